Background: an optimization exercise with open tools, aiming at small area, a short achievable clock period and few clock cycles. Do not read the settings as production practice.
In this exercise RTL edits were held to simulation tests only and were not proved equivalent to the original.
Order is by start time. A run may have started before the one above it ended, and the first run may already hold edits.
Some runs may be left out. An edit can pass the tests and still lose a function that they never use.
Power and IR drop assume default switching activity.

==> flow/design.v <==
module veryl_Alu (
    input  logic [8-1:0]  i_command,
    input  logic [32-1:0] i_a      ,
    input  logic [32-1:0] i_b      ,
    output logic [1-1:0]  o_zero   ,
    output logic [32-1:0] o_out
);
    logic signed [32-1:0] i_a_signed; always_comb i_a_signed = i_a;
    logic signed [32-1:0] i_b_signed; always_comb i_b_signed = i_b;
    logic signed [32-1:0] o_sra_out ; always_comb o_sra_out  = i_a_signed >>> i_b_signed[4:0];
    always_comb o_zero = (o_out == 32'b0);
    always_comb o_out = (((i_command) == (8'h1)) ? (
        i_a + i_b
    ) : ((i_command) == (8'h2)) ? (
        i_a - i_b
    ) : ((i_command) == (8'h3)) ? (
        i_a & i_b
    ) : ((i_command) == (8'h4)) ? (
        i_a | i_b
    ) : ((i_command) == (8'h5)) ? (
        i_a ^ i_b
    ) : ((i_command) == (8'h6)) ? (
        i_a >> i_b[4:0]
    ) : ((i_command) == (8'h7)) ? (
        o_sra_out
    ) : ((i_command) == (8'h8)) ? (
        i_a << i_b[4:0]
    ) : (
        32'b0
    ));
endmodule
module veryl_Core (
    input logic i_clk,
    input logic i_rst,
    output logic [32-1:0] o_imem_addr ,
    input  logic [48-1:0] i_imem_rdata,
    output logic [1-1:0]  o_imem_we   ,
    output logic [32-1:0] o_imem_waddr,
    output logic [8-1:0]  o_imem_wdata,
    output logic [32-1:0] o_dmem_addr ,
    output logic [1-1:0]  o_dmem_re   ,
    output logic [4-1:0]  o_dmem_wmask,
    output logic [32-1:0] o_dmem_wdata,
    input  logic [32-1:0] i_dmem_rdata,
    output logic [32-1:0] o_io_addr  ,
    output logic [1-1:0]  o_io_rd    ,
    input  logic [1-1:0]  i_io_rvalid,
    input  logic [32-1:0] i_io_rdata ,
    output logic [1-1:0]  o_io_wr    ,
    output logic [32-1:0] o_io_wdata ,
    input  logic [1-1:0]  i_io_wready
);
    localparam logic [32-1:0] IROM_BASE = 32'h8000_0004;
    logic [32-1:0] i_dev_id;
    logic [1-1:0]  if_io_bus_din_valid ;
    logic [1-1:0]  if_io_bus_din_ready ;
    logic [32-1:0] if_io_bus_din_bits  ;
    logic [1-1:0]  if_io_bus_dout_valid;
    logic [1-1:0]  if_io_bus_dout_ready;
    logic [32-1:0] if_io_bus_dout_bits ;
    typedef struct packed {
        logic [5-1:0]  opcode    ;
        logic [3-1:0]  opcode_sub;
        logic [5-1:0]  rd        ;
        logic [5-1:0]  rs1       ;
        logic [5-1:0]  rs1_i     ;
        logic [5-1:0]  rs1_s     ;
        logic [5-1:0]  rs2       ;
        logic [5-1:0]  rs2_s     ;
        logic [32-1:0] imm       ;
        logic [25-1:0] imm_b     ;
        logic [32-1:0] imm_b_sext;
    } Instructure;
    Instructure w_instr;
    logic [8-1:0]  w_command;
    logic [32-1:0] w_a      ;
    logic [32-1:0] w_b      ;
    logic [1-1:0]  w_zero   ;
    logic [32-1:0] w_out    ;
    logic [32-1:0] m_regfile [0:32-1];
    logic [32-1:0] w_pc_next    ;
    logic [32-1:0] w_pc_fetching;
    logic [32-1:0] r_pc_fetched ;
    logic [48-1:0] w_instr_raw  ;
    logic [1-1:0]  w_is_dmem  ;
    logic [1-1:0]  w_is_imem  ;
    logic [4-1:0]  w_wen      ;
    logic [1-1:0]  w_ren      ;
    logic [32-1:0] w_dmem_read;
    always_comb begin
        o_imem_addr  = w_pc_fetching;
        w_instr_raw  = i_imem_rdata;
        o_imem_we    = (|w_wen) & w_is_imem;
        o_imem_waddr = w_out;
        o_imem_wdata = m_regfile[w_instr.rs2_s][7:0];
        o_dmem_addr  = w_out;
        o_dmem_re    = w_ren;
        o_dmem_wmask = w_wen & {4{w_is_dmem}};
        o_dmem_wdata = m_regfile[w_instr.rs2_s];
        w_dmem_read  = i_dmem_rdata;
        o_io_addr            = i_dev_id;
        o_io_rd              = if_io_bus_din_ready;
        if_io_bus_din_valid  = i_io_rvalid;
        if_io_bus_din_bits   = i_io_rdata;
        o_io_wr              = if_io_bus_dout_valid;
        o_io_wdata           = if_io_bus_dout_bits;
        if_io_bus_dout_ready = i_io_wready;
    end
    logic [1-1:0] r_load_ready  ;
    logic [1-1:0] w_branch_taken;
    always_comb begin
        w_pc_next = ((({w_instr.opcode_sub, w_instr.opcode}) == (BEQ)) ? (
            ((w_branch_taken) ? ( r_pc_fetched + w_instr.imm_b_sext ) : ( r_pc_fetched + 32'h6 ))
        ) : (({w_instr.opcode_sub, w_instr.opcode}) == (BNE)) ? (
            ((w_branch_taken) ? ( r_pc_fetched + w_instr.imm_b_sext ) : ( r_pc_fetched + 32'h6 ))
        ) : (({w_instr.opcode_sub, w_instr.opcode}) == (BLT)) ? (
            ((w_branch_taken) ? ( r_pc_fetched + w_instr.imm_b_sext ) : ( r_pc_fetched + 32'h6 ))
        ) : (({w_instr.opcode_sub, w_instr.opcode}) == (BLE)) ? (
            ((w_branch_taken) ? ( r_pc_fetched + w_instr.imm_b_sext ) : ( r_pc_fetched + 32'h6 ))
        ) : (({w_instr.opcode_sub, w_instr.opcode}) == (JAL)) ? (
            w_out
        ) : (({w_instr.opcode_sub, w_instr.opcode}) == (LW)) ? (
            ((!r_load_ready) ? ( r_pc_fetched ) : ( r_pc_fetched + 32'h6 ))
        ) : (({w_instr.opcode_sub, w_instr.opcode}) == (LH)) ? (
            ((!r_load_ready) ? ( r_pc_fetched ) : ( r_pc_fetched + 32'h6 ))
        ) : (({w_instr.opcode_sub, w_instr.opcode}) == (LB)) ? (
            ((!r_load_ready) ? ( r_pc_fetched ) : ( r_pc_fetched + 32'h6 ))
        ) : (({w_instr.opcode_sub, w_instr.opcode}) == (LHU)) ? (
            ((!r_load_ready) ? ( r_pc_fetched ) : ( r_pc_fetched + 32'h6 ))
        ) : (({w_instr.opcode_sub, w_instr.opcode}) == (LBU)) ? (
            ((!r_load_ready) ? ( r_pc_fetched ) : ( r_pc_fetched + 32'h6 ))
        ) : (({w_instr.opcode_sub, w_instr.opcode}) == (IN)) ? (
            ((!if_io_bus_din_valid) ? ( r_pc_fetched ) : ( r_pc_fetched + 32'h6 ))
        ) : (({w_instr.opcode_sub, w_instr.opcode}) == (OUT)) ? (
            ((!if_io_bus_dout_ready) ? ( r_pc_fetched ) : ( r_pc_fetched + 32'h6 ))
        ) : (
            r_pc_fetched + 32'h6
        ));
    end
    always_comb w_pc_fetching = (i_rst) ? ( IROM_BASE ) : ( w_pc_next );
    always_ff @ (posedge i_clk) begin
        if (i_rst) begin
            r_pc_fetched <= IROM_BASE;
        end else begin
            r_pc_fetched <= w_pc_fetching;
        end
    end
    always_comb w_instr.opcode     = w_instr_raw[4:0];
    always_comb w_instr.opcode_sub = w_instr_raw[7:5];
    always_comb w_instr.rd         = w_instr_raw[12:8];
    always_comb w_instr.rs1        = w_instr_raw[17:13];
    always_comb w_instr.rs1_i      = {2'b0, w_instr_raw[15:13]};
    always_comb w_instr.rs1_s      = {2'b0, w_instr_raw[15:13]};
    always_comb w_instr.rs2        = w_instr_raw[22:18];
    always_comb w_instr.rs2_s      = w_instr_raw[12:8];
    always_comb w_instr.imm        = w_instr_raw[47:16];
    always_comb w_instr.imm_b      = w_instr_raw[47:23];
    always_comb w_instr.imm_b_sext = {{7{w_instr_raw[47]}}, w_instr_raw[47:23]};
    localparam logic [8-1:0] NOP  = (8'h0 << 5) | 8'h0;
    localparam logic [8-1:0] ADD  = (8'h1 << 5) | 8'h1;
    localparam logic [8-1:0] SUB  = (8'h2 << 5) | 8'h1;
    localparam logic [8-1:0] ADDI = (8'h1 << 5) | 8'h2;
    localparam logic [8-1:0] SUBI = (8'h2 << 5) | 8'h2;
    localparam logic [8-1:0] BEQ  = (8'h0 << 5) | 8'h3;
    localparam logic [8-1:0] BNE  = (8'h1 << 5) | 8'h3;
    localparam logic [8-1:0] BLT  = (8'h2 << 5) | 8'h3;
    localparam logic [8-1:0] BLE  = (8'h3 << 5) | 8'h3;
    localparam logic [8-1:0] JAL  = (8'h4 << 5) | 8'h3;
    localparam logic [8-1:0] LW   = (8'h0 << 5) | 8'h4;
    localparam logic [8-1:0] LH   = (8'h1 << 5) | 8'h4;
    localparam logic [8-1:0] LB   = (8'h2 << 5) | 8'h4;
    localparam logic [8-1:0] LHU  = (8'h3 << 5) | 8'h4;
    localparam logic [8-1:0] LBU  = (8'h4 << 5) | 8'h4;
    localparam logic [8-1:0] SW   = (8'h0 << 5) | 8'h5;
    localparam logic [8-1:0] SH   = (8'h1 << 5) | 8'h5;
    localparam logic [8-1:0] SB   = (8'h2 << 5) | 8'h5;
    localparam logic [8-1:0] ISB  = (8'h3 << 5) | 8'h5;
    localparam logic [8-1:0] IN   = (8'h0 << 5) | 8'h6;
    localparam logic [8-1:0] OUT  = (8'h1 << 5) | 8'h6;
    localparam logic [8-1:0] AND  = (8'h0 << 5) | 8'h7;
    localparam logic [8-1:0] OR   = (8'h1 << 5) | 8'h7;
    localparam logic [8-1:0] XOR  = (8'h2 << 5) | 8'h7;
    localparam logic [8-1:0] SRL  = (8'h3 << 5) | 8'h7;
    localparam logic [8-1:0] SRA  = (8'h4 << 5) | 8'h7;
    localparam logic [8-1:0] SLL  = (8'h5 << 5) | 8'h7;
    localparam logic [8-1:0] ANDI = (8'h0 << 5) | 8'h8;
    localparam logic [8-1:0] ORI  = (8'h1 << 5) | 8'h8;
    localparam logic [8-1:0] XORI = (8'h2 << 5) | 8'h8;
    localparam logic [8-1:0] SRLI = (8'h3 << 5) | 8'h8;
    localparam logic [8-1:0] SRAI = (8'h4 << 5) | 8'h8;
    localparam logic [8-1:0] SLLI = (8'h5 << 5) | 8'h8;
    typedef enum logic [3-1:0] {
        InstKind_R = 3'h0,
        InstKind_I = 3'h1,
        InstKind_B = 3'h2,
        InstKind_S = 3'h3,
        InstKind_Nop = 3'h7
    } InstKind;
    InstKind inst_kind; always_comb inst_kind = (((w_instr.opcode) == (1)) ? (
        InstKind_R
    ) : ((w_instr.opcode) == (2)) ? (
        InstKind_I
    ) : ((w_instr.opcode) == (3)) ? (
        (((w_instr.opcode_sub) == (0)) ? (
            InstKind_B
        ) : ((w_instr.opcode_sub) == (1)) ? (
            InstKind_B
        ) : ((w_instr.opcode_sub) == (2)) ? (
            InstKind_B
        ) : ((w_instr.opcode_sub) == (3)) ? (
            InstKind_B
        ) : ((w_instr.opcode_sub) == (4)) ? (
            InstKind_I
        )  
         : (            InstKind_Nop
        ))
    ) : ((w_instr.opcode) == (4)) ? (
        InstKind_I
    ) : ((w_instr.opcode) == (5)) ? (
        InstKind_S
    ) : ((w_instr.opcode) == (6)) ? (
        (((w_instr.opcode_sub) == (0)) ? (
            InstKind_I
        ) : ((w_instr.opcode_sub) == (1)) ? (
            InstKind_S
        )  
         : (            InstKind_Nop
        ))
    ) : ((w_instr.opcode) == (7)) ? (
        InstKind_R
    ) : ((w_instr.opcode) == (8)) ? (
        InstKind_I
    ) : (
        InstKind_Nop
    ));
    always_comb w_is_dmem = ((({w_instr.opcode_sub, w_instr.opcode}) == (LW)) ? (
        1'b1
    ) : (({w_instr.opcode_sub, w_instr.opcode}) == (LH)) ? (
        1'b1
    ) : (({w_instr.opcode_sub, w_instr.opcode}) == (LB)) ? (
        1'b1
    ) : (({w_instr.opcode_sub, w_instr.opcode}) == (LHU)) ? (
        1'b1
    ) : (({w_instr.opcode_sub, w_instr.opcode}) == (LBU)) ? (
        1'b1
    ) : (({w_instr.opcode_sub, w_instr.opcode}) == (SW)) ? (
        1'b1
    ) : (({w_instr.opcode_sub, w_instr.opcode}) == (SH)) ? (
        1'b1
    ) : (({w_instr.opcode_sub, w_instr.opcode}) == (SB)) ? (
        1'b1
    ) : (
        1'b0
    ));
    always_comb w_is_imem = ((({w_instr.opcode_sub, w_instr.opcode}) == (ISB)) ? (
        1'b1
    ) : (
        1'b0
    ));
    always_comb w_command = ((({w_instr.opcode_sub, w_instr.opcode}) == (ADD)) ? (
        8'h1
    ) : (({w_instr.opcode_sub, w_instr.opcode}) == (SUB)) ? (
        8'h2
    ) : (({w_instr.opcode_sub, w_instr.opcode}) == (ADDI)) ? (
        8'h1
    ) : (({w_instr.opcode_sub, w_instr.opcode}) == (SUBI)) ? (
        8'h2
    ) : (({w_instr.opcode_sub, w_instr.opcode}) == (BEQ)) ? (
        8'h2
    ) : (({w_instr.opcode_sub, w_instr.opcode}) == (BNE)) ? (
        8'h2
    ) : (({w_instr.opcode_sub, w_instr.opcode}) == (BLT)) ? (
        8'h2
    ) : (({w_instr.opcode_sub, w_instr.opcode}) == (BLE)) ? (
        8'h2
    ) : (({w_instr.opcode_sub, w_instr.opcode}) == (JAL)) ? (
        8'h1
    ) : (({w_instr.opcode_sub, w_instr.opcode}) == (LW)) ? (
        8'h1
    ) : (({w_instr.opcode_sub, w_instr.opcode}) == (LH)) ? (
        8'h1
    ) : (({w_instr.opcode_sub, w_instr.opcode}) == (LB)) ? (
        8'h1
    ) : (({w_instr.opcode_sub, w_instr.opcode}) == (LHU)) ? (
        8'h1
    ) : (({w_instr.opcode_sub, w_instr.opcode}) == (LBU)) ? (
        8'h1
    ) : (({w_instr.opcode_sub, w_instr.opcode}) == (SW)) ? (
        8'h1
    ) : (({w_instr.opcode_sub, w_instr.opcode}) == (SH)) ? (
        8'h1
    ) : (({w_instr.opcode_sub, w_instr.opcode}) == (SB)) ? (
        8'h1
    ) : (({w_instr.opcode_sub, w_instr.opcode}) == (ISB)) ? (
        8'h1
    ) : (({w_instr.opcode_sub, w_instr.opcode}) == (IN)) ? (
        8'h1
    ) : (({w_instr.opcode_sub, w_instr.opcode}) == (OUT)) ? (
        8'h1
    ) : (({w_instr.opcode_sub, w_instr.opcode}) == (AND)) ? (
        8'h3
    ) : (({w_instr.opcode_sub, w_instr.opcode}) == (OR)) ? (
        8'h4
    ) : (({w_instr.opcode_sub, w_instr.opcode}) == (XOR)) ? (
        8'h5
    ) : (({w_instr.opcode_sub, w_instr.opcode}) == (SRL)) ? (
        8'h6
    ) : (({w_instr.opcode_sub, w_instr.opcode}) == (SRA)) ? (
        8'h7
    ) : (({w_instr.opcode_sub, w_instr.opcode}) == (SLL)) ? (
        8'h8
    ) : (({w_instr.opcode_sub, w_instr.opcode}) == (ANDI)) ? (
        8'h3
    ) : (({w_instr.opcode_sub, w_instr.opcode}) == (ORI)) ? (
        8'h4
    ) : (({w_instr.opcode_sub, w_instr.opcode}) == (XORI)) ? (
        8'h5
    ) : (({w_instr.opcode_sub, w_instr.opcode}) == (SRLI)) ? (
        8'h6
    ) : (({w_instr.opcode_sub, w_instr.opcode}) == (SRAI)) ? (
        8'h7
    ) : (({w_instr.opcode_sub, w_instr.opcode}) == (SLLI)) ? (
        8'h8
    ) : (
        8'h0
    ));
    always_comb w_a = (((inst_kind) == (InstKind_R)) ? (
        m_regfile[w_instr.rs1]
    ) : ((inst_kind) == (InstKind_I)) ? (
        m_regfile[w_instr.rs1_i]
    ) : ((inst_kind) == (InstKind_B)) ? (
        m_regfile[w_instr.rs1]
    ) : ((inst_kind) == (InstKind_S)) ? (
        m_regfile[w_instr.rs1_s]
    ) : (
        0
    ));
    always_comb w_b = (((inst_kind) == (InstKind_R)) ? (
        m_regfile[w_instr.rs2]
    ) : ((inst_kind) == (InstKind_I)) ? (
        w_instr.imm
    ) : ((inst_kind) == (InstKind_B)) ? (
        m_regfile[w_instr.rs2]
    ) : ((inst_kind) == (InstKind_S)) ? (
        w_instr.imm
    ) : (
        0
    ));
    veryl_Alu alu (
        .i_command (w_command),
        .i_a       (w_a      ),
        .i_b       (w_b      ),
        .o_zero    (w_zero   ),
        .o_out     (w_out    )
    );
    always_comb begin
        case (1'b1)
            ({w_instr.opcode_sub, w_instr.opcode}) == (SW                                                  ): w_wen = 4'b1111;
            ({w_instr.opcode_sub, w_instr.opcode}) == (SH                                                  ): w_wen = 4'b0011;
            ({w_instr.opcode_sub, w_instr.opcode}) == (SB), ({w_instr.opcode_sub, w_instr.opcode}) == (ISB): w_wen = 4'b0001;
            default                                                                                          : w_wen = 4'b0000;
        endcase
        case (1'b1)
            ({w_instr.opcode_sub, w_instr.opcode}) == (LW), ({w_instr.opcode_sub, w_instr.opcode}) == (LH), ({w_instr.opcode_sub, w_instr.opcode}) == (LB), ({w_instr.opcode_sub, w_instr.opcode}) == (LHU), ({w_instr.opcode_sub, w_instr.opcode}) == (LBU): w_ren = 1'b1;
            default                                                                                                                                                                                                                                              : w_ren = 1'b0;
        endcase
    end
    always_ff @ (posedge i_clk) begin
        if (i_rst) begin
            r_load_ready <= 0;
        end else begin
            case (1'b1)
                ({w_instr.opcode_sub, w_instr.opcode}) == (LW), ({w_instr.opcode_sub, w_instr.opcode}) == (LH), ({w_instr.opcode_sub, w_instr.opcode}) == (LB), ({w_instr.opcode_sub, w_instr.opcode}) == (LHU), ({w_instr.opcode_sub, w_instr.opcode}) == (LBU): begin
                    if (!r_load_ready) begin
                        r_load_ready <= 1;
                    end else begin
                        r_load_ready <= 0;
                    end
                end
                default: r_load_ready <= 0;
            endcase
        end
    end
    always_comb begin
        i_dev_id = w_out;
        if_io_bus_din_ready = {w_instr.opcode_sub, w_instr.opcode} == IN;
        if_io_bus_dout_valid = {w_instr.opcode_sub, w_instr.opcode} == OUT;
        if_io_bus_dout_bits  = m_regfile[w_instr.rs2_s];
    end
    always_comb begin
        w_branch_taken = ((({w_instr.opcode_sub, w_instr.opcode}) == (BEQ)) ? (
            w_zero
        ) : (({w_instr.opcode_sub, w_instr.opcode}) == (BNE)) ? (
            !w_zero
        ) : (({w_instr.opcode_sub, w_instr.opcode}) == (BLT)) ? (
            w_out[31]
        ) : (({w_instr.opcode_sub, w_instr.opcode}) == (BLE)) ? (
            w_out[31] || w_zero
        ) : (({w_instr.opcode_sub, w_instr.opcode}) == (JAL)) ? (
            1'h1
        ) : (
            1'h0
        ));
    end
    always_ff @ (posedge i_clk) begin
        if (i_rst) begin
            for (int unsigned i = 0; i < 32; i++) begin
                m_regfile[i] <= 32'h0;
            end
        end else if (w_instr.rd != 0) begin
            m_regfile[w_instr.rd] <= ((({w_instr.opcode_sub, w_instr.opcode}) == (BEQ)) ? (
                r_pc_fetched + 32'h6
            ) : (({w_instr.opcode_sub, w_instr.opcode}) == (BNE)) ? (
                r_pc_fetched + 32'h6
            ) : (({w_instr.opcode_sub, w_instr.opcode}) == (BLT)) ? (
                r_pc_fetched + 32'h6
            ) : (({w_instr.opcode_sub, w_instr.opcode}) == (BLE)) ? (
                r_pc_fetched + 32'h6
            ) : (({w_instr.opcode_sub, w_instr.opcode}) == (JAL)) ? (
                r_pc_fetched + 32'h6
            ) : (({w_instr.opcode_sub, w_instr.opcode}) == (LW)) ? (
                w_dmem_read
            ) : (({w_instr.opcode_sub, w_instr.opcode}) == (LH)) ? (
                {{16{w_dmem_read[15]}}, w_dmem_read[0+:16]}
            ) : (({w_instr.opcode_sub, w_instr.opcode}) == (LHU)) ? (
                {16'b0, w_dmem_read[0+:16]}
            ) : (({w_instr.opcode_sub, w_instr.opcode}) == (LB)) ? (
                {{24{w_dmem_read[7]}}, w_dmem_read[0+:8]}
            ) : (({w_instr.opcode_sub, w_instr.opcode}) == (LBU)) ? (
                {24'b0, w_dmem_read[0+:8]}
            ) : (({w_instr.opcode_sub, w_instr.opcode}) == (SW)) ? (
                m_regfile[w_instr.rd]
            ) : (({w_instr.opcode_sub, w_instr.opcode}) == (SH)) ? (
                m_regfile[w_instr.rd]
            ) : (({w_instr.opcode_sub, w_instr.opcode}) == (SB)) ? (
                m_regfile[w_instr.rd]
            ) : (({w_instr.opcode_sub, w_instr.opcode}) == (ISB)) ? (
                m_regfile[w_instr.rd]
            ) : (({w_instr.opcode_sub, w_instr.opcode}) == (IN)) ? (
                ((if_io_bus_din_valid) ? ( if_io_bus_din_bits ) : ( m_regfile[w_instr.rd] ))
            ) : (({w_instr.opcode_sub, w_instr.opcode}) == (OUT)) ? (
                m_regfile[w_instr.rd]
            ) : (
                w_out
            ));
        end
    end
endmodule
==> flow/run.sh <==
#!/bin/bash
# synth_recipe.tcl (not shown) runs the flow's synth.tcl, then flattens the netlist and writes it again
# the make line also repeats each setting of config.mk as NAME=value (left out here)
make -C /OpenROAD-flow-scripts/flow DESIGN_CONFIG=/design/flow/config.mk WORK_HOME=/design/flow/orfs CLKGATE_MAP_FILE= SYNTH_SCRIPT=/design/flow/synth_recipe.tcl finish
==> flow/config.mk <==
export PLATFORM = sky130hd
export DESIGN_NAME = veryl_Core
export DESIGN_NICKNAME = veryl_Core
export VERILOG_FILES = /design/flow/design.v
export SDC_FILE = /design/flow/constraint.sdc
export NUM_CORES = 4
export LEC_CHECK = 0
export CAP_MARGIN = 20
export CORE_MARGIN = 2
export CORE_UTILIZATION = 40
export PLACE_DENSITY = 0.6
export SETUP_SLACK_MARGIN = 0.2
export SLEW_MARGIN = 20
==> flow/constraint.sdc <==
create_clock -name core_clock -period 14.0 [get_ports {i_clk}]
set_input_delay 2.8000 -clock core_clock [delete_from_list [all_inputs] [get_ports {i_clk}]]
set_output_delay 2.8000 -clock core_clock [all_outputs]
set_load 0.01 [all_outputs]
==> results of run 1 <==
-- cells in the mapped netlist (13+ instances only) --
master    instances
a211o_1          45
a211oi_1         81
a21o_1           20
a21oi_1         215
a221o_1          20
a221oi_1         37
a22oi_1         102
a31oi_1          81
and3_1           57
buf_1            85
buf_2            45
buf_4           119
buf_6            20
clkbuf_1        480
dfxtp_1          33
edfxtp_1       1024
ha_1            128
inv_1           119
mux2_2           28
mux2i_1         226
mux4_2          854
nand2_1         241
nand2b_1         58
nand3_1          45
nand4_1          16
nor2_1         1223
nor3_1           81
nor4_1           39
o211ai_1         32
o21ai_0         161
o21bai_1         27
o221ai_1         44
o22ai_1         213
o31ai_1          13
or3_1            23
xnor2_1          40
xor2_1           44
-- layout make-up --
class | instances | area [µm²]
inverters | 128 | 480.5
fillers | 16890 | 101700
clock buffers | 148 | 3023
diodes | 12 | 30.03
clock inverters | 68 | 575.6
well taps | 2511 | 3142
flip-flops and latches | 1057 | 31410
repair buffers | 830 | 7649
multi-input cells | 4495 | 42000
-- state kept, by name (all words and copies together) (netlist names) --
signal and cells:
m_regfile 1024, r_pc_fetched 32, r_load_ready 1
-- timing repair --
action / in CTS / in global routing
setup buffers: 4 / 5
gates resized for setup: 10 / 49
cloned: 2 / 2
setup endpoints to repair: 32 / 32
pin swaps: 1 / 1
-- per-stage QoR --
stage	utilization	power, µW	hold slack [ns]	TNS (ns)	setup slack (ns)
after floorplan	-	4998	0.3973	0	0.6848
after global placement	0.4428	6000	0.4089	-7.087	-0.3552
after detailed placement	0.4432	6015	0.4164	-3.976	-0.2405
after CTS	0.4629	8977	0.4270	0	0.2786
after global routing	0.4647	9248	0.4552	0	0.1918
final	0.4648	9082	0.4313	0	0.4202
-- cell families after synthesis --
logic type,Yosys count,share of synthesized area
and+or+nand+nor,1880,0.1056
AOI/OAI and AO/OA,1250,0.1122
muxes,1118,0.2877
DFF,1057,0.4110
buffers and inverters,879,0.05215
adders and majority gates,131,0.02174
xor gates and xnor gates,84,0.009627
other,1,0.00004907
-- metal layers --
metal | global-route usage | share of wire
met5 | 0 | 0.00033
met4 | 0.3252 | 0.10
met3 | 0.1296 | 0.14
met2 | 0.5853 | 0.44
met1 | 0.4404 | 0.32
-- report_power, final --
group          internal, µW  leakage, µW  switching (µW)
Clock                  1610      0.00174            1400
Sequential             3590       0.0109            88.6
Combinational           908       0.0184            1480
-- final timing paths --
| check | end | slack, ns |
|---|---|---|
| hold reg to reg | r_load_ready | 0.43 |
| setup reg to reg | m_regfile[28][30] | 6.33 |
| setup / recovery | o_imem_addr[26] | 0.42 |
| hold / removal | r_load_ready | 0.43 |
==> results by group, run 1 <==
Yosys
  – Post-synth EDFFs: 1024
  – Register area share after synthesis: 0.4110
  – Syn Inst Count: 6400
  – Synth Register Bits: 1057
  – Synth warn: 2
  – Async SR Flop Fraction: 0
  – Top cells by area, synth: edfxtp_1 40%, mux4_2 25%, nor2_1 6.0%, mux2i_1 3.0%, clkbuf_1 2.4%
  – Cell area after synthesis: 76420 µm²
  – Yosys top cell area share: 0.4024
  – Syn Area/Cell: 11.94 µm²
  – Primary FF master, synth: edfxtp_1
  – Cell taking the most area after synthesis: edfxtp_1
  – Synth cell types: 100

GRT
  – Initial antenna violation count: 21
  – First-pass GRT wire length: 518.6 mm
  – Total GRT Usage: 0.3858
  – Vias in the first global route: 64.05k
  – Total gr overflow: 0
  – Largest net degree at the start of global routing: 134

Worst setup path
  – CP Data Arrival Time: 10.78 ns
  – Critical Path RT: 11.20 ns
  – Crit path kind: in2out
  – CP max FO: 16
  – Critical path startpoint: i_imem_rdata[13]
  – Critical path buffers and inverters: 7
  – Delay-heaviest family, CP: simple AND/OR/NAND/NOR gates
  – Crit-path max cell delay: 0.63 ns
  – FF-to-FF path depth: 26
  – Setup crit end kind: primary output
  – Startpoint Class: input pin
  – Reg2reg start: m_regfile[29][0]
  – CP max-delay cell: mux4_2
  – Critical path depth: 29

Die
  – Die height: 441.1 µm
  – I/O pins: 324
  – Core area: 190000 µm²
  – Die width: 441.1 µm
  – Row cnt: 160
  – Die area: 194600 µm²
  – Initial core utilization: 0.4023

STA
  – Worst-margin pin slew: 1.284 ns
  – Max-slew violations: 0
  – Final-report hold violation count: 0
  – Final Cycle Share: 0.9700
  – Unrepaired setup endpoints after global routing: false
  – Period minus WS final: 13.58 ns
  – Worst Skew: 0.08960 ns
  – FMAX: 0.07364 GHz
  – Count of final setup violators: 0
  – Rel. slew slack: 0.1368

Clock network
  – Worst skew pair latency: 0.81 ns
  – Longest Clk Path Bufs: 3
  – Cts bufs inserted: 116
  – Root buffer cell: clkbuf_16
  – Clk sinks: 1057
  – Clock Pin Slew Worst Setup and Hold Paths: 0.07 ns
  – CTS tree: built
  – H-tree depth: 3
  – Hold_buf cts: 0

Detailed routing
  – DRC violation total after the first TritonRoute iteration: 10.18k
  – DR WL/cell: 41.43 µm
  – Post-DR vias/cell: 7.133
  – DRC errors left: 0
  – DR pass1 iterations: 8
  – Post-Route WL: 383.2 mm
  – Vias: 65.97k
  – Post-DRT Antenna Nets: 0

Min path
  – Hold Path Stages: 1
  – Beginning of the worst hold path: r_load_ready
  – Hold Path Class: reg2reg

Status
  – Outcome: no timing/DRC/antenna violations

Final layout
  – Final std cells w/o fill: 9249
  – Post-layout nets: 6875
  – Share of layout cells above drive strength 1: 0.2694
  – Leading cell type in the layout, fill and taps excluded: nor2_1
  – Commonest cells after routing, fill and taps aside: 1215 x nor2_1, 1024 x edfxtp_1, 854 x mux4_2
  – Final instance area: 88310 µm²
  – Synth-to-layout area growth: 15.56%

Place
  – Input/output buffers: 323
  – Detailed-placement wirelength estimate: 257.7 mm
  – DP Area: 84190 µm²
  – Placed cells: 9007
  – Routability cong.: 1.062

Power
  – Leakage power figure: 0.03104 µW
  – PD cells: 102.8 nW/µm²
  – Max IR drop VDD: 0.1245 mV

Flow run
  – Maximum capacitance violations: 0
Testbench counts, summed over its fixed seeds: cycles 108,608.
==> run 2: changes to the inputs <==
==> flow/design.v (replaced) <==
module veryl_Add32 (
    input  logic [32-1:0] i_a  ,
    input  logic [32-1:0] i_b  ,
    input  logic [1-1:0]  i_cin,
    output logic [32-1:0] o_sum
);
    logic [32-1:0] g ;
    logic [32-1:0] p ;
    logic [32-1:0] gg;
    logic [32-1:0] pp;
    always_comb begin
        g  = i_a & i_b;
        p  = i_a ^ i_b;
        gg = g;
        pp = p;
        gg[0] = g[0] | (p[0] & i_cin);
        for (int l = 0; l < 5; l++) begin
            for (int i = 0; i < 32; i++) begin
                if (((i >> l) & 1) == 1) begin
                    gg[i] = gg[i] | (pp[i] & gg[((i >> l) << l) - 1]);
                    pp[i] = pp[i] & pp[((i >> l) << l) - 1];
                end
            end
        end
        o_sum = p ^ {gg[30:0], i_cin};
    end
endmodule
module veryl_Alu (
    input  logic [32-1:0] i_a      ,
    input  logic [32-1:0] i_b      ,  
    input  logic [5-1:0]  i_shamt  ,  
    input  logic [1-1:0]  i_sub    ,
    input  logic [1-1:0]  i_sel_sum,
    input  logic [1-1:0]  i_sel_and,
    input  logic [1-1:0]  i_sel_or ,
    input  logic [1-1:0]  i_sel_xor,
    input  logic [1-1:0]  i_sel_sh ,
    input  logic [1-1:0]  i_sh_left,
    input  logic [1-1:0]  i_sh_arith,
    output logic [32-1:0] o_sum    ,
    output logic [32-1:0] o_out
);
    veryl_Add32 adder (
        .i_a  (i_a                 ),
        .i_b  (i_b                 ),
        .i_cin(i_sub               ),
        .o_sum(o_sum               )
    );
    logic [32-1:0] sh_in ;
    logic [32-1:0] sh_res;
    logic [32-1:0] sh_out;
    always_comb begin
        for (int i = 0; i < 32; i++) sh_in[i] = (i_sh_left) ? ( i_a[31 - i] ) : ( i_a[i] );
    end
    logic signed [33-1:0] sh_src;
    logic signed [33-1:0] sh_ext;
    always_comb sh_src = {i_sh_arith & i_a[31], sh_in};
    always_comb sh_ext = sh_src >>> i_shamt;
    always_comb sh_res = sh_ext[31:0];
    always_comb begin
        for (int i = 0; i < 32; i++) sh_out[i] = (i_sh_left) ? ( sh_res[31 - i] ) : ( sh_res[i] );
    end
    always_comb o_out = ({32{i_sel_sum}} & o_sum)
                      | ({32{i_sel_and}} & (i_a & i_b))
                      | ({32{i_sel_or}}  & (i_a | i_b))
                      | ({32{i_sel_xor}} & (i_a ^ i_b))
                      | ({32{i_sel_sh}}  & sh_out);
endmodule
module veryl_Core (
    input logic i_clk,
    input logic i_rst,
    output logic [32-1:0] o_imem_addr ,
    input  logic [48-1:0] i_imem_rdata,
    output logic [1-1:0]  o_imem_we   ,
    output logic [32-1:0] o_imem_waddr,
    output logic [8-1:0]  o_imem_wdata,
    output logic [32-1:0] o_dmem_addr ,
    output logic [1-1:0]  o_dmem_re   ,
    output logic [4-1:0]  o_dmem_wmask,
    output logic [32-1:0] o_dmem_wdata,
    input  logic [32-1:0] i_dmem_rdata,
    output logic [32-1:0] o_io_addr  ,
    output logic [1-1:0]  o_io_rd    ,
    input  logic [1-1:0]  i_io_rvalid,
    input  logic [32-1:0] i_io_rdata ,
    output logic [1-1:0]  o_io_wr    ,
    output logic [32-1:0] o_io_wdata ,
    input  logic [1-1:0]  i_io_wready
);
    localparam logic [32-1:0] IROM_BASE = 32'h8000_0004;
    logic [32-1:0] m_regfile [1:32-1];
    logic [32-1:0] r_pc_f;    
    logic [32-1:0] r_pc_d;    
    logic [1-1:0]  r_v_d ;    
    logic [1-1:0]  r_v_e      ;
    logic [1-1:0]  r_we_e     ;
    logic [5-1:0]  r_rd_e     ;
    logic [32-1:0] r_a_e      ;
    logic [32-1:0] r_addr_e   ;  
    logic [32-1:0] r_b_e      ;  
    logic [5-1:0]  r_shamt_e  ;  
    logic [32-1:0] r_s_e      ;  
    logic [32-1:0] r_tgt_e    ;  
    logic [1-1:0]  r_sub_e    ;
    logic [1-1:0]  r_sel_sum_e;
    logic [1-1:0]  r_sel_and_e;
    logic [1-1:0]  r_sel_or_e ;
    logic [1-1:0]  r_sel_xor_e;
    logic [1-1:0]  r_sel_sh_e ;
    logic [1-1:0]  r_sh_l_e   ;
    logic [1-1:0]  r_sh_a_e   ;
    logic [1-1:0]  r_link_e   ;
    logic [1-1:0]  r_ld_e     ;
    logic [3-1:0]  r_ldk_e    ;
    logic [4-1:0]  r_mask_e   ;
    logic [1-1:0]  r_isb_e    ;
    logic [1-1:0]  r_in_e     ;
    logic [1-1:0]  r_out_e    ;
    logic [1-1:0]  r_jal_e    ;  
    logic [1-1:0]  r_pred_e   ;  
    logic [1-1:0]  r_br_e     ;
    logic [2-1:0]  r_brk_e    ;
    logic [1-1:0]  r_we_w ;
    logic [5-1:0]  r_rd_w ;
    logic [32-1:0] r_res_w;
    logic [1-1:0]  r_ld_w ;
    logic [3-1:0]  r_ldk_w;
    logic [32-1:0] w_ld_val;
    logic [32-1:0] w_val_w ;
    always_comb begin
        case (r_ldk_w)
            3'd1   : w_ld_val = {{16{i_dmem_rdata[15]}}, i_dmem_rdata[15:0]};
            3'd2   : w_ld_val = {{24{i_dmem_rdata[7]}}, i_dmem_rdata[7:0]};
            3'd3   : w_ld_val = {16'b0, i_dmem_rdata[15:0]};
            3'd4   : w_ld_val = {24'b0, i_dmem_rdata[7:0]};
            default: w_ld_val = i_dmem_rdata;
        endcase
        w_val_w = (r_ld_w) ? ( w_ld_val ) : ( r_res_w );
    end
    logic [32-1:0] w_wdata;
    always_comb w_wdata = (i_rst) ? ( 32'h0 ) : ( w_val_w );
    always_ff @ (posedge i_clk) begin
        for (int i = 1; i < 32; i++) begin
            if (i_rst || (r_we_w && r_rd_w == 5'(i))) begin
                m_regfile[i] <= w_wdata;
            end
        end
    end
    logic [32-1:0] w_sum  ;
    logic [32-1:0] w_alu  ;
    logic [32-1:0] w_res_e;
    veryl_Alu alu (
        .i_a       (r_a_e      ),
        .i_b       (r_b_e      ),
        .i_shamt   (r_shamt_e  ),
        .i_sub     (r_sub_e    ),
        .i_sel_sum (r_sel_sum_e),
        .i_sel_and (r_sel_and_e),
        .i_sel_or  (r_sel_or_e ),
        .i_sel_xor (r_sel_xor_e),
        .i_sel_sh  (r_sel_sh_e ),
        .i_sh_left (r_sh_l_e   ),
        .i_sh_arith(r_sh_a_e   ),
        .o_sum     (w_sum      ),
        .o_out     (w_alu      )
    );
    always_comb w_res_e = (r_link_e) ? ( r_s_e ) : (r_in_e) ? ( i_io_rdata ) : ( w_alu );
    logic [1-1:0] w_eq   ;
    logic [1-1:0] w_taken;
    always_comb begin
        w_eq = &(r_a_e ^ r_b_e);
        case (r_brk_e)
            2'd0   : w_taken = w_eq;
            2'd1   : w_taken = !w_eq;
            2'd2   : w_taken = w_sum[31];
            default: w_taken = w_sum[31] | w_eq;
        endcase
    end
    logic [1-1:0]  w_stall_e ;
    logic [1-1:0]  w_redirect;
    logic [32-1:0] w_tgt     ;
    always_comb begin
        w_stall_e  = r_v_e & ((r_in_e & !i_io_rvalid) | (r_out_e & !i_io_wready));   
        w_redirect = r_v_e & (r_jal_e | (r_br_e & (w_taken != r_pred_e)) | w_stall_e);
        w_tgt      = (r_jal_e) ? ( r_addr_e ) : ( r_tgt_e );
    end
    always_comb begin
        o_dmem_addr  = r_addr_e;
        o_dmem_re    = r_v_e & r_ld_e;
        o_dmem_wmask = r_mask_e & {4{r_v_e}};
        o_dmem_wdata = r_s_e;
        o_imem_we    = r_v_e & r_isb_e;
        o_imem_waddr = r_addr_e;
        o_imem_wdata = r_s_e[7:0];
        o_io_addr    = r_addr_e;
        o_io_rd      = r_v_e & r_in_e;
        o_io_wr      = r_v_e & r_out_e;
        o_io_wdata   = r_s_e;
    end
    logic [32-1:0] w_fetch_next;
    logic [48-1:0] w_ir;
    always_comb w_ir = i_imem_rdata;
    logic [5-1:0]  d_op ;
    logic [3-1:0]  d_sub;
    logic [8-1:0]  d_key;
    logic [5-1:0]  d_rd ;
    logic [32-1:0] d_imm;
    logic [32-1:0] d_off;
    always_comb begin
        d_op  = w_ir[4:0];
        d_sub = w_ir[7:5];
        d_key = {d_sub, d_op};
        d_rd  = w_ir[12:8];
        d_imm = w_ir[47:16];
        d_off = {{7{w_ir[47]}}, w_ir[47:23]};
    end
    localparam logic [8-1:0] ADD  = (8'h1 << 5) | 8'h1;
    localparam logic [8-1:0] SUB  = (8'h2 << 5) | 8'h1;
    localparam logic [8-1:0] ADDI = (8'h1 << 5) | 8'h2;
    localparam logic [8-1:0] SUBI = (8'h2 << 5) | 8'h2;
    localparam logic [8-1:0] BEQ  = (8'h0 << 5) | 8'h3;
    localparam logic [8-1:0] BNE  = (8'h1 << 5) | 8'h3;
    localparam logic [8-1:0] BLT  = (8'h2 << 5) | 8'h3;
    localparam logic [8-1:0] BLE  = (8'h3 << 5) | 8'h3;
    localparam logic [8-1:0] JAL  = (8'h4 << 5) | 8'h3;
    localparam logic [8-1:0] LW   = (8'h0 << 5) | 8'h4;
    localparam logic [8-1:0] LH   = (8'h1 << 5) | 8'h4;
    localparam logic [8-1:0] LB   = (8'h2 << 5) | 8'h4;
    localparam logic [8-1:0] LHU  = (8'h3 << 5) | 8'h4;
    localparam logic [8-1:0] LBU  = (8'h4 << 5) | 8'h4;
    localparam logic [8-1:0] SW   = (8'h0 << 5) | 8'h5;
    localparam logic [8-1:0] SH   = (8'h1 << 5) | 8'h5;
    localparam logic [8-1:0] SB   = (8'h2 << 5) | 8'h5;
    localparam logic [8-1:0] ISB  = (8'h3 << 5) | 8'h5;
    localparam logic [8-1:0] IN   = (8'h0 << 5) | 8'h6;
    localparam logic [8-1:0] OUT  = (8'h1 << 5) | 8'h6;
    localparam logic [8-1:0] AND  = (8'h0 << 5) | 8'h7;
    localparam logic [8-1:0] OR   = (8'h1 << 5) | 8'h7;
    localparam logic [8-1:0] XOR  = (8'h2 << 5) | 8'h7;
    localparam logic [8-1:0] SRL  = (8'h3 << 5) | 8'h7;
    localparam logic [8-1:0] SRA  = (8'h4 << 5) | 8'h7;
    localparam logic [8-1:0] SLL  = (8'h5 << 5) | 8'h7;
    localparam logic [8-1:0] ANDI = (8'h0 << 5) | 8'h8;
    localparam logic [8-1:0] ORI  = (8'h1 << 5) | 8'h8;
    localparam logic [8-1:0] XORI = (8'h2 << 5) | 8'h8;
    localparam logic [8-1:0] SRLI = (8'h3 << 5) | 8'h8;
    localparam logic [8-1:0] SRAI = (8'h4 << 5) | 8'h8;
    localparam logic [8-1:0] SLLI = (8'h5 << 5) | 8'h8;
    logic [1-1:0] d_rb      ;
    logic [1-1:0] d_br      ;
    logic [1-1:0] d_jal     ;
    logic [1-1:0] d_ld      ;
    logic [1-1:0] d_st      ;
    logic [1-1:0] d_isb     ;
    logic [1-1:0] d_in      ;
    logic [1-1:0] d_out     ;
    logic [1-1:0] d_sub_op  ;
    logic [1-1:0] d_sel_sum ;
    logic [1-1:0] d_sel_and ;
    logic [1-1:0] d_sel_or  ;
    logic [1-1:0] d_sel_xor ;
    logic [1-1:0] d_sel_sh  ;
    logic [1-1:0] d_sh_l    ;
    logic [1-1:0] d_sh_a    ;
    logic [1-1:0] d_nowrite ;
    logic [1-1:0] d_use_a   ;
    logic [1-1:0] d_use_b   ;
    logic [3-1:0] d_ldk     ;
    logic [4-1:0] d_mask    ;
    always_comb begin
        d_rb      = (d_op == 5'd1) || (d_op == 5'd7) || (d_op == 5'd3 && d_sub <= 3'd3);
        d_br      = d_op == 5'd3 && d_sub <= 3'd3;
        d_jal     = d_key == JAL;
        d_ld      = d_op == 5'd4 && d_sub <= 3'd4;
        d_st      = d_op == 5'd5 && d_sub <= 3'd2;
        d_isb     = d_key == ISB;
        d_in      = d_key == IN;
        d_out     = d_key == OUT;
        d_sub_op  = d_key == SUB || d_key == SUBI || d_br;
        d_sel_sum = d_key == ADD || d_key == SUB || d_key == ADDI || d_key == SUBI;
        d_sel_and = d_key == AND || d_key == ANDI;
        d_sel_or  = d_key == OR || d_key == ORI;
        d_sel_xor = d_key == XOR || d_key == XORI;
        d_sel_sh  = d_key == SRL || d_key == SRA || d_key == SLL || d_key == SRLI || d_key == SRAI || d_key == SLLI;
        d_sh_l    = d_sub == 3'd5;
        d_sh_a    = d_sub == 3'd4;
        d_nowrite = d_st || d_isb || d_out;
        d_use_a   = (d_op >= 5'd1) && (d_op <= 5'd8);
        d_use_b   = d_rb || d_st || d_isb || d_out;
        d_ldk     = d_sub;
        case (d_sub)
            3'd0   : d_mask = 4'b1111;
            3'd1   : d_mask = 4'b0011;
            default: d_mask = 4'b0001;
        endcase
    end
    logic [5-1:0] d_ra;
    logic [5-1:0] d_rb_addr;
    always_comb begin
        d_ra      = (d_rb) ? ( w_ir[17:13] ) : ( {2'b0, w_ir[15:13]} );
        d_rb_addr = (d_rb) ? ( w_ir[22:18] ) : ( w_ir[12:8] );
    end
    logic [32-1:0] m_rz  [0:32-1];
    logic [32-1:0] d_grp [0:4-1] ;
    always_comb begin
        m_rz[0] = 32'h0;
        for (int i = 1; i < 32; i++) m_rz[i] = m_regfile[i];
        for (int k = 0; k < 4; k++) d_grp[k] = m_rz[{2'(k), w_ir[15:13]}];
    end
    logic [32-1:0] d_rf_a;
    logic [32-1:0] d_rf_b;
    always_comb begin
        d_rf_a = d_grp[d_ra[4:3]];
        d_rf_b = m_rz[d_rb_addr];
    end
    logic [1-1:0]  d_byp_ea;
    logic [1-1:0]  d_byp_wa;
    logic [1-1:0]  d_byp_eb;
    logic [1-1:0]  d_byp_wb;
    logic [1-1:0]  d_byp_ei;
    logic [1-1:0]  d_byp_wi;
    logic [32-1:0] d_base;
    logic [32-1:0] d_addr;
    logic [32-1:0] d_a;
    logic [32-1:0] d_b;
    always_comb begin
        d_byp_ea = r_v_e && r_we_e && r_rd_e == d_ra;
        d_byp_wa = r_we_w && r_rd_w == d_ra;
        d_byp_eb = r_v_e && r_we_e && r_rd_e == d_rb_addr;
        d_byp_wb = r_we_w && r_rd_w == d_rb_addr;
        d_a      = (d_byp_ea) ? ( w_res_e ) : (d_byp_wa) ? ( w_val_w ) : ( d_rf_a );
        d_byp_ei = r_v_e && r_we_e && r_rd_e == {2'b00, w_ir[15:13]};
        d_byp_wi = r_we_w && r_rd_w == {2'b00, w_ir[15:13]};
        d_base   = (d_byp_ei) ? ( w_res_e ) : (d_byp_wi) ? ( w_val_w ) : ( d_grp[0] );
        d_b      = (d_byp_eb) ? ( w_res_e ) : (d_byp_wb) ? ( w_val_w ) : ( d_rf_b );
    end
    veryl_Add32 addr_add (
        .i_a  (d_base),
        .i_b  (d_imm ),
        .i_cin(1'b0  ),
        .o_sum(d_addr)
    );
    logic [1-1:0] d_hazard;
    always_comb d_hazard = r_v_e && r_ld_e && r_we_e && ((d_use_a && r_rd_e == d_ra) || (d_use_b && r_rd_e == d_rb_addr));
    logic [1-1:0]  d_isb_hit ;
    always_comb begin
        d_isb_hit  = (w_ir[15:13] != 3'd0)
                  || (d_imm[31:3] == r_pc_f[31:3] && d_imm[2:0] >= r_pc_f[2:0] && d_imm[2:0] - r_pc_f[2:0] < 3'd6)
                  || (d_imm[31:3] == w_fetch_next[31:3] && r_pc_f[2:0] > {1'b0, d_imm[2:0]} + 4'd2);
    end
    logic [32-1:0] d_br_tgt;
    logic [32-1:0] d_tgt   ;
    veryl_Add32 tgt_add (
        .i_a  (r_pc_d  ),
        .i_b  (d_off   ),
        .i_cin(1'b0    ),
        .o_sum(d_br_tgt)
    );
    always_comb d_tgt = (d_in || d_out) ? ( r_pc_d ) : (d_pred) ? ( r_pc_f ) : ( d_br_tgt );
    logic [1-1:0]  d_jal_abs;
    logic [1-1:0]  d_pred   ;
    logic [1-1:0]  d_redir  ;
    logic [32-1:0] d_redir_pc;
    always_comb begin
        d_jal_abs  = d_jal && w_ir[15:13] == 3'd0;
        d_pred     = d_br && w_ir[47];
        d_redir    = d_jal_abs || d_pred || (d_isb && d_isb_hit);
        d_redir_pc = (d_jal_abs) ? ( d_imm ) : (d_pred) ? ( d_br_tgt ) : ( r_pc_f );
    end
    logic [1-1:0] w_accept;
    logic [1-1:0] w_replay;
    always_comb begin
        w_accept = r_v_d && !w_redirect && !d_hazard;
        w_replay = r_v_d && !w_redirect && d_hazard;
    end
    veryl_Add32 fetch_inc (
        .i_a  (r_pc_f      ),
        .i_b  (32'h6       ),
        .i_cin(1'b0        ),
        .o_sum(w_fetch_next)
    );
    always_comb o_imem_addr = r_pc_f;
    always_ff @ (posedge i_clk) r_pc_d <= r_pc_f;
    always_ff @ (posedge i_clk) begin
        if (i_rst) begin
            r_pc_f <= IROM_BASE;
            r_v_d  <= 1'b0;
        end else if (w_redirect) begin
            r_pc_f <= w_tgt;
            r_v_d  <= 1'b0;
        end else if (w_replay) begin
            r_pc_f <= r_pc_d;
            r_v_d  <= 1'b0;
        end else if (w_accept && d_redir) begin
            r_pc_f <= d_redir_pc;
            r_v_d  <= 1'b0;
        end else begin
            r_pc_f <= w_fetch_next;
            r_v_d  <= 1'b1;
        end
    end
    always_ff @ (posedge i_clk) begin
        if (i_rst) begin
            r_v_e <= 1'b0;
        end else begin
            r_v_e <= w_accept;
        end
    end
    always_ff @ (posedge i_clk) begin
        begin
            r_we_e      <= (d_rd != 5'd0) && !d_nowrite;
            r_rd_e      <= d_rd;
            r_a_e       <= d_a;
            r_addr_e    <= d_addr;
            r_b_e       <= ((d_rb) ? ( d_b ) : ( d_imm )) ^ {32{d_sub_op}};
            r_shamt_e   <= (d_rb) ? ( d_b[4:0] ) : ( d_imm[4:0] );
            r_s_e       <= (d_br || d_jal) ? ( r_pc_f ) : ( d_b );
            r_tgt_e     <= d_tgt;
            r_sub_e     <= d_sub_op;
            r_sel_sum_e <= d_sel_sum;
            r_sel_and_e <= d_sel_and;
            r_sel_or_e  <= d_sel_or;
            r_sel_xor_e <= d_sel_xor;
            r_sel_sh_e  <= d_sel_sh;
            r_sh_l_e    <= d_sh_l;
            r_sh_a_e    <= d_sh_a;
            r_link_e    <= d_br || d_jal;
            r_ld_e      <= d_ld;
            r_ldk_e     <= d_ldk;
            r_mask_e    <= (d_st || d_isb) ? ( ((d_isb) ? ( 4'b0000 ) : ( d_mask )) ) : ( 4'b0000 );
            r_isb_e     <= d_isb;
            r_in_e      <= d_in;
            r_out_e     <= d_out;
            r_jal_e     <= d_jal && !d_jal_abs;
            r_pred_e    <= d_pred;
            r_br_e      <= d_br;
            r_brk_e     <= d_sub[1:0];
        end
    end
    always_ff @ (posedge i_clk) begin
        if (i_rst) begin
            r_we_w <= 1'b0;
        end else begin
            r_we_w <= r_v_e && !w_stall_e && r_we_e;
        end
        r_rd_w  <= r_rd_e;
        r_res_w <= w_res_e;
        r_ld_w  <= r_ld_e;
        r_ldk_w <= r_ldk_e;
    end
endmodule
==> run 2 against run 1 <==
Compared with the run above:
- total power is 17% higher
- final area is 12% lower
- non-clock buffer count is 257 lower
- die area is 12% lower
- critical path depth is 3 lower
- maximum frequency is 53% higher
- global-route usage hardly changed
- sequential cell count is 236 higher
- sequential share of layout area is 10 points higher
- largest power group unchanged
==> results by group, run 2 <==
Worst setup path
  – Setup crit end kind: flop
  – R2R Setup Slk: 6.26 ns (-0.07 ns)
  – Critical Path RT: 14.75 ns (+3.55 ns)
  – Crit path kind: in2reg
  – CP max FO: 77 (+61)
  – Critical path buffers and inverters: 4 (-3)
  – CP max-delay cell: a2111oi_0
  – CP Data Arrival Time: 9.63 ns (-1.15 ns)
  – Delay-heaviest family, CP: compound AO/OA/AOI/OAI gates
  – Crit-path max cell delay: 0.81 ns (+0.18 ns)
  – Startpoint Class: input pin

Place
  – Detailed-placement wirelength estimate: 218.3 mm (-15%)
  – DP Area: 73570 µm² (-13%)
  – Placed cells: 8312 (-7.7%)
  – Routability cong.: 1.021 (-3.8%)
  – Input/output buffers: 323 (unchanged)

Clock network
  – Cts bufs inserted: 140 (+21%)
  – Longest Clk Path Bufs: 3 (unchanged)
  – Root buffer cell: clkbuf_16
  – Hold_buf cts: 0 (unchanged)
  – Clock Pin Slew Worst Setup and Hold Paths: 0.06 ns (about the same)
  – Setup Buffers After CTS: 0 (-4)
  – Clk sinks: 1293 (+22%)
  – CTS tree: built
  – # resized after CTS: 0 (-10)
  – H-tree depth: 4 (+1)
  – Worst skew pair latency: 0.86 ns (+0.05 ns)

Final layout
  – Final core occ: 0.4674 (+0.002525)
  – Leading cell type in the layout, fill and taps excluded: edfxtp_1
  – Final instance area: 78150 µm² (-12%)
  – Post-layout nets: 6526 (-5.1%)
  – Largest reg by FF count: m_regfile
  – Share of layout cells above drive strength 1: 0.1179 (-0.1515)
  – Final std cells w/o fill: 8583 (-7.2%)
  – Synth-to-layout area growth: 15.89%
  – Max reg flops: 992 (-3.1%)
  – Commonest cells after routing, fill and taps aside: 992 x edfxtp_1, 492 x o21ai_0, 469 x nand2_1

Die
  – Core area: 167200 µm² (-12%)
  – Die height: 414.6 µm (-6.0%)
  – I/O pins: 324 (unchanged)
  – Die area: 171900 µm² (-12%)
  – Die width: 414.6 µm (-6.0%)
  – Row cnt: 150 (-6.3%)
  – Initial core utilization: 0.4033 (+0.001026)

Yosys
  – Post-synthesis xor/xnor area fraction: 0.02221 (+0.01258)
  – Synth cell types: 96 (-4.0%)
  – Synth Area in Simple Gates: 0.09011 (-0.01546)
  – Post-synthesis compound-gate area fraction: 0.2122 (+0.1000)
  – Primary FF master, synth: edfxtp_1
  – Syn Area/Cell: 11.04 µm² (-7.6%)
  – Post-Synth Adder-Cell Area: 0.03009 (+0.008351)
  – Post-synth EDFFs: 992 (-3.1%)
  – Syn Inst Count: 6110 (-4.5%)
  – Synth warn: 6 (+4)
  – Register area share after synthesis: 0.5311 (+0.1201)
  – Async SR Flop Fraction: 0 (unchanged)
  – Post-synth top cells: 992 x edfxtp_1, 507 x o21ai_0, 480 x nand2_1
  – Multiplexer area fraction after synthesis: 0.06744 (-0.2202)
  – Top cells by area, synth: edfxtp_1 44%, dfxtp_1 8.9%, o21ai_0 3.8%, mux2i_1 3.4%, a22oi_1 3.2%
  – Most common cell in the netlist: edfxtp_1
  – Yosys top cell area share: 0.4417 (+0.03935)
  – Main combinational cell family by area after synthesis: compound AO/OA/AOI/OAI gates
  – Cell taking the most area after synthesis: edfxtp_1
  – Synth Register Bits: 1293 (+22%)
  – Cell area after synthesis: 67440 µm² (-12%)

Detailed routing
  – DRC errors left: 0 (unchanged)
  – Post-DRT Antenna Nets: 0 (unchanged)
  – DR pass1 iterations: 10 (+2)
  – DR WL/cell: 40.21 µm (-2.9%)
  – Vias: 61.57k (-6.7%)
  – Post-DR vias/cell: 7.174 (+0.58%)
  – Post-Route WL: 345.1 mm (-9.9%)
  – DRC violation total after the first TritonRoute iteration: 12.66k (+24%)

GRT
  – Vias in the first global route: 56.97k (-11%)
  – Global-route track usage on met2: 0.5629 (-0.02239)
  – Global Route met3 Usage: 0.1500 (+0.02040)
  – Total gr overflow: 0 (unchanged)
  – First-pass GRT wire length: 465.4 mm (-10%)
  – Largest net degree at the start of global routing: 102 (-24%)
  – Initial antenna violation count: 25 (+19%)
  – Global Route met1 Usage: 0.4528 (+0.01235)
  – Global route hottest layer: met2
  – Total GRT Usage: 0.3859 (about the same)

Status
  – Outcome: no timing/DRC/antenna violations

Power
  – PD cells: 135.5 nW/µm² (+32%)
  – Int Pwr: 7301 µW (+20%)
  – Sequential power share: 0.455 (+0.050)
  – Leakage power figure: 0.02808 µW (-9.5%)
  – Sw Share: 0.3108 (-0.01669)
  – NetSw: 3292 µW (+11%)
  – Clk pwr share: 0.352 (+0.020)
  – Gate power share: 0.193 (-0.070)
  – Max IR drop VDD: 0.1093 mV (-12%)
  – Tot Pwr: 10590 µW (+17%)

STA
  – Worst Skew: 0.07009 ns (-0.01951 ns)
  – Final-report hold violation count: 0 (unchanged)
  – Period minus WS final: 8.880 ns (-4.700 ns)
  – Setup TNS: 0 ns (unchanged)
  – FMAX: 0.1126 GHz (+53%)
  – Max-slew violations: 0 (unchanged)
  – Final Cycle Share: 0.6343 (-0.3357)
  – Rel. slew slack: 0.09626 (-0.04057)
  – Worst-margin pin slew: 1.354 ns (+0.07008 ns)
  – Unrepaired setup endpoints after global routing: false
  – Count of final setup violators: 0 (unchanged)

Min path
  – Hold Path Class: reg2reg

Flow run
  – Maximum capacitance violations: 0 (unchanged)
## run 2: changes by cell type after synthesis, moves of 168 or more
cell | before | now
a22oi_1 | 102 | 291
o21ai_0 | 161 | 507
mux4_2 | 854 | 57
dfxtp_1 | 33 | 301
nand2_1 | 241 | 480
nor2_1 | 1223 | 353
a221oi_1 | 37 | 205
## run 2: final timing paths
kind	end	start	cells after the start
max reg2reg	r_addr_e[31]	r_shamt_e[0]	25
max	r_addr_e[31]	i_imem_rdata[14]	26
min reg2reg	r_ldk_w[2]	r_ldk_e[2]	0
min	r_ldk_w[2]	r_ldk_e[2]	0
## run 2: final cells by class
class	count	area, µm²
antenna	17	42.54
clock buffer	181	3742
clock inverter	65	704.4
fill	15170	89070
inverter	147	556.8
multi-input combinational	4103	29390
sequential	1293	35820
tap	2204	2758
timing repair buffer	573	5145
## run 2: kinds of logic after synthesis
group                    count (synthesis)
adder cells (fa/ha/maj)                152
AND/OR/NAND/NOR                       1323
multiplexers                           372
XOR/XNOR                               171
AO/OA/AOI/OAI                         2085
buffers and inverters                  714
flip-flops                            1293
## run 2: through the flow
step	worst slack (ns)	hold slack, ns
global route	4.924	0.3968
CTS	5.527	0.3884
floorplan	5.358	0.3096
global placement	4.651	0.3878
detailed placement	4.696	0.3732
finish	5.120	0.3976
## run 2: power groups by stage
stage / registers, µW / logic (µW) / clock network [µW]
4_1_cts: 4800 / 1950 / 3710
6_report: 4820 / 2050 / 3730
5_1_grt: 4830 / 2100 / 3850
3_3_place_gp: 4880 / 1930 / 0
3_5_place_dp: 4880 / 1940 / 0
2_1_floorplan: 4690 / 1120 / 0
## run 2: layer usage
| metal | share of wire | routed length (µm) |
|---|---|---|
| met2 | 0.41 | 141600 |
| met5 | 0.00048 | 167 |
| met1 | 0.33 | 114300 |
| met3 | 0.15 | 53020 |
| met4 | 0.10 | 36110 |
Testbench counts for the RTL of run 2, summed over its fixed seeds: cycles 125,356.
==> run 3: changes to the inputs <==
==> flow/flow/run.sh (new file) <==
#!/bin/bash
# The standard layout (standard.sh, unchanged synthesis and steps), with
# the resizer's setup repair aiming at a larger slack margin so that it keeps
# shortening the paths well below the 14 ns clock. Each tool's output goes to
# its own log file in the work folder.
set -euo pipefail
export SETUP_SLACK_MARGIN=8
bash standard.sh synth > synth.log 2>&1
bash standard.sh > layout.log 2>&1
==> flow/standard.sh (new file) <==
#!/bin/bash
# synth_recipe.tcl (not shown) runs the flow's synth.tcl, then flattens the netlist and writes it again
# the make line also repeats each setting of config.mk as NAME=value (left out here)
make -C /OpenROAD-flow-scripts/flow DESIGN_CONFIG=/design/flow/config.mk WORK_HOME=/design/flow/orfs CLKGATE_MAP_FILE= SYNTH_SCRIPT=/design/flow/synth_recipe.tcl "${@:-finish}"
--- a/flow/config.mk
+++ b/flow/config.mk
@@ -11,3 +11,2 @@
 export PLACE_DENSITY = 0.6
-export SETUP_SLACK_MARGIN = 0.2
 export SLEW_MARGIN = 20
removed: flow/run.sh
==> run 3 against run 2 <==
Compared with the run above:
- routed wire length rose by 6.0%
- sequential cell count did not move
- final area rose by 5.1%
- clock-buffer cell count fell by 2
- synthesized cell count did not move
- sequential power barely moved
- setup slack improved by 2.3 ns
- via count rose by 3.1%
- cell count rose by 2.0%
- maximum frequency rose by 35%
- hold slack got worse by 0.023 ns
- critical path type unchanged
- largest cell class unchanged
- critical endpoint unchanged
==> results by group, run 3 <==
Status
  – Outcome: no timing/DRC/antenna violations

Clock network
  – Cts bufs inserted: 142 (+1.4%)
  – H-tree depth: 4 (unchanged)
  – Root buffer cell: clkbuf_16
  – Longest Clk Path Bufs: 3 (unchanged)
  – Worst skew pair latency: 0.85 ns (about the same)
  – Hold_buf cts: 0 (unchanged)
  – Clk sinks: 1293 (unchanged)
  – Clock Pin Slew Worst Setup and Hold Paths: 0.06 ns (about the same)
  – CTS tree: built

Worst setup path
  – Critical path buffers and inverters: 5 (+1)
  – Cell mode on critical path: o21a_1
  – CP Data Arrival Time: 7.34 ns (-2.29 ns)
  – Critical path startpoint: i_imem_rdata[13]
  – Worst R2R End: r_addr_e[31]
  – Worst path cell trace: buf_16, clkinv_16, buf_4, nor3_4, buf_12, buf_4, a221o_1, a221oi_4, nand2_1, o211ai_1, o21ai_1, ha_1, a21oi_1, nand3b_1, o211a_1, a311o_1, nand2_2, a21boi_2, o21a_1, o21a_1, o21a_1, nor2_2, xnor2_1
  – Setup crit end: r_addr_e[31]
  – Delay-heaviest family, CP: compound AO/OA/AOI/OAI gates
  – Setup crit end kind: flop
  – CP max-delay cell: buf_4
  – FF-to-FF path depth: 25 (unchanged)
  – R2R Setup Slk: 7.65 ns (+1.39 ns)
  – CP max FO: 21 (-73%)
  – Critical Path RT: 14.76 ns (about the same)
  – Crit path kind: in2reg
  – Critical path depth: 23 (-12%)
  – Reg2reg start: r_a_e[3]
  – Crit-path max cell delay: 0.48 ns (-0.33 ns)
  – Startpoint Class: input pin

STA
  – Max-slew violations: 0 (unchanged)
  – Period minus WS final: 6.579 ns (-2.301 ns)
  – Rel. slew slack: 0.1590 (+0.06275)
  – Count of final setup violators: 0 (unchanged)
  – Worst Skew: 0.05529 ns (-0.01480 ns)
  – Worst-margin pin slew: 1.261 ns (-0.09266 ns)
  – Final Cycle Share: 0.4700 (-0.1643)
  – Unrepaired setup endpoints after global routing: true
  – Final-report hold violation count: 0 (unchanged)
  – Setup TNS: 0 ns (unchanged)
  – FMAX: 0.1520 GHz (+35%)

Yosys
  – Register area share after synthesis: 0.5311 (unchanged)
  – Post-synth EDFFs: 992 (unchanged)
  – Post-synth top cells: 992 x edfxtp_1, 507 x o21ai_0, 480 x nand2_1
  – Cell taking the most area after synthesis: edfxtp_1
  – Synth Register Bits: 1293 (unchanged)
  – Synth cell types: 96 (unchanged)
  – Primary FF master, synth: edfxtp_1
  – Top cells by area, synth: edfxtp_1 44%, dfxtp_1 8.9%, o21ai_0 3.8%, mux2i_1 3.4%, a22oi_1 3.2%
  – Syn Area/Cell: 11.04 µm² (unchanged)
  – Cell area after synthesis: 67440 µm² (unchanged)
  – Syn Inst Count: 6110 (unchanged)
  – Synth warn: 6 (unchanged)
  – Most common cell in the netlist: edfxtp_1
  – Yosys top cell area share: 0.4417 (unchanged)
  – Async SR Flop Fraction: 0 (unchanged)

Die
  – Row cnt: 150 (unchanged)
  – I/O pins: 324 (unchanged)
  – Core area: 167200 µm² (unchanged)
  – Initial core utilization: 0.4033 (unchanged)
  – Die area: 171900 µm² (unchanged)
  – Die height: 414.6 µm (unchanged)
  – Die width: 414.6 µm (unchanged)

Final layout
  – Commonest cells after routing, fill and taps aside: 992 x edfxtp_1, 459 x o21ai_0, 458 x nand2_1
  – Share of layout cells above drive strength 1: 0.1705 (+0.05263)
  – Final core occ: 0.4912 (+0.02387)
  – Synth-to-layout area growth: 21.81%
  – Final std cells w/o fill: 8752 (+2.0%)
  – Post-layout nets: 6689 (+2.5%)
  – Max reg flops: 992 (unchanged)
  – Leading cell type in the layout, fill and taps excluded: edfxtp_1
  – Fillers: 14.76k (-2.7%)
  – Largest reg by FF count: m_regfile

Min path
  – Hold Path Class: reg2reg

Detailed routing
  – DRC errors left: 0 (unchanged)
  – Post-DR vias/cell: 7.255 (+1.1%)
  – DRC violation total after the first TritonRoute iteration: 13.08k (+3.3%)
  – DR pass1 iterations: 9 (-1)
  – DR WL/cell: 41.80 µm (+4.0%)
  – Post-Route WL: 365.9 mm (+6.0%)
  – Post-DRT Antenna Nets: 0 (unchanged)
  – Vias: 63.49k (+3.1%)

GRT
  – Largest net degree at the start of global routing: 66 (-35%)
  – Initial antenna violation count: 18 (-28%)
  – Vias in the first global route: 58.22k (+2.2%)
  – First-pass GRT wire length: 484.9 mm (+4.2%)
  – Total gr overflow: 0 (unchanged)
  – Total GRT Usage: 0.4053 (+0.01940)

Place
  – Input/output buffers: 323 (unchanged)
  – Placed cells: 8312 (unchanged)
  – Detailed-placement wirelength estimate: 222.3 mm (+1.9%)
  – Routability cong.: 1.017 (-0.42%)

Power
  – Clk pwr share: 0.352 (about the same)
  – Gate power share: 0.204 (+0.011)
  – Max IR drop VDD: 0.1342 mV (+23%)
  – Int Pwr: 7414 µW (+1.5%)
  – Sequential power share: 0.445 (-0.010)
  – Sw Share: 0.3167 (+0.005898)
  – Leakage power figure: 0.02980 µW (+6.1%)
  – PD cells: 132.1 nW/µm² (-2.6%)
  – NetSw: 3436 µW (+4.4%)

Flow run
  – Maximum capacitance violations: 0 (unchanged)
-- run 3: kinds of logic after synthesis --
logic type,share of synthesized area
compound gates,0.2122
simple gates,0.09011
flops,0.5311
buf+inv,0.04683
mux,0.06744
xor+xnor,0.02221
fa+ha+maj,0.03009
-- run 3: worst reg2reg max path: stages (launching register included) --
cell,delay (ns)
dfxtp_1,0.61
inv_1,0.10
ha_1,0.39
a21oi_1,0.23
a21o_1,0.24
a21oi_1,0.11
nor2_1,0.20
o21bai_1,0.18
nand2_1,0.16
or4b_2,0.59
o21ai_0,0.21
a221o_1,0.22
o221ai_1,0.30
o21ai_1,0.52
ha_1,0.36
a21oi_1,0.20
nand3b_1,0.11
o211a_1,0.27
a311o_1,0.31
nand2_2,0.10
a21boi_2,0.06
o21a_1,0.19
o21a_1,0.18
o21a_1,0.19
nor2_2,0.10
xnor2_1,0.12
-- run 3: final cells by class --
class	instances	area, µm²	share of cell area
clock inverters	77	892.1	0.01086
repair buffers	726	7670	0.09337
clock buffers	179	3762	0.04580
well taps	2204	2758	0.03357
inverters	147	616.8	0.007509
multi-input cells	4108	30530	0.3717
flip-flops and latches	1293	35830	0.4361
repair inverters	3	48.80	0.0005940
diodes	15	37.54	0.0004569
-- run 3: how the worst min path moves through the flow --
stage	cells after the start	slack [ns]	startpoint	end
floorplan	0	0.31	r_ldk_e[2]	r_ldk_w[2]
global placement	0	0.36	r_ldk_e[2]	r_ldk_w[2]
detailed placement	0	0.35	r_ldk_e[2]	r_ldk_w[2]
CTS	0	0.37	r_ldk_e[2]	r_ldk_w[2]
global route	0	0.38	r_ldk_e[2]	r_ldk_w[2]
finish	0	0.37	r_ldk_e[2]	r_ldk_w[2]
-- run 3: timing repair --
action	4_1_cts	5_1_grt
setup endpoints to repair	148	101
resized for setup	298	168
gates cloned	25	10
pin swaps	55	71
setup buffers	94	40
hold endpoints to repair	0	0
-- run 3: metrics by stage --
step / instance area [µm²] / power, µW / hold WS, ns / setup WS [ns]
floorplan: 67850 / 5830 / 0.3096 / 7.029
global placement: 73700 / 6832 / 0.3582 / 5.109
detailed placement: 73730 / 6842 / 0.3481 / 5.171
CTS: 80890 / 10670 / 0.3702 / 7.389
global route: 82110 / 11050 / 0.3763 / 7.436
finish: 82150 / 10850 / 0.3744 / 7.421
-- run 3: power by group through the flow --
| stage | clock network [µW] | logic, µW | registers (µW) |
|---|---|---|---|
| detailed placement | 0 | 1960 | 4880 |
| CTS | 3800 | 2060 | 4800 |
| global route | 3960 | 2260 | 4830 |
| global placement | 0 | 1950 | 4880 |
| floorplan | 0 | 1140 | 4690 |
| finish | 3810 | 2210 | 4820 |
-- run 3: layer usage --
layer / wire length, µm / track usage / up-vias / share of wire
li1: - / - / 24390 / -
met1: 119200 / 0.4652 / 30490 / 0.33
met2: 148700 / 0.5839 / 6574 / 0.41
met3: 59530 / 0.1861 / 2015 / 0.16
met4: 37550 / 0.3129 / 27 / 0.10
met5: 850 / 0.01806 / - / 0.0023
==> run 4: changes to the inputs <==
--- a/flow/design.v
+++ b/flow/design.v
@@ -27,2 +27,28 @@
 endmodule
+module veryl_Inc6 (
+    input  logic [32-1:0] i_a  ,
+    output logic [32-1:0] o_sum
+);
+    logic [32-1:0] b ;
+    logic [32-1:0] g ;
+    logic [32-1:0] p ;
+    logic [32-1:0] gg;
+    logic [32-1:0] pp;
+    always_comb begin
+        b  = 32'h6;
+        g  = i_a & b;
+        p  = i_a ^ b;
+        gg = g;
+        pp = p;
+        for (int l = 0; l < 5; l++) begin
+            for (int i = 0; i < 32; i++) begin
+                if (((i >> l) & 1) == 1) begin
+                    gg[i] = gg[i] | (pp[i] & gg[((i >> l) << l) - 1]);
+                    pp[i] = pp[i] & pp[((i >> l) << l) - 1];
+                end
+            end
+        end
+        o_sum = p ^ {gg[30:0], 1'b0};
+    end
+endmodule
 module veryl_Alu (
@@ -94,2 +120,3 @@
     logic [1-1:0]  r_v_d ;    
+    logic [1-1:0]  r_fall_d;  
     logic [1-1:0]  r_v_e      ;
@@ -184,3 +211,3 @@
         w_redirect = r_v_e & (r_jal_e | (r_br_e & (w_taken != r_pred_e)) | w_stall_e);
-        w_tgt      = (r_jal_e) ? ( r_addr_e ) : ( r_tgt_e );
+        w_tgt      = (r_jal_e) ? ( r_addr_e ) : (r_pred_e && !w_keep) ? ( r_s_e ) : ( r_tgt_e );
     end
@@ -267,2 +294,3 @@
     logic [1-1:0] d_use_b   ;
+    logic [1-1:0] d_use_base;
     logic [3-1:0] d_ldk     ;
@@ -287,4 +315,5 @@
         d_nowrite = d_st || d_isb || d_out;
-        d_use_a   = (d_op >= 5'd1) && (d_op <= 5'd8);
+        d_use_a   = d_rb || d_op == 5'd2 || d_op == 5'd8;
         d_use_b   = d_rb || d_st || d_isb || d_out;
+        d_use_base = d_ld || d_st || d_isb || d_in || d_out || d_jal;
         d_ldk     = d_sub;
@@ -299,4 +328,4 @@
     always_comb begin
-        d_ra      = (d_rb) ? ( w_ir[17:13] ) : ( {2'b0, w_ir[15:13]} );
-        d_rb_addr = (d_rb) ? ( w_ir[22:18] ) : ( w_ir[12:8] );
+        d_ra      = {w_ir[17:16] & {2{d_op[0]}}, w_ir[15:13]};
+        d_rb_addr = (d_op[0] & (d_op[1] | !d_op[2])) ? ( w_ir[22:18] ) : ( w_ir[12:8] );
     end
@@ -343,3 +372,4 @@
     logic [1-1:0] d_hazard;
-    always_comb d_hazard = r_v_e && r_ld_e && r_we_e && ((d_use_a && r_rd_e == d_ra) || (d_use_b && r_rd_e == d_rb_addr));
+    always_comb d_hazard = r_v_e && r_ld_e && r_we_e && ((d_use_a && r_rd_e == d_ra) || (d_use_b && r_rd_e == d_rb_addr)
+                                                      || (d_use_base && r_rd_e == {2'b00, w_ir[15:13]}));
     logic [1-1:0]  d_isb_hit ;
@@ -358,3 +388,3 @@
     );
-    always_comb d_tgt = (d_in || d_out) ? ( r_pc_d ) : (d_pred) ? ( r_pc_f ) : ( d_br_tgt );
+    always_comb d_tgt = (d_in || d_out) ? ( r_pc_d ) : (d_pred) ? ( w_fetch_next ) : ( d_br_tgt );
     logic [1-1:0]  d_jal_abs;
@@ -369,2 +399,3 @@
     end
+    logic [1-1:0] w_keep  ;
     logic [1-1:0] w_accept;
@@ -372,9 +403,8 @@
     always_comb begin
-        w_accept = r_v_d && !w_redirect && !d_hazard;
+        w_keep   = r_fall_d && !d_br && !d_jal && !d_isb;
+        w_accept = r_v_d && !d_hazard && ((r_fall_d) ? ( w_redirect && w_keep ) : ( !w_redirect ));
         w_replay = r_v_d && !w_redirect && d_hazard;
     end
-    veryl_Add32 fetch_inc (
+    veryl_Inc6 fetch_inc (
         .i_a  (r_pc_f      ),
-        .i_b  (32'h6       ),
-        .i_cin(1'b0        ),
         .o_sum(w_fetch_next)
@@ -395,3 +425,3 @@
             r_pc_f <= d_redir_pc;
-            r_v_d  <= 1'b0;
+            r_v_d  <= d_pred;
         end else begin
@@ -403,2 +433,9 @@
         if (i_rst) begin
+            r_fall_d <= 1'b0;
+        end else begin
+            r_fall_d <= !w_redirect && !w_replay && w_accept && d_pred;
+        end
+    end
+    always_ff @ (posedge i_clk) begin
+        if (i_rst) begin
             r_v_e <= 1'b0;
@@ -414,4 +451,4 @@
             r_addr_e    <= d_addr;
-            r_b_e       <= ((d_rb) ? ( d_b ) : ( d_imm )) ^ {32{d_sub_op}};
-            r_shamt_e   <= (d_rb) ? ( d_b[4:0] ) : ( d_imm[4:0] );
+            r_b_e       <= ((d_op[0]) ? ( d_b ) : ( d_imm )) ^ {32{d_sub_op}};
+            r_shamt_e   <= (d_op[0]) ? ( d_b[4:0] ) : ( d_imm[4:0] );
             r_s_e       <= (d_br || d_jal) ? ( r_pc_f ) : ( d_b );
==> flow/flow/run.sh (replaced) <==
#!/bin/bash
# The standard layout (standard.sh, unchanged synthesis and steps) with two
# changes to how the layout is made:
#  - the resizer's setup repair aims at a larger slack margin, so that it keeps
#    shortening the paths well below the 14 ns clock;
#  - every input and output port still gets its own buffer, but a plain buffer
#    cell rather than the delay cell buffer_ports picks by default.
# Each tool's output goes to its own log file in the work folder.
set -euo pipefail
export SETUP_SLACK_MARGIN=8
export BUFFER_PORTS_ARGS="-buffer_cell sky130_fd_sc_hd__buf_2"
bash standard.sh synth > synth.log 2>&1
bash standard.sh > layout.log 2>&1
--- a/flow/config.mk
+++ b/flow/config.mk
@@ -12 +12,3 @@
 export SLEW_MARGIN = 20
+export SYNTH_HIERARCHICAL = 1
+export SYNTH_MINIMUM_KEEP_SIZE = 0
==> run 4 against run 3 <==
Compared with the run above:
- routed wire length increased by 6.5%
- sequential cell count is 1 higher
- combinational power is 8% higher
- global-route usage is 0.17 points lower
- via count grew 8.6%
- critical path type unchanged
- non-clock buffer count decreased by 27
- maximum frequency rose by 5.0%
- register-to-register slack improved by 0.34 ns
- critical path depth is 7 lower
- hold slack worse by 0.039 ns
- clock-buffer cell count up 3
- clock power up 3%
- critical endpoint unchanged
==> results by group, run 4 <==
GRT
  – First-pass GRT wire length: 520.1 mm (+7.3%)
  – Initial antenna violation count: 34 (+16)
  – Total gr overflow: 0 (unchanged)
  – Total GRT Usage: 0.4035 (-0.001743)
  – Vias in the first global route: 63.29k (+8.7%)
  – Largest net degree at the start of global routing: 117 (+77%)

Min path
  – Hold Path Stages: 0 (unchanged)
  – Hold Path Class: reg2reg
  – WHS Endpoint: r_ldk_w[2]
  – Beginning of the worst hold path: r_ldk_e[2]

STA
  – Final-report hold violation count: 0 (unchanged)
  – Setup TNS: 0 ns (unchanged)
  – Final Cycle Share: 0.4478 (-0.02219)
  – Rel. slew slack: 0.02260 (-0.1364)
  – Period minus WS final: 6.269 ns (-0.3106 ns)
  – Count of final setup violators: 0 (unchanged)
  – Max-slew violations: 0 (unchanged)
  – Unrepaired setup endpoints after global routing: true
  – FMAX: 0.1595 GHz (+5.0%)
  – Worst-margin pin slew: 1.456 ns (+0.1947 ns)
  – Worst Skew: 0.06321 ns (+0.007914 ns)

Worst setup path
  – FF-to-FF path depth: 26 (+4.0%)
  – Reg2reg start: r_a_e[0]
  – Critical path startpoint: i_imem_rdata[13]
  – CP Data Arrival Time: 6.95 ns (-0.39 ns)
  – R2R Setup Slk: 7.99 ns (+0.34 ns)
  – Critical Path RT: 14.68 ns (-0.08 ns)
  – Worst R2R End: r_addr_e[30]
  – CP max FO: 30 (+43%)
  – Startpoint Class: input pin
  – Crit path kind: in2reg
  – Setup crit end kind: flop

Power
  – PD cells: 132.2 nW/µm² (about the same)
  – Max IR drop VDD: 0.1473 mV (+9.8%)
  – Leakage power figure: 0.03091 µW (+3.7%)
  – NetSw: 3760 µW (+9.5%)
  – Clk pwr share: 0.352 (about the same)
  – Sequential power share: 0.434 (-0.011)
  – Tot Pwr: 11110 µW (+2.4%)
  – Sw Share: 0.3386 (+0.02191)
  – Int Pwr: 7346 µW (-0.92%)
  – Gate power share: 0.214 (+0.010)

Yosys
  – Multiplexer area fraction after synthesis: 0.07473 (+0.007284)
  – Primary FF master, synth: edfxtp_1
  – Synth cell types: 111 (+16%)
  – Main combinational cell family by area after synthesis: compound AO/OA/AOI/OAI gates
  – Post-Synth Adder-Cell Area: 0.03313 (+0.003040)
  – Syn Area/Cell: 10.79 µm² (-2.2%)
  – Synth warn: 13 (+7)
  – Syn Inst Count: 6661 (+9.0%)
  – Synth Register Bits: 1294 (+0.077%)
  – Async SR Flop Fraction: 0 (unchanged)
  – Top cells by area, synth: edfxtp_1 41%, dfxtp_1 8.4%, nand4_1 4.8%, a22oi_1 3.8%, mux2i_1 3.5%
  – Post-synthesis xor/xnor area fraction: 0.02937 (+0.007167)
  – Most common cell in the netlist: edfxtp_1
  – Cell area after synthesis: 71900 µm² (+6.6%)
  – Cell taking the most area after synthesis: edfxtp_1
  – Register area share after synthesis: 0.4984 (-0.03267)
  – Yosys top cell area share: 0.4143 (-0.02740)
  – Synth Area in Simple Gates: 0.1360 (+0.04589)
  – Post-synth EDFFs: 992 (unchanged)
  – Post-synth top cells: 992 x edfxtp_1, 549 x nand4_1, 517 x nand2_1
  – Post-synthesis compound-gate area fraction: 0.1747 (-0.03751)

Clock network
  – Cts bufs inserted: 144 (+1.4%)
  – Clock Pin Slew Worst Setup and Hold Paths: 0.06 ns (about the same)
  – Clk sinks: 1294 (+0.077%)
  – Worst skew pair latency: 0.86 ns (about the same)
  – Longest Clk Path Bufs: 3 (unchanged)
  – Hold_buf cts: 0 (unchanged)
  – H-tree depth: 4 (unchanged)
  – CTS tree: built
  – Root buffer cell: clkbuf_16

Final layout
  – Fillers: 16.27k (+10%)
  – Leading cell type in the layout, fill and taps excluded: edfxtp_1
  – Post-layout nets: 7134 (+6.7%)
  – Largest reg by FF count: m_regfile
  – Max reg flops: 992 (unchanged)
  – Synth-to-layout area growth: 16.87%
  – Commonest cells after routing, fill and taps aside: 992 x edfxtp_1, 549 x nand4_1, 500 x nand2_1
  – Share of layout cells above drive strength 1: 0.2077 (+0.03719)

Detailed routing
  – Post-Route WL: 389.6 mm (+6.5%)
  – DRC errors left: 0 (unchanged)
  – DR WL/cell: 41.73 µm (-0.18%)
  – Post-DRT Antenna Nets: 0 (unchanged)
  – DR pass1 iterations: 17 (+8)
  – Vias: 68.93k (+8.6%)
  – DRC violation total after the first TritonRoute iteration: 14.63k (+12%)
  – Post-DR vias/cell: 7.383 (+1.8%)

Die
  – Die area: 183200 µm² (+6.5%)
  – Die height: 428.0 µm (+3.2%)
  – Row cnt: 155 (+3.3%)
  – I/O pins: 324 (unchanged)
  – Core area: 178600 µm² (+6.8%)
  – Die width: 428.0 µm (+3.2%)
  – Initial core utilization: 0.4025 (-0.0007489)

Status
  – Outcome: no timing/DRC/antenna violations

Flow run
  – Maximum capacitance violations: 0 (unchanged)

Place
  – Detailed-placement wirelength estimate: 232.6 mm (+4.6%)
  – Routability cong.: 1.003 (-1.4%)
  – Input/output buffers: 323 (unchanged)
[run 4: cell count changes in the layout (fill, tap and decap cells not counted), sizes merged, moves of 79 or more]
cell | previous run | this run
nor2 | 353 | 269
nand4 | 79 | 553
a221oi | 206 | 101
o21ai | 514 | 383
nand3 | 85 | 164
clkdlybuf4s50 | 298 | 0
buf | 386 | 669
[run 4: cells by family after synthesis]
family | Yosys count
XOR/XNOR | 239
buffers and inverters | 854
AND/OR/NAND/NOR | 1877
multiplexers | 438
AO/OA/AOI/OAI | 1779
flip-flops | 1294
adder cells (fa/ha/maj) | 179
other | 1
[run 4: worst max path at each step]
stage                               to  slack [ns]  depth (start not counted)
after floorplan           r_addr_e[23]        7.67                         23
after global placement    r_addr_e[31]        5.38                         16
after detailed placement  r_addr_e[31]        5.32                         16
after CTS                 r_addr_e[31]        7.95                         25
after global routing      r_addr_e[30]        7.77                         15
final                     r_addr_e[31]        7.73                         16
[run 4: per-layer routing]
layer	wire [µm]	share of wire	track usage
met3	61740	0.16	0.1786
met5	808	0.0021	0.01665
met2	157100	0.40	0.5749
met4	42500	0.11	0.3205
met1	127500	0.33	0.4695
[run 4: repair_timing]
action	in CTS	in global routing
pin swaps	23	26
endpoints found under the setup margin	148	92
buffers inserted	58	65
gates cloned	21	7
gates resized for setup	274	107
[run 4: through the flow]
stage / std cells / setup WS (ns) / hold slack, ns / area, µm² / util
after floorplan: 6662 / 7.674 / 0.3096 / 72200 / -
after global placement: 8890 / 5.377 / 0.3396 / 75670 / 0.4236
after detailed placement: 8892 / 5.318 / 0.3226 / 75690 / 0.4237
after CTS: 9230 / 7.952 / 0.3362 / 82710 / 0.4630
after global routing: 9311 / 7.770 / 0.3459 / 83970 / 0.4701
final: 9337 / 7.731 / 0.3357 / 84030 / 0.4705
[run 4: per-module statistics from Yosys (local to each module, per instance)]
module | times used | flip-flops and latches
veryl_Core | 1 | 1294
veryl_Add32 | 3 | 0
veryl_Alu | 1 | 0
veryl_Inc6 | 1 | 0
[run 4: critical path, stage by stage]
cell	delay, ns
buf_16	0.13
buf_16	0.16
nand2b_4	0.22
nor2_4	0.17
buf_12	0.13
buf_4	0.16
buf_4	0.61
a22oi_1	0.19
nand2_1	0.11
a21oi_1	0.20
mux2_2	0.40
o21ai_1	0.67
ha_1	0.39
and3_1	0.23
a211oi_2	0.25
xnor2_1	0.08
[run 4: final cells by class]
cell class | instances | area (µm²) | area share
sequential | 1294 | 35860 | 0.4267
multi-input combinational | 4517 | 33790 | 0.4021
timing repair buffer | 699 | 5931 | 0.07058
clock buffer | 182 | 3846 | 0.04577
tap | 2355 | 2947 | 0.03507
clock inverter | 77 | 883.3 | 0.01051
inverter | 183 | 701.9 | 0.008353
antenna | 30 | 75.07 | 0.0008934
[run 4: power by group through the flow]
stage,Clock [µW],Sequential (µW),Combinational (µW)
2_1_floorplan,0,4680,1270
3_3_place_gp,0,4880,2050
3_5_place_dp,0,4880,2060
4_1_cts,3890,4800,2180
5_1_grt,4040,4820,2400
6_report,3910,4820,2380
Testbench counts for the RTL of run 4, summed over its fixed seeds: cycles 123,669.
==> run 5: changes to the inputs <==
--- a/flow/flow/run.sh
+++ b/flow/flow/run.sh
@@ -9,3 +9,3 @@
 set -euo pipefail
-export SETUP_SLACK_MARGIN=8
+export SETUP_SLACK_MARGIN=7.5
 export BUFFER_PORTS_ARGS="-buffer_cell sky130_fd_sc_hd__buf_2"
==> run 5 against run 4 <==
Compared with the run above:
- still clean on timing, DRC and antenna
- hold slack improved by 0.016 ns
- die area unchanged
- non-clock buffer count decreased by 113
- setup slack got worse by 0.47 ns
- largest cell class unchanged
- largest power group unchanged
- highest routed layer unchanged
==> results by group, run 5 <==
Worst setup path
  – Worst path cell trace: buf_6, inv_2, o21ai_1, nand2_4, buf_12, and3_1, buf_4, a22o_1, a221oi_1, nand4_1, o31ai_1, a311oi_1, a21o_1
  – Delay-heaviest family, CP: compound AO/OA/AOI/OAI gates
  – CP max-delay cell: o31ai_1
  – Setup crit end kind: flop
  – CP Data Arrival Time: 7.44 ns (+0.49 ns)
  – Crit path kind: in2reg
  – Crit-path max cell delay: 0.69 ns (+0.02 ns)
  – Critical Path RT: 14.71 ns (+0.03 ns)
  – CP max FO: 120 (+300%)
  – Critical path buffers and inverters: 4 (-1)
  – Startpoint Class: input pin

Yosys
  – Post-synth top cells: 992 x edfxtp_1, 549 x nand4_1, 517 x nand2_1
  – Async SR Flop Fraction: 0 (unchanged)
  – Syn Area/Cell: 10.79 µm² (unchanged)
  – Cell taking the most area after synthesis: edfxtp_1
  – Register area share after synthesis: 0.4984 (unchanged)
  – Synth cell types: 111 (unchanged)
  – Syn Inst Count: 6661 (unchanged)
  – Primary FF master, synth: edfxtp_1
  – Synth warn: 13 (unchanged)
  – Synth Register Bits: 1294 (unchanged)
  – Top cells by area, synth: edfxtp_1 41%, dfxtp_1 8.4%, nand4_1 4.8%, a22oi_1 3.8%, mux2i_1 3.5%
  – Most common cell in the netlist: edfxtp_1
  – Post-synth EDFFs: 992 (unchanged)
  – Cell area after synthesis: 71900 µm² (unchanged)
  – Yosys top cell area share: 0.4143 (unchanged)

Final layout
  – Share of layout cells above drive strength 1: 0.1826 (-0.02509)
  – Post-layout nets: 7019 (-1.6%)
  – Leading cell type in the layout, fill and taps excluded: edfxtp_1
  – Fillers: 16.34k (+0.43%)
  – Final instance area: 81920 µm² (-2.5%)
  – Commonest cells after routing, fill and taps aside: 992 x edfxtp_1, 549 x nand4_1, 503 x nand2_1
  – Synth-to-layout area growth: 13.94%
  – Max reg flops: 992 (unchanged)
  – Largest reg by FF count: m_regfile

Die
  – I/O pins: 324 (unchanged)
  – Core area: 178600 µm² (unchanged)
  – Die area: 183200 µm² (unchanged)
  – Row cnt: 155 (unchanged)
  – Initial core utilization: 0.4025 (unchanged)
  – Die height: 428.0 µm (unchanged)
  – Die width: 428.0 µm (unchanged)

Detailed routing
  – Vias: 66.96k (-2.9%)
  – Post-DR vias/cell: 7.260 (-1.7%)
  – Post-Route WL: 369.5 mm (-5.2%)
  – DR pass1 iterations: 9 (-8)
  – DRC violation total after the first TritonRoute iteration: 13.60k (-7.1%)
  – DR WL/cell: 40.06 µm (-4.0%)
  – Post-DRT Antenna Nets: 0 (unchanged)
  – DRC errors left: 0 (unchanged)

STA
  – FMAX: 0.1485 GHz (-6.9%)
  – Max-slew violations: 0 (unchanged)
  – Count of final setup violators: 0 (unchanged)
  – Final-report hold violation count: 0 (unchanged)
  – Final Cycle Share: 0.4810 (+0.03328)
  – Period minus WS final: 6.735 ns (+0.4659 ns)
  – Rel. slew slack: 0.1261 (+0.1035)
  – Unrepaired setup endpoints after global routing: true
  – Worst setup margin: 7.265 ns (-0.4659 ns)
  – Setup TNS: 0 ns (unchanged)
  – Worst-margin pin slew: 1.301 ns (-0.1554 ns)
  – Worst Skew: 0.06105 ns (-0.002155 ns)

Place
  – Detailed-placement wirelength estimate: 229.4 mm (-1.4%)
  – Routability cong.: 1.003 (about the same)
  – Post-Place Setup Slack: 5.511 ns (+0.1924 ns)
  – DP Area: 75690 µm² (about the same)
  – Input/output buffers: 323 (unchanged)

Clock network
  – Worst skew pair latency: 0.83 ns (-0.03 ns)
  – Clk sinks: 1294 (unchanged)
  – CTS tree: built
  – Hold_buf cts: 0 (unchanged)
  – Cts bufs inserted: 145 (+0.69%)
  – Clock Pin Slew Worst Setup and Hold Paths: 0.06 ns (about the same)
  – Longest Clk Path Bufs: 3 (unchanged)
  – Root buffer cell: clkbuf_16
  – H-tree depth: 4 (unchanged)

Power
  – Leakage power figure: 0.02993 µW (-3.2%)
  – PD cells: 136.1 nW/µm² (+3.0%)
  – Max IR drop VDD: 0.1315 mV (-11%)
  – Tot Pwr: 11150 µW (+0.41%)

GRT
  – Total GRT Usage: 0.3833 (-0.02026)
  – Initial antenna violation count: 31 (-8.8%)
  – Largest net degree at the start of global routing: 121 (+3.4%)
  – Vias in the first global route: 61.68k (-2.5%)
  – Total gr overflow: 0 (unchanged)
  – First-pass GRT wire length: 497.2 mm (-4.4%)

Min path
  – Hold Path Class: reg2reg

Flow run
  – Maximum capacitance violations: 0 (unchanged)

Status
  – Outcome: no timing/DRC/antenna violations
run 5: cell counts after synthesis:
Identical to the previous run, type by type.
run 5: metal layers:
layer	up-vias	track usage	share of wire	wire (µm)
li1	26040	-	-	-
met1	32070	0.4543	0.34	124000
met2	6838	0.5549	0.41	151500
met3	1990	0.1548	0.15	56580
met4	24	0.2901	0.10	37050
met5	-	0.007286	0.00098	363
run 5: report_power, final:
part           switching, µW  total, µW  leakage (µW)  internal [µW]
Clock                   1730       4100       0.00242           2370
Combinational           1520       2230        0.0148            709
Sequential               408       4820        0.0127           4410
run 5: final timing paths:
path | from | cells past startpoint | slack, ns | endpoint
setup reg to reg | r_a_e[31] | 18 | 7.64 | r_addr_e[27]
setup / recovery | i_imem_rdata[0] | 13 | 7.27 | r_s_e[20]
hold / removal | r_ldk_e[2] | 0 | 0.35 | r_ldk_w[2]
hold reg to reg | r_ldk_e[2] | 0 | 0.35 | r_ldk_w[2]
run 5: final cells by class:
cell class                 count  area (µm²)  area share
antenna                       23       57.56   0.0007026
inverter                     183       690.7    0.008431
clock buffer                 172        3834     0.04680
clock inverter                96        1181     0.01442
multi-input combinational   4514       33180      0.4050
tap                         2355        2947     0.03597
timing repair buffer         586        4187     0.05111
sequential                  1294       35850      0.4376
run 5: logic make-up (layout without fill, tap and decap cells):
| family | count (synthesis) | count (layout) | share of synthesized area |
|---|---|---|---|
| compound gates | 1779 | 1779 | 0.1747 |
| xor+xnor | 239 | 239 | 0.02937 |
| fa+ha+maj | 179 | 179 | 0.03313 |
| buf+inv | 854 | 1037 | 0.05358 |
| flops | 1294 | 1294 | 0.4984 |
| mux | 438 | 438 | 0.07472 |
| other cells | 1 | 25 | 0.00005216 |
| simple gates | 1877 | 1877 | 0.1360 |
run 5: repair_timing:
item                       in CTS  in global routing
pin swaps                       2                  8
setup endpoints to repair     152                 93
setup buffers                   7                 24
gates cloned                    0                  6
gates resized for setup        97                 73
run 5: Yosys stat by module, one instance, submodules excluded:
module / flip-flops and latches / cell area [µm²] / times used / cells
veryl_Add32: 0 / 1285 / 3 / 155
veryl_Core: 1294 / 62270 / 1 / 5483
veryl_Alu: 0 / 5226 / 1 / 634
veryl_Inc6: 0 / 551.8 / 1 / 79
run 5: worst register-to-register path: stages (launching register included):
cell and delay (ns):
dfxtp_1 0.67, inv_1 0.23, o32ai_1 0.86, mux2i_1 0.45, a22oi_1 0.43, o22ai_1 0.28, o221ai_1 0.24, mux2i_1 0.09
o21ai_0 0.82, inv_1 0.14, a21oi_1 0.41, ha_1 0.35, and3_1 0.18, a32oi_1 0.23, o21ai_2 0.14, a21boi_2 0.24
inv_1 0.09, a41o_1 0.26, xor2_1 0.14
run 5: per-stage QoR:
step / utilization / hold WS [ns] / cells
after global placement: 0.4235 / 0.3199 / 8888
after floorplan: - / 0.3096 / 6662
after detailed placement: 0.4238 / 0.3266 / 8891
final: 0.4586 / 0.3516 / 9223
after CTS: 0.4544 / 0.3438 / 9166
after global routing: 0.4583 / 0.3523 / 9202
==> run 6: changes to the inputs <==
--- a/flow/flow/run.sh
+++ b/flow/flow/run.sh
@@ -9,3 +9,3 @@
 set -euo pipefail
-export SETUP_SLACK_MARGIN=7.5
+export SETUP_SLACK_MARGIN=8
 export BUFFER_PORTS_ARGS="-buffer_cell sky130_fd_sc_hd__buf_2"
--- a/flow/config.mk
+++ b/flow/config.mk
@@ -9,4 +9,4 @@
 export CORE_MARGIN = 2
-export CORE_UTILIZATION = 40
-export PLACE_DENSITY = 0.6
+export CORE_UTILIZATION = 50
+export PLACE_DENSITY = 0.65
 export SLEW_MARGIN = 20
==> run 6 against run 5 <==
Compared with the run above:
- global-route usage is 10 points higher
- register-to-register slack gained 0.16 ns
- synthesized area unchanged
- combinational power increased by 4%
- critical path depth fell by 2
- setup slack better by 0.44 ns
- clock skew decreased by 0.0087 ns
- still clean
- utilization increased by 12 points
==> results by group, run 6 <==
Place
  – Input/output buffers: 323 (unchanged)
  – DP Area: 75150 µm² (-0.72%)
  – Routability cong.: 1.030 (+2.6%)
  – Placed cells: 8437 (-5.1%)
  – Detailed-placement wirelength estimate: 222.3 mm (-3.1%)

Yosys
  – Multiplexer area fraction after synthesis: 0.07473 (unchanged)
  – Synth Area in Simple Gates: 0.1360 (unchanged)
  – Synth Register Bits: 1294 (unchanged)
  – Post-Synth Adder-Cell Area: 0.03313 (unchanged)
  – Yosys top cell area share: 0.4143 (unchanged)
  – Post-synth EDFFs: 992 (unchanged)
  – Main combinational cell family by area after synthesis: compound AO/OA/AOI/OAI gates
  – Cell taking the most area after synthesis: edfxtp_1
  – Post-synthesis compound-gate area fraction: 0.1747 (unchanged)
  – Top cells by area, synth: edfxtp_1 41%, dfxtp_1 8.4%, nand4_1 4.8%, a22oi_1 3.8%, mux2i_1 3.5%
  – Primary FF master, synth: edfxtp_1
  – Async SR Flop Fraction: 0 (unchanged)
  – Syn Inst Count: 6661 (unchanged)
  – Post-synth top cells: 992 x edfxtp_1, 549 x nand4_1, 517 x nand2_1
  – Synth warn: 13 (unchanged)
  – Post-synthesis xor/xnor area fraction: 0.02937 (unchanged)
  – Most common cell in the netlist: edfxtp_1
  – Register area share after synthesis: 0.4984 (unchanged)
  – Synth cell types: 111 (unchanged)
  – Syn Area/Cell: 10.79 µm² (unchanged)
  – Cell area after synthesis: 71900 µm² (unchanged)

Clock network
  – Clk sinks: 1294 (unchanged)
  – CTS tree: built
  – Root buffer cell: clkbuf_16
  – Worst skew pair latency: 0.84 ns (about the same)
  – Longest Clk Path Bufs: 3 (unchanged)
  – Cts bufs inserted: 141 (-2.8%)
  – Clock Pin Slew Worst Setup and Hold Paths: 0.06 ns (about the same)
  – Hold_buf cts: 0 (unchanged)
  – H-tree depth: 4 (unchanged)

GRT
  – Global route hottest layer: met2
  – Initial antenna violation count: 34 (+9.7%)
  – Largest net degree at the start of global routing: 125 (+3.3%)
  – Total gr overflow: 0 (unchanged)
  – Global Route met3 Usage: 0.2310 (+0.07621)
  – Global Route met1 Usage: 0.5741 (+0.1198)
  – Total GRT Usage: 0.4864 (+0.1032)
  – First-pass GRT wire length: 497.4 mm (about the same)
  – Vias in the first global route: 62.44k (+1.2%)
  – Global-route track usage on met2: 0.6703 (+0.1154)

Worst setup path
  – Crit-path max cell delay: 0.75 ns (+0.06 ns)
  – Startpoint Class: input pin
  – Worst R2R End: r_addr_e[23]
  – Critical Path RT: 14.61 ns (-0.10 ns)
  – FF-to-FF path depth: 19 (+1)
  – CP max FO: 36 (-70%)
  – Worst path cell trace: buf_16, buf_16, buf_16, or3_2, buf_4, buf_4, nand2_2, buf_4, or4_1, a31oi_1, o21ai_0
  – R2R Setup Slk: 7.80 ns (+0.16 ns)
  – Crit path kind: in2reg
  – CP Data Arrival Time: 6.90 ns (-0.54 ns)
  – Reg2reg start: r_shamt_e[2]
  – Setup crit end kind: flop
  – CP max-delay cell: a31oi_1

Detailed routing
  – Vias: 68.09k (+1.7%)
  – Post-DR vias/cell: 7.717 (+6.3%)
  – Post-DRT Antenna Nets: 0 (unchanged)
  – DR WL/cell: 41.80 µm (+4.3%)
  – DRC errors left: 0 (unchanged)
  – DRC violation total after the first TritonRoute iteration: 12.97k (-4.6%)
  – DR pass1 iterations: 11 (+2)
  – Post-Route WL: 368.8 mm (-0.19%)

STA
  – Period minus WS final: 6.294 ns (-0.4404 ns)
  – Max-slew violations: 0 (unchanged)
  – Setup TNS: 0 ns (unchanged)
  – Count of final setup violators: 0 (unchanged)
  – Final-report hold violation count: 0 (unchanged)
  – FMAX: 0.1589 GHz (+7.0%)
  – Worst Skew: 0.05235 ns (-0.008705 ns)
  – Worst-margin pin slew: 1.298 ns (-0.002890 ns)
  – Unrepaired setup endpoints after global routing: true
  – Rel. slew slack: 0.1281 (+0.001941)
  – Final Cycle Share: 0.4496 (-0.03146)

Final layout
  – Final instance area: 82830 µm² (+1.1%)
  – Max reg flops: 992 (unchanged)
  – Share of layout cells above drive strength 1: 0.2020 (+0.01938)
  – Commonest cells after routing, fill and taps aside: 992 x edfxtp_1, 549 x nand4_1, 502 x nand2_1
  – Post-layout nets: 7084 (+0.93%)
  – Fillers: 11.85k (-27%)
  – Final std cells w/o fill: 8823 (-4.3%)
  – Synth-to-layout area growth: 15.20%
  – Leading cell type in the layout, fill and taps excluded: edfxtp_1
  – Largest reg by FF count: m_regfile

Die
  – Die width: 383.2 µm (-10%)
  – Initial core utilization: 0.5023 (+0.09979)
  – Die area: 146800 µm² (-20%)
  – Core area: 143100 µm² (-20%)
  – Row cnt: 139 (-10%)
  – Die height: 383.2 µm (-10%)
  – I/O pins: 324 (unchanged)

Power
  – Max IR drop VDD: 0.1019 mV (-23%)
  – PD cells: 133.8 nW/µm² (-1.7%)
  – Leakage power figure: 0.03060 µW (+2.2%)

Min path
  – Beginning of the worst hold path: r_ldk_e[2]
  – Hold Path Stages: 0 (unchanged)
  – WHS Endpoint: r_ldk_w[2]
  – Hold Path Class: reg2reg

Flow run
  – Maximum capacitance violations: 0 (unchanged)

Status
  – Outcome: no timing/DRC/antenna violations
[run 6: Yosys stat by module, one instance, submodules excluded]
module	flops+latches	cells	times used	cell area [µm²]
veryl_Core	1294	5483	1	62270
veryl_Add32	0	155	3	1285
veryl_Inc6	0	79	1	551.8
veryl_Alu	0	634	1	5226
[run 6: timing repair]
item                                    in CTS  in global routing
buffers inserted                            74                 15
endpoints found under the setup margin     159                 99
pin swaps                                   27                 16
gates resized for setup                    247                 90
cloned                                      18                  1
endpoints found under the hold margin        0                  0
[run 6: worst max-delay path, delay by kind of cell]
| family | cells | cell delay [ns] |
|---|---|---|
| AOI/OAI and AO/OA | 2 | 1.04 |
| buffers and inverters | 6 | 1.96 |
| and+or+nand+nor | 3 | 0.98 |
[run 6: kinds of logic after synthesis]
logic type,after synthesis
AO/OA/AOI/OAI,1779
XOR/XNOR,239
adder cells (fa/ha/maj),179
buffers and inverters,854
flip-flops,1294
multiplexers,438
other,1
AND/OR/NAND/NOR,1877
[run 6: worst max path at each step]
stage | cells past startpoint | slack [ns] | endpoint | start
2_1_floorplan | 23 | 7.67 | r_addr_e[23] | i_imem_rdata[15]
3_3_place_gp | 19 | 5.46 | r_addr_e[27] | i_imem_rdata[14]
3_5_place_dp | 19 | 5.43 | r_addr_e[27] | i_imem_rdata[14]
4_1_cts | 15 | 7.90 | r_b_e[2] | i_imem_rdata[0]
5_1_grt | 24 | 7.66 | r_addr_e[23] | i_imem_rdata[13]
6_report | 11 | 7.71 | r_a_e[22] | i_imem_rdata[15]
[run 6: power breakdown]
| group | switching [µW] | leakage (µW) | internal (µW) |
|---|---|---|---|
| sequential | 399 | 0.0127 | 4410 |
| clock | 1670 | 0.00233 | 2280 |
| combinational | 1550 | 0.0155 | 768 |
[run 6: stage by stage]
step / power (µW) / worst slack [ns] / util / hold WS [ns]
floorplan: 5944 / 7.674 / - / 0.3096
global placement: 6861 / 5.465 / 0.5250 / 0.3125
detailed placement: 6874 / 5.427 / 0.5250 / 0.3216
CTS: 10850 / 7.896 / 0.5736 / 0.3358
global route: 11230 / 7.664 / 0.5784 / 0.3474
finish: 11080 / 7.706 / 0.5787 / 0.3374
[run 6: area by class of cell]
type / instances / area, µm² / share of cell area
Antenna cell: 19 / 47.55 / 0.0005740
Clock buffer: 179 / 3874 / 0.04677
Clock inverter: 76 / 927.1 / 0.01119
Inverter: 183 / 695.7 / 0.008399
Multi-Input combinational cell: 4516 / 33840 / 0.4086
Sequential cell: 1294 / 35850 / 0.4328
Tap cell: 1903 / 2381 / 0.02875
Timing Repair Buffer: 653 / 5211 / 0.06292
[run 6: per-layer routing]
metal	vias to the layer above	routed length [µm]
met5	-	776
met4	33	38960
met3	2209	62520
met2	7266	145900
met1	32410	120600
li1	26170	-
==> run 7: changes to the inputs <==
--- a/flow/flow/run.sh
+++ b/flow/flow/run.sh
@@ -9,3 +9,3 @@
 set -euo pipefail
-export SETUP_SLACK_MARGIN=8
+export SETUP_SLACK_MARGIN=8.25
 export BUFFER_PORTS_ARGS="-buffer_cell sky130_fd_sc_hd__buf_2"
--- a/flow/config.mk
+++ b/flow/config.mk
@@ -9,4 +9,4 @@
 export CORE_MARGIN = 2
-export CORE_UTILIZATION = 50
-export PLACE_DENSITY = 0.65
+export CORE_UTILIZATION = 40
+export PLACE_DENSITY = 0.6
 export SLEW_MARGIN = 20
==> run 7 against run 6 <==
Compared with the run above:
- still clean on timing, DRC and antenna
- sequential share of layout area down 0.99 points
- hold slack got worse by 0.0070 ns
- first-iteration DRC count grew 9.9%
- critical endpoint is now r_addr_e[31]
==> results by group, run 7 <==
Detailed routing
  – Post-Route WL: 387.8 mm (+5.2%)
  – DR WL/cell: 41.47 µm (-0.77%)
  – DRC errors left: 0 (unchanged)
  – Post-DRT Antenna Nets: 0 (unchanged)
  – DR pass1 iterations: 12 (+1)
  – DRC violation total after the first TritonRoute iteration: 14.26k (+9.9%)
  – Post-DR vias/cell: 7.321 (-5.1%)
  – Vias: 68.45k (+0.54%)

GRT
  – Vias in the first global route: 62.51k (+0.11%)
  – First-pass GRT wire length: 518.6 mm (+4.3%)
  – Largest net degree at the start of global routing: 84 (-33%)
  – Total GRT Usage: 0.4032 (-0.08319)
  – Initial antenna violation count: 23 (-32%)
  – Total gr overflow: 0 (unchanged)

Yosys
  – Cell taking the most area after synthesis: edfxtp_1
  – Synth warn: 13 (unchanged)
  – Syn Inst Count: 6661 (unchanged)
  – Synth cell types: 111 (unchanged)
  – Cell area after synthesis: 71900 µm² (unchanged)
  – Post-synth EDFFs: 992 (unchanged)
  – Post-synth top cells: 992 x edfxtp_1, 549 x nand4_1, 517 x nand2_1
  – Top cells by area, synth: edfxtp_1 41%, dfxtp_1 8.4%, nand4_1 4.8%, a22oi_1 3.8%, mux2i_1 3.5%
  – Async SR Flop Fraction: 0 (unchanged)
  – Primary FF master, synth: edfxtp_1
  – Most common cell in the netlist: edfxtp_1
  – Syn Area/Cell: 10.79 µm² (unchanged)
  – Yosys top cell area share: 0.4143 (unchanged)
  – Synth Register Bits: 1294 (unchanged)
  – Register area share after synthesis: 0.4984 (unchanged)

STA
  – Final Cycle Share: 0.4451 (-0.004440)
  – Max-slew violations: 0 (unchanged)
  – Worst-margin pin slew: 1.347 ns (+0.04887 ns)
  – Unrepaired setup endpoints after global routing: true
  – Worst Skew: 0.04426 ns (-0.008090 ns)
  – Setup TNS: 0 ns (unchanged)
  – Rel. slew slack: 0.09265 (-0.03541)
  – FMAX: 0.1605 GHz (+1.0%)
  – Period minus WS final: 6.232 ns (-0.06216 ns)
  – Count of final setup violators: 0 (unchanged)
  – Final-report hold violation count: 0 (unchanged)
  – Worst setup margin: 7.768 ns (+0.06216 ns)

Min path
  – Hold Path Class: reg2reg
  – Beginning of the worst hold path: r_ldk_e[2]
  – WHS Endpoint: r_ldk_w[2]
  – Hold Path Stages: 0 (unchanged)

Flow run
  – Maximum capacitance violations: 0 (unchanged)

Die
  – Die width: 428.0 µm (+12%)
  – Core area: 178600 µm² (+25%)
  – Row cnt: 155 (+12%)
  – Initial core utilization: 0.4025 (-0.09979)
  – Die area: 183200 µm² (+25%)
  – Die height: 428.0 µm (+12%)
  – I/O pins: 324 (unchanged)

Power
  – Max IR drop VDD: 0.1466 mV (+44%)
  – PD cells: 131.3 nW/µm² (-1.9%)
  – Tot Pwr: 11130 µW (+0.46%)
  – Leakage power figure: 0.03120 µW (+1.9%)

Worst setup path
  – Crit-path max cell delay: 0.70 ns (-0.05 ns)
  – Reg2reg start: r_a_e[2]
  – Critical Path RT: 14.70 ns (+0.09 ns)
  – FF-to-FF path depth: 24 (+5)
  – Delay-heaviest family, CP: compound AO/OA/AOI/OAI gates
  – Worst path cell trace: buf_16, buf_16, buf_12, mux4_2, a21oi_1, mux2i_1, nor2_1, a21oi_2, ha_1, and3_1, and3_1, a32oi_2, o21ai_2, a21boi_2, o21ai_2, a211oi_2, xnor2_1
  – Crit path kind: in2reg
  – Startpoint Class: input pin
  – CP Data Arrival Time: 6.93 ns (+0.03 ns)
  – R2R Setup Slk: 7.92 ns (+0.12 ns)
  – Setup crit end kind: flop
  – Critical path buffers and inverters: 3 (-3)
  – CP max FO: 32 (-11%)
  – Worst R2R End: r_addr_e[30]
  – Critical path startpoint: i_imem_rdata[15]
  – CP max-delay cell: a21oi_1

Clock network
  – H-tree depth: 4 (unchanged)
  – Cts bufs inserted: 146 (+3.5%)
  – Worst skew pair latency: 0.86 ns (+0.02 ns)
  – Clock Pin Slew Worst Setup and Hold Paths: 0.06 ns (about the same)
  – Clk sinks: 1294 (unchanged)
  – Root buffer cell: clkbuf_16
  – CTS tree: built
  – Longest Clk Path Bufs: 3 (unchanged)

Final layout
  – Largest reg by FF count: m_regfile
  – Leading cell type in the layout, fill and taps excluded: edfxtp_1
  – Final std cells w/o fill: 9350 (+6.0%)
  – FF+latch area: 35850 µm² (about the same)
  – Commonest cells after routing, fill and taps aside: 992 x edfxtp_1, 549 x nand4_1, 499 x nand2_1
  – Synth-to-layout area growth: 17.92%
  – Max reg flops: 992 (unchanged)
  – Multi-input gate area: 34240 µm² (+1.2%)
  – Share of layout cells above drive strength 1: 0.2159 (+0.01391)
  – Post-layout nets: 7151 (+0.95%)
  – Fillers: 16.16k (+36%)

Place
  – Detailed-placement wirelength estimate: 232.3 mm (+4.5%)
  – Input/output buffers: 323 (unchanged)
  – Post-Place Setup Slack: 5.344 ns (-0.08316 ns)
  – Placed cells: 8903 (+5.5%)
  – Routability cong.: 1.014 (-1.5%)

Status
  – Outcome: no timing/DRC/antenna violations
## run 7: stage by stage
step	utilization	hold slack [ns]	area (µm²)
3_5_place_dp	0.4241	0.3157	75760
4_1_cts	0.4679	0.3332	83580
2_1_floorplan	-	0.3096	72230
5_1_grt	0.4744	0.3435	84740
6_report	0.4747	0.3305	84790
3_3_place_gp	0.4241	0.3213	75740
## run 7: modules after synthesis, one instance, submodules excluded
module,cell area (µm²),times used
veryl_Alu,5226,1
veryl_Add32,1285,3
veryl_Core,62270,1
veryl_Inc6,551.8,1
## run 7: worst max path at each step
stage                        end  slack [ns]  cells past startpoint
floorplan           r_addr_e[23]        7.67                     23
global placement    r_addr_e[30]        5.38                     18
detailed placement     r_b_e[26]        5.34                     15
CTS                 r_addr_e[31]        8.04                     25
global route        r_addr_e[31]        7.78                     25
finish              r_addr_e[31]        7.77                     17
## run 7: layer usage
layer | vias up | wire, µm | global-route usage
met3 | 2127 | 61010 | 0.1730
met2 | 7184 | 156400 | 0.5737
met1 | 32790 | 128600 | 0.4723
met4 | 16 | 41340 | 0.3238
met5 | - | 396 | 0.01249
li1 | 26340 | - | -
## run 7: cell type report
type,instances,share of cell area
clock buffers,180,0.04669
multi-input cells,4516,0.4038
inverters,183,0.008249
clock inverters,87,0.008825
well taps,2355,0.03475
flip-flops and latches,1294,0.4229
repair buffers,715,0.07421
diodes,20,0.0005903
## run 7: worst register-to-register path: stages (launching register included)
cell      delay, ns
dfxtp_1        0.77
ha_1           0.38
a211oi_2       0.29
o211ai_1       0.25
a32oi_1        0.30
o21ai_2        0.15
a21boi_4       0.24
nor2_1         0.09
a211oi_2       0.17
xnor2_1        0.11
a22oi_1        0.15
o211ai_1       0.19
a221o_1        0.30
mux2i_1        0.36
o21ai_0        0.39
nand2_1        0.16
o21ai_0        0.11
buf_4          0.19
ha_1           0.37
a21o_1         0.21
a21oi_2        0.20
o21ai_0        0.11
o21a_2         0.23
o21ai_2        0.15
a221oi_2       0.07
## run 7: power by group
group          internal, µW  switching (µW)  total [µW]
combinational           817            1630        2450
clock                  2180            1700        3890
sequential             4410             379        4790
total                  7410            3720       11100
## run 7: cell families after synthesis
logic type | share of synthesized area
AND/OR/NAND/NOR | 0.1360
AO/OA/AOI/OAI | 0.1747
flip-flops | 0.4984
buffers and inverters | 0.05358
multiplexers | 0.07472
XOR/XNOR | 0.02937
adder cells (fa/ha/maj) | 0.03313
other | 0.00005216
## run 7: timing repair
| item | CTS | global route |
|---|---|---|
| setup endpoints to repair | 163 | 122 |
| hold buffers | 0 | 0 |
| hold endpoints to repair | 0 | 0 |
| resized for setup | 360 | 120 |
| pin swaps | 33 | 36 |
| setup buffers | 81 | 44 |
| gates cloned | 26 | 5 |

static timing again, ports no longer ideal:
How much do the figures lean on ideal ports? The routed layouts below were timed once more, with nothing changed but the port constraints. Step 1, drivers: a clkbuf_16 drives i_clk and a buf_2 each remaining input, both assumed. Step 2 moves the port delays by t, midway between the first and last clock arrival at a register: inputs arrive t later, outputs are due t later. That takes back most of the time a late clock gives input paths. Three values: no drivers, after step 1, after step 2; two values: the first two.
run | shift t [ns] | setup slack, ns | worst setup path at the end | slew at the worst register clock pin (ns)
run 1 | 0.827 | 0.420 / 0.370 / 0.370 | input to output | 0.07 / 0.07
run 2 | 0.905 | 5.120 / 5.167 / 4.262 | input to register | 0.07 / 0.07
run 3 | 0.908 | 7.421 / 7.152 / 6.244 | input to register | 0.07 / 0.07
run 4 | 0.913 | 7.731 / 7.476 / 6.563 | input to register | 0.07 / 0.07
run 5 | 0.885 | 7.265 / 7.295 / 6.409 | input to register | 0.07 / 0.07
run 6 | 0.887 | 7.706 / 7.541 / 6.654 | input to register | 0.08 / 0.08
run 7 | 0.919 | 7.768 / 7.483 / 6.564 | input to register | 0.07 / 0.07
After both steps setup and hold are still met in every run listed. The setup slack of run 7, which loses most, moves by -0.285 ns with the drivers and by -1.204 ns with both steps.
